Context: an optimization exercise on an open-source flow, tuned for small area. The choices shown serve that exercise and are no tape-out recipe.
Where RTL was checked, it was by simulation tests only, not by an equivalence proof against the original.
The runs stand in the order in which they began. Some may have run side by side, so a run need not build on the results above it, and the first need not be the original design.
Not every run is shown, and edits may drop behaviour that the tests do not exercise.
For runs 3 and 4, only the layout was checked, not whether the RTL still works.
The flow treats the clock pin as an ideal source, which a real chip does not have.

[design/flow/constraint.sdc]
create_clock -name core_clock -period 15.0 [get_ports {clock}]
set_input_delay 3.0000 -clock core_clock [delete_from_list [all_inputs] [get_ports {clock}]]
set_output_delay 3.0000 -clock core_clock [all_outputs]
set_load 0.01 [all_outputs]
[design/flow/design.v]
module buttonControl #(
  parameter integer DEBOUNCE_CYCLES  = 500,
  parameter integer LONG_PRESS_CYCLES = 11
)(
  input  wire clock,
  input  wire reset,
  input  wire button_raw,
  output reg  valid_vote,
  output reg  pressed_level
);
  localparam integer DBW = $clog2(DEBOUNCE_CYCLES + 1);
  localparam integer LPW = $clog2(LONG_PRESS_CYCLES + 1);
  reg sync_0, sync_1;
  reg [DBW-1:0] debounce_cnt;
  reg debounced;
  reg [LPW-1:0] hold_cnt;
  always @(posedge clock) begin
    if (reset) begin
      sync_0        <= 1'b0;
      sync_1        <= 1'b0;
      debounce_cnt  <= {DBW{1'b0}};
      debounced     <= 1'b0;
      hold_cnt      <= {LPW{1'b0}};
      valid_vote    <= 1'b0;
      pressed_level <= 1'b0;
    end else begin
      sync_0 <= button_raw;
      sync_1 <= sync_0;
      if (sync_1 != debounced) begin
        if (debounce_cnt < DEBOUNCE_CYCLES)
          debounce_cnt <= debounce_cnt + 1'b1;
        else begin
          debounced    <= sync_1;
          debounce_cnt <= {DBW{1'b0}};
        end
      end else
        debounce_cnt <= {DBW{1'b0}};
      pressed_level <= debounced;
      valid_vote <= 1'b0;
      if (debounced) begin
        if (hold_cnt == (LONG_PRESS_CYCLES - 1)) begin
          hold_cnt   <= hold_cnt + 1'b1;
          valid_vote <= 1'b1;
        end else if (hold_cnt < (LONG_PRESS_CYCLES - 1))
          hold_cnt <= hold_cnt + 1'b1;
      end else
        hold_cnt <= {LPW{1'b0}};
    end
  end
endmodule
module voteLogger(
  input             clock,
  input             reset,
  input             mode,
  input             cand1_vote_valid,
  input             cand2_vote_valid,
  input             cand3_vote_valid,
  input             cand4_vote_valid,
  output reg [7:0]  cand1_vote_recvd,
  output reg [7:0]  cand2_vote_recvd,
  output reg [7:0]  cand3_vote_recvd,
  output reg [7:0]  cand4_vote_recvd
);
  always @(posedge clock) begin
    if (reset) begin
      cand1_vote_recvd <= 8'd0;
      cand2_vote_recvd <= 8'd0;
      cand3_vote_recvd <= 8'd0;
      cand4_vote_recvd <= 8'd0;
    end else if (mode == 1'b0) begin
      if (cand1_vote_valid)
        cand1_vote_recvd <= cand1_vote_recvd + 1'b1;
      else if (cand2_vote_valid)
        cand2_vote_recvd <= cand2_vote_recvd + 1'b1;
      else if (cand3_vote_valid)
        cand3_vote_recvd <= cand3_vote_recvd + 1'b1;
      else if (cand4_vote_valid)
        cand4_vote_recvd <= cand4_vote_recvd + 1'b1;
    end
  end
endmodule
module modeControl(
  input             clock,
  input             reset,
  input             mode,
  input             valid_vote_casted,
  input      [7:0]  candidate1_vote,
  input      [7:0]  candidate2_vote,
  input      [7:0]  candidate3_vote,
  input      [7:0]  candidate4_vote,
  input             candidate1_button_pressed_level,
  input             candidate2_button_pressed_level,
  input             candidate3_button_pressed_level,
  input             candidate4_button_pressed_level,
  output reg [7:0]  leds
);
  localparam integer FLASH_CYCLES = 100;
  localparam integer FCW = $clog2(FLASH_CYCLES + 1);
  reg [FCW-1:0] flash_ctr;
  always @(posedge clock) begin
    if (reset)
      flash_ctr <= {FCW{1'b0}};
    else if (valid_vote_casted)
      flash_ctr <= FLASH_CYCLES;
    else if (flash_ctr > 0)
      flash_ctr <= flash_ctr - 1'b1;
  end
  always @(posedge clock) begin
    if (reset)
      leds <= 8'h00;
    else if (mode == 1'b0)
      leds <= (flash_ctr > 0) ? 8'hFF : 8'h00;
    else begin
      if (candidate1_button_pressed_level)
        leds <= candidate1_vote;
      else if (candidate2_button_pressed_level)
        leds <= candidate2_vote;
      else if (candidate3_button_pressed_level)
        leds <= candidate3_vote;
      else if (candidate4_button_pressed_level)
        leds <= candidate4_vote;
      else
        leds <= 8'h00;
    end
  end
endmodule
module results(
  input  wire [7:0] cand1,
  input  wire [7:0] cand2,
  input  wire [7:0] cand3,
  input  wire [7:0] cand4,
  output reg  [2:0] winner_id,
  output reg  [7:0] winner_votes,
  output reg        tie
);
  integer eq_count;
  always @(*) begin
    winner_id    = 3'd1;
    winner_votes = cand1;
    tie          = 1'b0;
    if (cand2 > winner_votes) begin winner_votes = cand2; winner_id = 3'd2; end
    if (cand3 > winner_votes) begin winner_votes = cand3; winner_id = 3'd3; end
    if (cand4 > winner_votes) begin winner_votes = cand4; winner_id = 3'd4; end
    eq_count = 0;
    if (cand1 == winner_votes) eq_count++;
    if (cand2 == winner_votes) eq_count++;
    if (cand3 == winner_votes) eq_count++;
    if (cand4 == winner_votes) eq_count++;
    if (eq_count > 1) begin
      tie = 1'b1;
      winner_id = 3'd0;
    end
  end
endmodule
module votingMachine(
  input        clock,
  input        reset,
  input        mode,
  input        button1_raw,
  input        button2_raw,
  input        button3_raw,
  input        button4_raw,
  output [7:0] led,
  output [2:0] winner_id,
  output [7:0] winner_votes,
  output       tie,
  output [7:0] cand1_count,
  output [7:0] cand2_count,
  output [7:0] cand3_count,
  output [7:0] cand4_count
);
  wire valid_vote_1, valid_vote_2, valid_vote_3, valid_vote_4;
  wire pressed_1, pressed_2, pressed_3, pressed_4;
  wire [7:0] c1, c2, c3, c4;
  wire anyValidVote = valid_vote_1 | valid_vote_2 | valid_vote_3 | valid_vote_4;
  buttonControl bc1(clock, reset, button1_raw, valid_vote_1, pressed_1);
  buttonControl bc2(clock, reset, button2_raw, valid_vote_2, pressed_2);
  buttonControl bc3(clock, reset, button3_raw, valid_vote_3, pressed_3);
  buttonControl bc4(clock, reset, button4_raw, valid_vote_4, pressed_4);
  voteLogger VL(
    clock, reset, mode,
    valid_vote_1, valid_vote_2, valid_vote_3, valid_vote_4,
    c1, c2, c3, c4
  );
  modeControl MC(
    clock, reset, mode, anyValidVote,
    c1, c2, c3, c4,
    pressed_1, pressed_2, pressed_3, pressed_4,
    led
  );
  results RES(c1, c2, c3, c4, winner_id, winner_votes, tie);
  assign cand1_count = c1;
  assign cand2_count = c2;
  assign cand3_count = c3;
  assign cand4_count = c4;
endmodule
[design/flow/config.mk]
export PLATFORM = sky130hd
export DESIGN_NAME = votingMachine
export DESIGN_NICKNAME = votingMachine
export VERILOG_FILES = /design/flow/design.v
export SDC_FILE = /design/flow/constraint.sdc
export NUM_CORES = 4
export LEC_CHECK = 0
export CAP_MARGIN = 20
export CORE_MARGIN = 2
export CORE_UTILIZATION = 40
export SLEW_MARGIN = 20
[design/flow/run.sh]
#!/bin/bash
# synth_recipe.tcl (not shown) runs the flow's synth.tcl, then flattens the netlist and writes it again
# the make line also repeats each setting of config.mk as NAME=value (left out here)
make -C /OpenROAD-flow-scripts/flow DESIGN_CONFIG=/design/flow/config.mk WORK_HOME=/design/flow/orfs CLKGATE_MAP_FILE= SYNTH_SCRIPT=/design/flow/synth_recipe.tcl finish
==> results of run 1 <==
==> cells in the mapped netlist (3+ instances only) <==
cell	count	share of area
a211oi_1	21	0.021
a21o_1	4	0.0040
a21oi_1	64	0.043
a311oi_1	5	0.0059
a31oi_1	13	0.011
and2_1	5	0.0042
and3_1	13	0.011
and4_1	6	0.0070
buf_1	3	0.0015
clkbuf_1	46	0.023
dfxtp_1	119	0.32
ha_1	41	0.069
inv_1	51	0.026
mux2i_1	15	0.020
nand2_1	44	0.022
nand2b_1	8	0.0067
nand3_1	40	0.027
nand3b_1	6	0.0060
nand4_1	13	0.011
nor2_1	142	0.071
nor2b_1	17	0.014
nor3_1	27	0.018
o2111a_1	4	0.0060
o211ai_1	11	0.011
o21ai_0	18	0.012
o221ai_1	8	0.0094
o22ai_1	8	0.0067
o31ai_1	4	0.0040
o32ai_1	4	0.0047
or3_1	9	0.0075
xnor2_1	62	0.073
xor2_1	36	0.042
==> worst max-delay path, delay by kind of cell, from the launching register on <==
family / cells / cell delay [ps]
AO/OA/AOI/OAI: 15 / 4180
XOR/XNOR: 1 / 130
adder cells (fa/ha/maj): 4 / 1280
buffers and inverters: 4 / 950
flip-flops: 1 / 620
multiplexers: 1 / 380
AND/OR/NAND/NOR: 8 / 2300
==> how the worst max path moves through the flow <==
stage                     slack, ps  cells after the start                           startpoint      endpoint
final                          1690                     33  VL.cand1_vote_recvd[3]$_SDFFE_PP0P_  winner_id[0]
after global routing           1050                     34  VL.cand1_vote_recvd[2]$_SDFFE_PP0P_  winner_id[0]
after CTS                      1890                     34  VL.cand1_vote_recvd[2]$_SDFFE_PP0P_  winner_id[0]
after detailed placement       2380                     34  VL.cand1_vote_recvd[2]$_SDFFE_PP0P_  winner_id[0]
after global placement         2460                     34  VL.cand1_vote_recvd[2]$_SDFFE_PP0P_  winner_id[0]
after floorplan                4250                     36  VL.cand1_vote_recvd[6]$_SDFFE_PP0P_  winner_id[0]
==> cells in the final DEF, fill, tap and decap left out, drive strengths merged, types with 11 or more instances in the layout <==
cell / n
xnor2: 62
a211oi: 21
a31oi: 14
clkbuf: 19
ha: 41
inv: 56
mux2i: 15
o211ai: 12
nor3: 27
nor2: 142
dfxtp: 119
xor2: 36
clkdlybuf4s50: 57
a21oi: 66
buf: 11
nor2b: 17
o21ai: 21
nand4: 13
and3: 14
nand3: 40
nand2: 44
==> cells by family (layout without fill, tap and decap cells) <==
logic type,after synthesis,in the layout,synth area share
buffers and inverters,104,152,0.0545
AO/OA/AOI/OAI,207,207,0.199
AND/OR/NAND/NOR,344,344,0.224
flip-flops,119,119,0.319
multiplexers,15,15,0.0201
adder cells (fa/ha/maj),41,41,0.0687
XOR/XNOR,98,98,0.115
==> layout make-up <==
class | count | area, um2
multi-input combinational | 705 | 4680
inverter | 52 | 195
sequential | 119 | 2380
clock inverter | 13 | 119
fill | 1774 | 9390
tap | 229 | 287
clock buffer | 19 | 453
timing repair buffer | 68 | 651
==> sequential cells by signal (all words and copies together) (netlist names), 4 cells and up <==
register,count
bc1.debounce_cnt,9
bc2.debounce_cnt,9
bc3.debounce_cnt,9
bc4.debounce_cnt,9
MC.leds,8
VL.cand1_vote_recvd,8
VL.cand2_vote_recvd,8
VL.cand3_vote_recvd,8
VL.cand4_vote_recvd,8
MC.flash_ctr,7
bc1.hold_cnt,4
bc2.hold_cnt,4
bc3.hold_cnt,4
bc4.hold_cnt,4
==> through the flow <==
| stage | setup slack [ps] | hold WS [ps] | cells | cell area (um2) | util |
|---|---|---|---|---|---|
| 2_1_floorplan | 4250 | 413 | 928 | 7460 | - |
| 3_3_place_gp | 2460 | 425 | 1173 | 8190 | 0.451 |
| 3_5_place_dp | 2380 | 426 | 1173 | 8190 | 0.451 |
| 4_1_cts | 1890 | 444 | 1205 | 8760 | 0.483 |
| 5_1_grt | 1050 | 464 | 1205 | 8760 | 0.483 |
| 6_report | 1690 | 437 | 1205 | 8760 | 0.483 |
==> routing by layer <==
metal,global-route usage,up-vias,share of wire
li1,-,3352,-
met1,0.296,3185,0.46
met2,0.335,279,0.43
met3,0.0598,50,0.082
met4,0.0895,0,0.027
met5,0,-,0
==> key figures, run 1 <==
Status
  • Outcome: finished clean

Detailed routing
  • Via count: 6866
  • Antenna Nets Post-Route: 0
  • Final wirelength: 21500 um
  • Initial DRC Count: 716
  • DRC Markers: 0
  • Drt via density: 5.70
  • WL/cell: 17.9 um
  • DRT Pass-1 Iters: 6

CTS
  • Number of clock sinks: 119
  • Cts bufs inserted: 17
  • CTS H-Tree Depth: 4
  • Hold Buf Count CTS: 0
  • CTS tree: built
  • Post_cts resized: 0
  • Root buffer cell: clkbuf_16
  • Clock transition at path regs: 60 ps
  • Post-CTS Setup Inserts: 0
  • Worst skew pair latency: 420 ps
  • Max clock buf depth: 2

Worst setup path
  • Reg2Reg Launch Point: MC.flash_ctr[0]$_SDFFE_PP0N_
  • Reg2reg setup slack: 13010 ps
  • CP Launch Type: flip-flop
  • Slowest CP cell: a21oi_1
  • Critical Path RT: 12000 ps
  • Worst-path fanout max: 35
  • Crit. End Element: output port
  • Reg2Reg Depth: 6
  • FF-to-FF End: MC.leds[5]$_SDFF_PP0_
  • Most used cell, CP: a21oi_1
  • Worst Path Arrival: 10310 ps
  • Critical Path Max Stage Delay: 640 ps
  • CP Class: flip-flop to output port

GRT
  • First-pass GRT wire length: 34400 um
  • Antenna violations before repair: 0
  • Total gr overflow: 0
  • Pin count of the biggest net entering global routing: 57
  • Vias in the first global route: 6486
  • Gr usage total: 0.220

Synthesis
  • Syn Area/Cell: 8.04 um2
  • Synth warn: 4
  • Asr flop ratio synth: 0
  • Seq/Total Area, Yosys: 0.319
  • Gate Count Post-Synth: 928
  • Ys flop type: dfxtp_1
  • Flop and latch count out of synthesis: 119
  • Syn nets: 976
  • Netlist cell types: 75
  • Number of synthesized flops with an enable pin: 0
  • Mapped Area: 7460 um2

Floorplan
  • Std cell rows: 49
  • Initial Util: 0.411
  • DIE AREA: 19800 um2
  • Die W: 141 um
  • Area of the core: 18100 um2
  • Number of top-level pins: 59
  • Die H: 141 um

Hold path
  • Worst hold stages: 1
  • Hold Crit Start: bc1.debounce_cnt[0]$_SDFF_PP0_
  • Hold path endpoint: bc1.debounce_cnt[0]$_SDFF_PP0_
  • Hold Path Class: flip-flop to flip-flop

Timing
  • Slew @ Worst Pin: 802 ps
  • Final setup TNS: 0 ps
  • Tcrit/Tclk final: 0.887
  • Highest Clock Rate: 75.1 MHz
  • Fin Clk Skew: 17.8 ps
  • Unrepaired setup endpoints after global routing: no
  • Setup violators final: 0
  • Final min period: 13310 ps
  • Hold Vio Cnt, Final: 0
  • Max-slew violations: 0
  • Slew Limit Headroom: 0.461

Run
  • Number of max-cap violations: 0

Finish
  • Nets: 1011
  • Diode count: 0
  • Layout cell share with drive strength beyond 1: 0.0676
  • Area Overhead vs Synth: 17.4%

Place
  • Global placement routability congestion: 0.964
  • I/O Buffers: 58
  • Detailed Place HPWL: 15300 um
Power of run 1 is not shown: the default activity estimate is doubtful for this run.
==> run 2: changes to the inputs <==
==> design/flow/design.v (replaced) <==
module buttonControl (
  input  wire clock,
  input  wire reset,
  input  wire button_raw,
  output wire valid_vote,
  output wire pressed_level
);
  reg       sync_0, sync_1;
  reg [8:0] debounce_cnt;
  reg       debounced;
  reg [3:0] hold_cnt;
  wire mismatch = sync_1 ^ debounced;
  wire term     = (debounce_cnt == 9'd67);
  wire clr      = reset | ~mismatch | term;
  wire [8:0] lfsr_next = {debounce_cnt[7:0], ~(debounce_cnt[8] ^ debounce_cnt[4])};
  always @(posedge clock) begin
    sync_0       <= ~reset & button_raw;
    sync_1       <= sync_0;
    debounce_cnt <= clr ? 9'd0 : lfsr_next;
    debounced    <= ~reset & (debounced ^ (mismatch & term));
    if (reset | ~debounced)
      hold_cnt <= 4'd0;
    else if (hold_cnt[3] & hold_cnt[2])
      hold_cnt <= hold_cnt;
    else
      hold_cnt <= hold_cnt + 4'd1;
  end
  assign valid_vote    = hold_cnt[3] & hold_cnt[1] & hold_cnt[0];
  assign pressed_level = |hold_cnt;
endmodule
module voteLogger(
  input             clock,
  input             reset,
  input             mode,
  input             cand1_vote_valid,
  input             cand2_vote_valid,
  input             cand3_vote_valid,
  input             cand4_vote_valid,
  output reg [7:0]  cand1_vote_recvd,
  output reg [7:0]  cand2_vote_recvd,
  output reg [7:0]  cand3_vote_recvd,
  output reg [7:0]  cand4_vote_recvd
);
  always @(posedge clock) begin
    if (reset) begin
      cand1_vote_recvd <= 8'd0;
      cand2_vote_recvd <= 8'd0;
      cand3_vote_recvd <= 8'd0;
      cand4_vote_recvd <= 8'd0;
    end else if (mode == 1'b0) begin
      if (cand1_vote_valid)
        cand1_vote_recvd <= cand1_vote_recvd + 1'b1;
      else if (cand2_vote_valid)
        cand2_vote_recvd <= cand2_vote_recvd + 1'b1;
      else if (cand3_vote_valid)
        cand3_vote_recvd <= cand3_vote_recvd + 1'b1;
      else if (cand4_vote_valid)
        cand4_vote_recvd <= cand4_vote_recvd + 1'b1;
    end
  end
endmodule
module modeControl(
  input             clock,
  input             reset,
  input             mode,
  input             valid_vote_casted,
  input      [7:0]  candidate1_vote,
  input      [7:0]  candidate2_vote,
  input      [7:0]  candidate3_vote,
  input      [7:0]  candidate4_vote,
  input             candidate1_button_pressed_level,
  input             candidate2_button_pressed_level,
  input             candidate3_button_pressed_level,
  input             candidate4_button_pressed_level,
  output     [7:0]  leds
);
  reg [6:0] flash;
  wire flash_on = |flash;
  wire fb = flash[5] ? ~flash[6] : (flash[6] & |flash[4:0]);
  always @(posedge clock) begin
    if (reset)
      flash <= 7'd0;
    else if (valid_vote_casted)
      flash <= 7'd72;
    else
      flash <= {flash[5:0], fb};
  end
  reg sel_on, sel_1, sel_2, sel_3, sel_4;
  wire p1 = candidate1_button_pressed_level;
  wire p2 = candidate2_button_pressed_level;
  wire p3 = candidate3_button_pressed_level;
  wire p4 = candidate4_button_pressed_level;
  always @(posedge clock) begin
    sel_on <= ~reset & ~mode & flash_on;
    sel_1  <= ~reset & mode & p1;
    sel_2  <= ~reset & mode & ~p1 & p2;
    sel_3  <= ~reset & mode & ~p1 & ~p2 & p3;
    sel_4  <= ~reset & mode & ~p1 & ~p2 & ~p3 & p4;
  end
  assign leds = {8{sel_on}}
              | ({8{sel_1}} & candidate1_vote)
              | ({8{sel_2}} & candidate2_vote)
              | ({8{sel_3}} & candidate3_vote)
              | ({8{sel_4}} & candidate4_vote);
endmodule
module results(
  input  wire [7:0] cand1,
  input  wire [7:0] cand2,
  input  wire [7:0] cand3,
  input  wire [7:0] cand4,
  output reg  [2:0] winner_id,
  output reg  [7:0] winner_votes,
  output reg        tie
);
  reg [3:0] alive;
  integer b;
  always @(*) begin
    alive = 4'b1111;
    for (b = 7; b >= 0; b = b - 1) begin
      winner_votes[b] = (alive[0] & cand1[b]) | (alive[1] & cand2[b]) |
                        (alive[2] & cand3[b]) | (alive[3] & cand4[b]);
      alive = alive & ({cand4[b], cand3[b], cand2[b], cand1[b]} | {4{~winner_votes[b]}});
    end
    tie = (alive[0] & (alive[1] | alive[2] | alive[3])) |
          (alive[1] & (alive[2] | alive[3])) |
          (alive[2] & alive[3]);
    winner_id = tie ? 3'd0 :
                alive[0] ? 3'd1 : alive[1] ? 3'd2 : alive[2] ? 3'd3 : 3'd4;
  end
endmodule
module votingMachine(
  input        clock,
  input        reset,
  input        mode,
  input        button1_raw,
  input        button2_raw,
  input        button3_raw,
  input        button4_raw,
  output [7:0] led,
  output [2:0] winner_id,
  output [7:0] winner_votes,
  output       tie,
  output [7:0] cand1_count,
  output [7:0] cand2_count,
  output [7:0] cand3_count,
  output [7:0] cand4_count
);
  wire valid_vote_1, valid_vote_2, valid_vote_3, valid_vote_4;
  wire pressed_1, pressed_2, pressed_3, pressed_4;
  wire [7:0] c1, c2, c3, c4;
  wire anyValidVote = valid_vote_1 | valid_vote_2 | valid_vote_3 | valid_vote_4;
  buttonControl bc1(clock, reset, button1_raw, valid_vote_1, pressed_1);
  buttonControl bc2(clock, reset, button2_raw, valid_vote_2, pressed_2);
  buttonControl bc3(clock, reset, button3_raw, valid_vote_3, pressed_3);
  buttonControl bc4(clock, reset, button4_raw, valid_vote_4, pressed_4);
  voteLogger VL(
    clock, reset, mode,
    valid_vote_1, valid_vote_2, valid_vote_3, valid_vote_4,
    c1, c2, c3, c4
  );
  modeControl MC(
    clock, reset, mode, anyValidVote,
    c1, c2, c3, c4,
    pressed_1, pressed_2, pressed_3, pressed_4,
    led
  );
  results RES(c1, c2, c3, c4, winner_id, winner_votes, tie);
  assign cand1_count = c1;
  assign cand2_count = c2;
  assign cand3_count = c3;
  assign cand4_count = c4;
endmodule
--- a/design/flow/config.mk
+++ b/design/flow/config.mk
@@ -5,6 +5,7 @@
 export SDC_FILE = /design/flow/constraint.sdc
 export NUM_CORES = 4
 export LEC_CHECK = 0
+export ABC_AREA = 1
 export CAP_MARGIN = 20
 export CORE_MARGIN = 2
 export CORE_UTILIZATION = 40
==> run 2 against run 1 <==
- via count decreased by 36%
- synthesized cell count decreased by 28%
- worst hold slack got worse by 110 ps
- highest routed layer unchanged
- still clean on timing, DRC and antenna
- register-to-register slack got worse by 470 ps
- die area decreased by 31%
- first-iteration DRC count decreased by 67%
- sequential share of layout area increased by 8.0 points
- clock-buffer cell count decreased by 8
- core utilization increased by 0.83 points
- cell count decreased by 25%
==> key figures, run 2 <==
Synthesis
  • Seq/Total Area, Yosys: 0.426 (was 0.319)
  • Netlist cell types: 38 (was 75)
  • Synth top area cells: dfxtp_1 43%, inv_1 10%, nor2_1 5.8% (was dfxtp_1 32%, xnor2_1 7.3%, nor2_1 7.1%)
  • Synth top area share: 0.426 (was 0.319)
  • Syn nets: 689 (was 976)
  • Gate Count Post-Synth: 670 (was 928)
  • Flop and latch count out of synthesis: 108 (was 119)
  • Synth warn: 4 (unchanged)
  • Most frequent cell after synthesis: inv_1 (was nor2_1)
  • Asr flop ratio synth: 0 (unchanged)
  • Post-synth top area cell: dfxtp_1 (unchanged)
  • Synth top cells by count: 135 x inv_1, 108 x dfxtp_1, 78 x nor2_1 (was 142 x nor2_1, 119 x dfxtp_1, 64 x a21oi_1)
  • Number of synthesized flops with an enable pin: 0 (unchanged)
  • Syn Area/Cell: 7.58 um2 (was 8.04 um2)
  • Mapped Area: 5080 um2 (was 7460 um2)
  • Ys flop type: dfxtp_1 (unchanged)

Finish
  • Register area: 2160 um2 (was 2380 um2)
  • Area Overhead vs Synth: 21.0% (was 17.4%)
  • Nets: 751 (was 1011)
  • Layout cell share with drive strength beyond 1: 0.111 (was 0.0676)
  • Most frequent cells in the layout: 135 x inv_1, 108 x dfxtp_1, 78 x nor2_1, 70 x nand2_1, 58 x clkdlybuf4s50_1 (was 142 x nor2_1, 119 x dfxtp_1, 64 x a21oi_1, 62 x xnor2_1, 57 x clkdlybuf4s50_1)
  • Fin cells: 908 (was 1205)
  • Post-Layout Inst Area: 6150 um2 (was 8760 um2)
  • Filler Cell Count: 1259 (was 1774)
  • Most common cell after layout, fill and taps aside: inv_1 (was nor2_1)
  • Area of the multi-input gates: 2350 um2 (was 4680 um2)
  • Diode count: 0 (unchanged)

Detailed routing
  • Antenna Nets Post-Route: 0 (unchanged)
  • Via count: 4388 (was 6866)
  • DRC Markers: 0 (unchanged)
  • DRT Pass-1 Iters: 4 (was 6)
  • WL/cell: 12.7 um (was 17.9 um)
  • Initial DRC Count: 235 (was 716)
  • Drt via density: 4.83 (was 5.70)
  • Final wirelength: 11500 um (was 21500 um)

Worst setup path
  • FF-to-FF End: VL.cand2_vote_recvd[7]$_SDFFE_PP0P_ (was MC.leds[5]$_SDFF_PP0_)
  • Slowest CP cell: clkdlybuf4s50_1 (was a21oi_1)
  • Worst-path fanout max: 5 (was 35)
  • Most used cell, CP: nand2_2 (was a21oi_1)
  • Critical Path Max Stage Delay: 520 ps (was 640 ps)
  • Reg2Reg Depth: 12 (was 6)
  • Crit. End Element: output port (unchanged)
  • Reg2Reg Launch Point: bc2.hold_cnt[0]$_SDFFE_PP0N_ (was MC.flash_ctr[0]$_SDFFE_PP0N_)
  • CP Launch Type: flip-flop (unchanged)
  • Critical Path RT: 12000 ps (about the same)
  • Worst Path Arrival: 4420 ps (was 10310 ps)
  • CP Class: flip-flop to output port (unchanged)
  • Reg2reg setup slack: 12540 ps (was 13010 ps)

Floorplan
  • DIE AREA: 13600 um2 (was 19800 um2)
  • Initial Util: 0.406 (was 0.411)
  • Number of top-level pins: 59 (unchanged)
  • Die W: 117 um (was 141 um)
  • Std cell rows: 41 (was 49)
  • Die H: 117 um (was 141 um)
  • Area of the core: 12500 um2 (was 18100 um2)

GRT
  • Total gr overflow: 0 (unchanged)
  • Pin count of the biggest net entering global routing: 31 (was 57)
  • Gr usage total: 0.182 (was 0.220)
  • Antenna violations before repair: 0 (unchanged)
  • First-pass GRT wire length: 19600 um (was 34400 um)
  • Vias in the first global route: 4259 (was 6486)

CTS
  • CTS H-Tree Depth: 3 (was 4)
  • Max clock buf depth: 2 (unchanged)
  • Post-CTS Setup Inserts: 0 (unchanged)
  • Worst skew pair latency: 350 ps (was 420 ps)
  • CTS tree: built (unchanged)
  • Hold Buf Count CTS: 0 (unchanged)
  • Root buffer cell: clkbuf_16 (unchanged)
  • Number of clock sinks: 108 (was 119)
  • Clock transition at path regs: 70 ps (was 60 ps)
  • Post_cts resized: 0 (unchanged)
  • Cts bufs inserted: 9 (was 17)

Timing
  • Slew Limit Headroom: 0.410 (was 0.461)
  • Highest Clock Rate: 135 MHz (was 75.1 MHz)
  • Hold slack: 331 ps (was 437 ps)
  • Fin Clk Skew: 8.69 ps (was 17.8 ps)
  • Final min period: 7420 ps (was 13310 ps)
  • Unrepaired setup endpoints after global routing: no (unchanged)
  • Hold Vio Cnt, Final: 0 (unchanged)
  • Final setup TNS: 0 ps (unchanged)
  • Tcrit/Tclk final: 0.495 (was 0.887)
  • Setup violators final: 0 (unchanged)
  • Slew @ Worst Pin: 884 ps (was 802 ps)
  • Max-slew violations: 0 (unchanged)

Place
  • I/O Buffers: 58 (unchanged)
  • Detailed Place HPWL: 8720 um (was 15300 um)
  • Inst Count DP: 893 (was 1173)
  • Placement Cell Area: 5850 um2 (was 8190 um2)
  • Global placement routability congestion: 0.856 (was 0.964)

Run
  • Number of max-cap violations: 0 (unchanged)

Hold path
  • Hold Crit Start: bc2.sync_0$_DFF_P_ (was bc1.debounce_cnt[0]$_SDFF_PP0_)
  • Hold path endpoint: bc2.sync_1$_DFF_P_ (was bc1.debounce_cnt[0]$_SDFF_PP0_)
  • Worst hold stages: 0 (was 1)
  • Hold Path Class: flip-flop to flip-flop (unchanged)

Status
  • Outcome: finished clean (unchanged)
## run 2: changes by cell type after synthesis, moves of 18 or more
cell | previous run | this run
clkbuf_1 | 46 | 6
nor2_1 | 142 | 78
xnor2_1 | 62 | 0
nand2_2 | 0 | 18
nand2_1 | 44 | 70
inv_1 | 51 | 135
a21oi_1 | 64 | 43
xor2_1 | 36 | 4
ha_1 | 41 | 12
## run 2: worst max-delay path, delay by kind of cell, from the launching register on
kind                   cells  cell delay (ps)
AND/OR/NAND/NOR           27             2460
buffers and inverters      5              800
flip-flops                 1              420
AO/OA/AOI/OAI              3              380
## run 2: routing by layer
metal | vias to the layer above | global-route usage | routed length, um
li1 | 2291 | - | -
met1 | 2005 | 0.219 | 5230
met2 | 71 | 0.318 | 5490
met3 | 21 | 0.0337 | 521
met4 | 0 | 0.0784 | 272
met5 | - | 0 | 0
## run 2: logic make-up after synthesis
family	count (synthesis)	synth area share
buffers and inverters	151	0.112
xor gates and xnor gates	4	0.00689
DFF	108	0.426
AOI/OAI and AO/OA	123	0.148
adders and majority gates	12	0.0295
and+or+nand+nor	272	0.278
## run 2: area by class of cell
cell class                 count  share of cell area
sequential                   108               0.352
clock buffer                  11              0.0395
timing repair buffer          59              0.0957
multi-input combinational    411               0.383
clock inverter                 4             0.00814
tap                          172              0.0350
inverter                     143              0.0873
## run 2: worst max path at each step
stage / startpoint / end / slack (ps) / cells after the start
after floorplan: VL.cand1_vote_recvd[7]$_SDFFE_PP0P_ / winner_id[0] / 8710 / 32
after global placement: VL.cand4_vote_recvd[7]$_SDFFE_PP0P_ / winner_id[0] / 8040 / 29
after detailed placement: VL.cand4_vote_recvd[7]$_SDFFE_PP0P_ / winner_id[0] / 7980 / 29
after CTS: VL.cand4_vote_recvd[7]$_SDFFE_PP0P_ / winner_id[0] / 7590 / 29
after global routing: VL.cand2_vote_recvd[7]$_SDFFE_PP0P_ / tie / 7110 / 35
final: VL.cand2_vote_recvd[7]$_SDFFE_PP0P_ / tie / 7580 / 35
## run 2: per-stage QoR
stage | util | setup WS [ps]
after CTS | 0.491 | 7590
after detailed placement | 0.468 | 7980
after global routing | 0.491 | 7110
final | 0.491 | 7580
after global placement | 0.468 | 8040
after floorplan | - | 8710
Power of run 2 is not shown: the default activity estimate is doubtful for this run.
==> run 3: changes to the inputs <==
--- a/design/flow/design.v
+++ b/design/flow/design.v
@@ -5,28 +5,33 @@
   output wire valid_vote,
   output wire pressed_level
 );
-  reg       sync_0, sync_1;
+  reg       sync_0;
   reg [8:0] debounce_cnt;
   reg       debounced;
   reg [3:0] hold_cnt;
-  wire mismatch = sync_1 ^ debounced;
-  wire term     = (debounce_cnt == 9'd67);
+  wire mismatch = sync_0 ^ debounced;
+  localparam [8:0] INV = 9'b010101010;
+  wire [8:0] lfsr   = debounce_cnt ^ INV;
+  wire term     = (lfsr == 9'd67);
   wire clr      = reset | ~mismatch | term;
-  wire [8:0] lfsr_next = {debounce_cnt[7:0], ~(debounce_cnt[8] ^ debounce_cnt[4])};
+  wire [8:0] lfsr_next = {lfsr[7:0], ~(lfsr[8] ^ lfsr[4])};
+  reg [3:0] hold_next;
+  always @(*) begin
+    if (reset)
+      hold_next = 4'd0;
+    else if (debounced)
+      hold_next = (hold_cnt == 4'd13) ? 4'd13 : hold_cnt + 4'd1;
+    else
+      hold_next = (hold_cnt == 4'd0 || hold_cnt == 4'd15) ? 4'd0 : 4'd15;
+  end
   always @(posedge clock) begin
     sync_0       <= ~reset & button_raw;
-    sync_1       <= sync_0;
-    debounce_cnt <= clr ? 9'd0 : lfsr_next;
+    debounce_cnt <= clr ? INV : lfsr_next ^ INV;
     debounced    <= ~reset & (debounced ^ (mismatch & term));
-    if (reset | ~debounced)
-      hold_cnt <= 4'd0;
-    else if (hold_cnt[3] & hold_cnt[2])
-      hold_cnt <= hold_cnt;
-    else
-      hold_cnt <= hold_cnt + 4'd1;
+    hold_cnt     <= hold_next;
   end
-  assign valid_vote    = hold_cnt[3] & hold_cnt[1] & hold_cnt[0];
-  assign pressed_level = |hold_cnt;
+  assign valid_vote    = (hold_cnt == 4'd12);
+  assign pressed_level = (hold_cnt >= 4'd2);
 endmodule
 module voteLogger(
   input             clock,
==> design/flow/flow/run.sh (new file) <==
#!/bin/bash
# Own layout flow: the standard ORFS flow (standard.sh) with
#  - an area-oriented ABC mapping script (area.abc) in place of ORFS's,
#    applied through a wrapper around the standard flow's unchanged synthesis script;
#  - the smallest buffer for the port buffers;
#  - clock tree synthesis with small clock buffers and no dummy loads.
# Each tool's output goes to a log in this folder.
set -uo pipefail
HERE=$(pwd)
cat > my_synth.tcl <<EOT
proc abc {args} {
  set i [lsearch -exact \$args -script]
  if {\$i >= 0} { lset args [expr {\$i+1}] $HERE/flow/area.abc }
  puts "abc wrapper: [join \$args]"
  yosys abc {*}\$args
}
source $HERE/synth_recipe.tcl
EOT
source flow/settings.sh
bash standard.sh SYNTH_SCRIPT=$HERE/my_synth.tcl "${EXTRA[@]}" finish > flow_make.log 2>&1
rc=$?
cp -r orfs/logs/sky130hd/votingMachine/base orfs_logs 2>/dev/null
exit $rc
==> design/flow/flow/area.abc (new file) <==
strash; &get -n; &dch -f; &nf -R 1000; &put
==> design/flow/flow/settings.sh (new file) <==
EXTRA=(
  "BUFFER_PORTS_ARGS=-buffer_cell sky130_fd_sc_hd__buf_1"
  "CTS_ARGS=-sink_clustering_enable -repair_clock_nets -dont_use_dummy_load -buf_list sky130_fd_sc_hd__clkbuf_8"
)
==> design/flow/standard.sh (new file) <==
#!/bin/bash
# synth_recipe.tcl (not shown) runs the flow's synth.tcl, then flattens the netlist and writes it again
# the make line also repeats each setting of config.mk as NAME=value (left out here)
make -C /OpenROAD-flow-scripts/flow DESIGN_CONFIG=/design/flow/config.mk WORK_HOME=/design/flow/orfs CLKGATE_MAP_FILE= SYNTH_SCRIPT=/design/flow/synth_recipe.tcl "${@:-finish}"
--- a/design/flow/config.mk
+++ b/design/flow/config.mk
@@ -8,5 +8,5 @@
 export ABC_AREA = 1
 export CAP_MARGIN = 20
 export CORE_MARGIN = 2
-export CORE_UTILIZATION = 40
+export CORE_UTILIZATION = 60
 export SLEW_MARGIN = 20
removed: design/flow/run.sh
==> run 3 against run 2 <==
- worst hold slack improved by 45 ps
- critical path type unchanged
- maximum frequency shrank 30%
- cell count is 28% lower
- clock skew grew 29 ps
- clock-buffer cell count decreased by 2
- sequential cell count shrank 4
- synthesized cell count fell by 27%
- critical path depth down 4
- first-iteration DRC count grew 22%
- wire length decreased by 17%
- die area decreased by 43%
==> key figures, run 3 <==
Finish
  • Fin cells: 655 (was 908)
  • Filler Cell Count: 595 (was 1259)
  • Area Overhead vs Synth: 11.2% (was 21.0%)
  • Post-Layout Inst Area: 4740 um2 (was 6150 um2)
  • Nets: 572 (was 751)
  • Diode count: 0 (unchanged)
  • Most frequent cells in the layout: 104 x dfxtp_1, 57 x buf_1, 55 x nand2_1, 53 x a21oi_1, 52 x nor2_1 (was 135 x inv_1, 108 x dfxtp_1, 78 x nor2_1, 70 x nand2_1, 58 x clkdlybuf4s50_1)
  • Layout Utilization: 0.694 (was 0.491)
  • Most common cell after layout, fill and taps aside: dfxtp_1 (was inv_1)
  • Layout cell share with drive strength beyond 1: 0.0215 (was 0.111)

Timing
  • Final min period: 10550 ps (was 7420 ps)
  • Highest Clock Rate: 94.8 MHz (was 135 MHz)
  • Slew @ Worst Pin: 1050 ps (was 884 ps)
  • Final setup TNS: 0 ps (unchanged)
  • Tcrit/Tclk final: 0.704 (was 0.495)
  • Slew Limit Headroom: 0.296 (was 0.410)
  • Hold Vio Cnt, Final: 0 (unchanged)
  • Max-slew violations: 0 (unchanged)
  • Unrepaired setup endpoints after global routing: no (unchanged)
  • Setup violators final: 0 (unchanged)
  • Fin Clk Skew: 37.2 ps (was 8.69 ps)

CTS
  • Worst skew pair latency: 360 ps (was 350 ps)
  • Hold Buf Count CTS: 0 (unchanged)
  • Root buffer cell: clkbuf_8 (was clkbuf_16)
  • CTS H-Tree Depth: 3 (unchanged)
  • Post-CTS Setup Inserts: 0 (unchanged)
  • Post_cts resized: 0 (unchanged)
  • CTS tree: built (unchanged)
  • Clock transition at path regs: 100 ps (was 70 ps)
  • Number of clock sinks: 104 (was 108)
  • Cts bufs inserted: 9 (unchanged)
  • Max clock buf depth: 2 (unchanged)

Place
  • Detailed Place HPWL: 6890 um (was 8720 um)
  • I/O Buffers: 58 (unchanged)
  • Inst Count DP: 646 (was 893)
  • Global placement routability congestion: 1.00 (was 0.856)
  • Placement Cell Area: 4620 um2 (was 5850 um2)

Synthesis
  • Synth top cells by count: 104 x dfxtp_1, 55 x nand2_1, 53 x a21oi_1 (was 135 x inv_1, 108 x dfxtp_1, 78 x nor2_1)
  • Netlist cell types: 40 (was 38)
  • Synth warn: 4 (unchanged)
  • Most frequent cell after synthesis: dfxtp_1 (was inv_1)
  • Gate Count Post-Synth: 490 (was 670)
  • Flop and latch count out of synthesis: 104 (was 108)
  • Number of synthesized flops with an enable pin: 0 (unchanged)
  • Synth top area cells: dfxtp_1 49%, a21oi_1 6.2%, nand2_1 4.8% (was dfxtp_1 43%, inv_1 10%, nor2_1 5.8%)
  • Mapped Area: 4270 um2 (was 5080 um2)
  • Ys flop type: dfxtp_1 (unchanged)
  • Syn Area/Cell: 8.70 um2 (was 7.58 um2)
  • Seq/Total Area, Yosys: 0.488 (was 0.426)
  • Synth top area share: 0.488 (was 0.426)
  • Syn nets: 501 (was 689)
  • Asr flop ratio synth: 0 (unchanged)
  • Post-synth top area cell: dfxtp_1 (unchanged)

Worst setup path
  • Most used cell, CP: o21ai_0 (was nand2_2)
  • Critical Path Max Stage Delay: 740 ps (was 520 ps)
  • Worst-path fanout max: 8 (was 5)
  • CP top delay family: compound AO/OA/AOI/OAI gates (was simple AND/OR/NAND/NOR gates)
  • Crit. End Element: output port (unchanged)
  • Critical Path RT: 12000 ps (about the same)
  • Reg2reg setup slack: 12360 ps (was 12540 ps)
  • CP Class: flip-flop to output port (unchanged)
  • Bufs and invs on worst path: 4 (was 5)
  • CP Launch Type: flip-flop (unchanged)
  • Slowest CP cell: nor4_1 (was clkdlybuf4s50_1)
  • Worst Path Arrival: 7550 ps (was 4420 ps)

Detailed routing
  • Initial DRC Count: 286 (was 235)
  • WL/cell: 14.6 um (was 12.7 um)
  • DRT Pass-1 Iters: 5 (was 4)
  • Final wirelength: 9580 um (was 11500 um)
  • DRC Markers: 0 (unchanged)
  • Antenna Nets Post-Route: 0 (unchanged)
  • Via count: 3913 (was 4388)
  • Drt via density: 5.97 (was 4.83)

Floorplan
  • Area of the core: 6830 um2 (was 12500 um2)
  • Die W: 88.3 um (was 117 um)
  • DIE AREA: 7800 um2 (was 13600 um2)
  • Std cell rows: 30 (was 41)
  • Die H: 88.3 um (was 117 um)
  • Number of top-level pins: 59 (unchanged)
  • Initial Util: 0.624 (was 0.406)

GRT
  • Gr usage total: 0.247 (was 0.182)
  • Vias in the first global route: 3372 (was 4259)
  • Total gr overflow: 0 (unchanged)
  • Pin count of the biggest net entering global routing: 67 (was 31)
  • Antenna violations before repair: 0 (unchanged)
  • First-pass GRT wire length: 15300 um (was 19600 um)

Hold path
  • Hold Path Class: flip-flop to flip-flop (unchanged)

Run
  • Number of max-cap violations: 0 (unchanged)

Status
  • Outcome: finished clean (unchanged)
## run 3: through the flow
stage	hold WS, ps	setup slack (ps)
finish	377	4450
global route	376	3660
global placement	363	5600
floorplan	358	5700
detailed placement	369	5070
CTS	374	4640
## run 3: kinds of logic after synthesis
group / share of synthesized area
buf+inv: 0.0150
xor+xnor: 0.0308
mux: 0.00939
simple gates: 0.229
fa+ha+maj: 0.0117
flops: 0.488
compound gates: 0.216
## run 3: cell type report
cell class | instances | area [um2] | share of cell area
repair buffers | 60 | 234 | 0.0493
flip-flops and latches | 104 | 2080 | 0.439
inverters | 17 | 63.8 | 0.0135
multi-input cells | 369 | 2120 | 0.447
clock buffers | 9 | 124 | 0.0261
well taps | 96 | 120 | 0.0253
## run 3: layer usage
metal / global-route usage / share of wire
met3: 0.0392 / 0.068
met1: 0.322 / 0.45
met2: 0.416 / 0.47
met4: 0.0923 / 0.017
met5: 0 / 0
## run 3: worst paths after layout
check | startpoint | end | cells past startpoint
min | bc2.debounce_cnt[1]$_SDFF_PP1_ | bc2.debounce_cnt[2]$_SDFF_PP0_ | 1
min reg2reg | bc2.debounce_cnt[1]$_SDFF_PP1_ | bc2.debounce_cnt[2]$_SDFF_PP0_ | 1
max | VL.cand2_vote_recvd[7]$_SDFFE_PP0P_ | winner_id[0] | 31
max reg2reg | bc3.hold_cnt[1]$_SDFF_PP0_ | VL.cand3_vote_recvd[6]$_SDFFE_PP0P_ | 7
Power of run 3 is not shown: the default activity estimate is doubtful for this run.
==> run 4: changes to the inputs <==
--- a/design/flow/design.v
+++ b/design/flow/design.v
@@ -17,12 +17,41 @@
   wire [8:0] lfsr_next = {lfsr[7:0], ~(lfsr[8] ^ lfsr[4])};
   reg [3:0] hold_next;
   always @(*) begin
-    if (reset)
-      hold_next = 4'd0;
-    else if (debounced)
-      hold_next = (hold_cnt == 4'd13) ? 4'd13 : hold_cnt + 4'd1;
-    else
-      hold_next = (hold_cnt == 4'd0 || hold_cnt == 4'd15) ? 4'd0 : 4'd15;
+    case ({debounced, hold_cnt})
+      5'd0 : hold_next = 4'd12;
+      5'd1 : hold_next = 4'd12;
+      5'd2 : hold_next = 4'd12;
+      5'd3 : hold_next = 4'd12;
+      5'd4 : hold_next = 4'd12;
+      5'd5 : hold_next = 4'd12;
+      5'd6 : hold_next = 4'd12;
+      5'd7 : hold_next = 4'd12;
+      5'd8 : hold_next = 4'd8;
+      5'd9 : hold_next = 4'd12;
+      5'd10: hold_next = 4'd12;
+      5'd11: hold_next = 4'd12;
+      5'd12: hold_next = 4'd8;
+      5'd13: hold_next = 4'd12;
+      5'd14: hold_next = 4'd8;
+      5'd15: hold_next = 4'd12;
+      5'd16: hold_next = 4'd1;
+      5'd17: hold_next = 4'd3;
+      5'd18: hold_next = 4'd5;
+      5'd19: hold_next = 4'd6;
+      5'd20: hold_next = 4'd9;
+      5'd21: hold_next = 4'd11;
+      5'd22: hold_next = 4'd13;
+      5'd23: hold_next = 4'd15;
+      5'd24: hold_next = 4'd0;
+      5'd25: hold_next = 4'd2;
+      5'd26: hold_next = 4'd4;
+      5'd27: hold_next = 4'd7;
+      5'd28: hold_next = 4'd8;
+      5'd29: hold_next = 4'd10;
+      5'd30: hold_next = 4'd8;
+      5'd31: hold_next = 4'd15;
+    endcase
+    if (reset) hold_next = 4'd8;
   end
   always @(posedge clock) begin
     sync_0       <= ~reset & button_raw;
@@ -30,8 +59,8 @@
     debounced    <= ~reset & (debounced ^ (mismatch & term));
     hold_cnt     <= hold_next;
   end
-  assign valid_vote    = (hold_cnt == 4'd12);
-  assign pressed_level = (hold_cnt >= 4'd2);
+  assign valid_vote    = (hold_cnt == 4'd7);
+  assign pressed_level = (hold_cnt != 4'd8) & (hold_cnt != 4'd0);
 endmodule
 module voteLogger(
   input             clock,
==> run 4 against run 3 <==
- still clean
- sequential share of layout area increased by 1.3 points
- via count shrank 5.5%
- non-clock buffer count stayed put
- worst setup slack got worse by 3.3 ps
- critical path depth did not move
- cell count fell by 6.0%
- maximum frequency hardly changed
- clock-buffer cell count stayed put
==> key figures, run 4 <==
Status
  • Outcome: finished clean (unchanged)

Synthesis
  • Mapped Area: 4150 um2 (was 4270 um2)
  • Netlist cell types: 37 (was 40)
  • Syn nets: 478 (was 501)
  • Ys flop type: dfxtp_1 (unchanged)
  • Synth top area share: 0.502 (was 0.488)
  • Synth top area cells: dfxtp_1 50%, a21oi_1 4.9%, nor2_1 4.8% (was dfxtp_1 49%, a21oi_1 6.2%, nand2_1 4.8%)
  • Synth warn: 4 (unchanged)
  • Most frequent cell after synthesis: dfxtp_1 (unchanged)
  • Flop and latch count out of synthesis: 104 (unchanged)
  • Seq/Total Area, Yosys: 0.502 (was 0.488)
  • Syn Area/Cell: 8.89 um2 (was 8.70 um2)
  • Synth top cells by count: 104 x dfxtp_1, 53 x nor2_1, 41 x a21oi_1 (was 104 x dfxtp_1, 55 x nand2_1, 53 x a21oi_1)
  • Gate Count Post-Synth: 467 (was 490)
  • Asr flop ratio synth: 0 (unchanged)
  • Number of synthesized flops with an enable pin: 0 (unchanged)
  • Post-synth top area cell: dfxtp_1 (unchanged)

Worst setup path
  • Critical Path RT: 12000 ps (about the same)
  • Critical Path Max Stage Delay: 780 ps (was 740 ps)
  • Crit. End Element: output port (unchanged)
  • Most used cell, CP: o21ai_0 (unchanged)
  • CP Class: flip-flop to output port (unchanged)
  • CP Launch Type: flip-flop (unchanged)
  • Slowest CP cell: nor4_1 (unchanged)
  • Reg2reg setup slack: 12630 ps (was 12360 ps)
  • Worst Path Arrival: 7560 ps (was 7550 ps)
  • Reg2Reg Launch Point: bc3.hold_cnt[1]$_SDFF_PP0_ (unchanged)
  • FF-to-FF End: VL.cand4_vote_recvd[7]$_SDFFE_PP0P_ (was VL.cand3_vote_recvd[6]$_SDFFE_PP0P_)
  • Worst-path fanout max: 8 (unchanged)
  • Reg2Reg Depth: 8 (was 7)

Floorplan
  • Area of the core: 6760 um2 (was 6830 um2)
  • Number of top-level pins: 59 (unchanged)
  • Std cell rows: 30 (unchanged)
  • DIE AREA: 7600 um2 (was 7800 um2)
  • Die W: 87.2 um (was 88.3 um)
  • Die H: 87.2 um (was 88.3 um)
  • Initial Util: 0.614 (was 0.624)

CTS
  • Max clock buf depth: 2 (unchanged)
  • CTS H-Tree Depth: 3 (unchanged)
  • Post_cts resized: 0 (unchanged)
  • Clock transition at path regs: 90 ps (was 100 ps)
  • Worst skew pair latency: 370 ps (was 360 ps)
  • CTS tree: built (unchanged)
  • Cts bufs inserted: 9 (unchanged)
  • Post-CTS Setup Inserts: 0 (unchanged)
  • Hold Buf Count CTS: 0 (unchanged)
  • Number of clock sinks: 104 (unchanged)
  • Root buffer cell: clkbuf_8 (unchanged)

Detailed routing
  • DRT Pass-1 Iters: 5 (unchanged)
  • Via count: 3699 (was 3913)
  • DRC Markers: 0 (unchanged)
  • Drt via density: 6.00 (was 5.97)
  • WL/cell: 15.4 um (was 14.6 um)
  • Initial DRC Count: 192 (was 286)
  • Final wirelength: 9460 um (was 9580 um)
  • Antenna Nets Post-Route: 0 (unchanged)

Finish
  • Nets: 549 (was 572)
  • Most frequent cells in the layout: 104 x dfxtp_1, 57 x buf_1, 53 x nor2_1, 41 x a21oi_1, 32 x nand2_1 (was 104 x dfxtp_1, 57 x buf_1, 55 x nand2_1, 53 x a21oi_1, 52 x nor2_1)
  • Most common cell after layout, fill and taps aside: dfxtp_1 (unchanged)
  • Area Overhead vs Synth: 11.0% (was 11.2%)
  • Filler Cell Count: 591 (was 595)
  • Diode count: 0 (unchanged)
  • Layout cell share with drive strength beyond 1: 0.0224 (was 0.0215)

Hold path
  • Worst hold stages: 1 (unchanged)
  • Hold path endpoint: bc1.debounce_cnt[3]$_SDFF_PP1_ (was bc2.debounce_cnt[2]$_SDFF_PP0_)
  • Hold Crit Start: bc1.debounce_cnt[2]$_SDFF_PP0_ (was bc2.debounce_cnt[1]$_SDFF_PP1_)
  • Hold Path Class: flip-flop to flip-flop (unchanged)

Timing
  • Final setup TNS: 0 ps (unchanged)
  • Max-slew violations: 0 (unchanged)
  • Slew @ Worst Pin: 864 ps (was 1050 ps)
  • Hold Vio Cnt, Final: 0 (unchanged)
  • Fin Clk Skew: 37.3 ps (was 37.2 ps)
  • Tcrit/Tclk final: 0.704 (about the same)
  • Setup violators final: 0 (unchanged)
  • Slew Limit Headroom: 0.419 (was 0.296)
  • Unrepaired setup endpoints after global routing: no (unchanged)
  • Highest Clock Rate: 94.7 MHz (was 94.8 MHz)
  • Final min period: 10560 ps (was 10550 ps)

Place
  • Detailed Place HPWL: 6960 um (was 6890 um)
  • Global placement routability congestion: 0.921 (was 1.00)
  • I/O Buffers: 58 (unchanged)

GRT
  • First-pass GRT wire length: 15500 um (was 15300 um)
  • Total gr overflow: 0 (unchanged)
  • Pin count of the biggest net entering global routing: 72 (was 67)
  • Gr usage total: 0.261 (was 0.247)
  • Vias in the first global route: 3379 (was 3372)
  • Antenna violations before repair: 0 (unchanged)

Run
  • Number of max-cap violations: 0 (unchanged)
run 4: changes by cell type in the layout (fill, tap and decap cells not counted), sizes merged, moves of 10 or more:
cell / delta
nand2: -23
o21ai: -10
or2: -10
clkinv: +10
a21oi: -12
run 4: how the worst max path moves through the flow:
stage | from | to | depth (start not counted)
after global placement | VL.cand1_vote_recvd[7]$_SDFFE_PP0P_ | winner_id[0] | 31
after CTS | VL.cand1_vote_recvd[7]$_SDFFE_PP0P_ | winner_id[0] | 31
after floorplan | VL.cand1_vote_recvd[7]$_SDFFE_PP0P_ | winner_id[0] | 30
final | VL.cand1_vote_recvd[7]$_SDFFE_PP0P_ | winner_id[0] | 31
after global routing | VL.cand2_vote_recvd[7]$_SDFFE_PP0P_ | winner_id[0] | 31
after detailed placement | VL.cand2_vote_recvd[7]$_SDFFE_PP0P_ | winner_id[0] | 31
run 4: worst max-delay path, delay by kind of cell, from the launching register on:
family          cells  cell delay, ps
compound gates     22            4730
buf+inv             4             640
flops               1             380
simple gates        5            1440
run 4: layer usage:
metal | GRT usage | wire length, um | part of all wire
met5 | 0 | 0 | 0
met4 | 0.103 | 210 | 0.022
met3 | 0.0597 | 425 | 0.045
met2 | 0.446 | 4600 | 0.49
met1 | 0.317 | 4220 | 0.45
run 4: final cells by class:
type / count / area, um2 / area share
Sequential cell: 104 / 2080 / 0.452
Multi-Input combinational cell: 336 / 1970 / 0.427
Timing Repair Buffer: 60 / 234 / 0.0508
Clock buffer: 9 / 124 / 0.0269
Inverter: 27 / 101 / 0.0220
Tap cell: 80 / 100 / 0.0217
run 4: per-stage QoR:
| step | cell area, um2 | worst slack (ps) | std cells | util | hold WS (ps) |
|---|---|---|---|---|---|
| finish | 4610 | 4440 | 616 | 0.682 | 380 |
| global route | 4610 | 3540 | 616 | 0.682 | 386 |
| CTS | 4610 | 4600 | 616 | 0.682 | 382 |
| detailed placement | 4490 | 5010 | 607 | 0.664 | 363 |
| global placement | 4490 | 5480 | 607 | 0.664 | 361 |
| floorplan | 4150 | 5710 | 467 | - | 354 |
run 4: cell families (layout without fill, tap and decap cells):
| group | Yosys count | count (layout) | share of synthesized area |
|---|---|---|---|
| flip-flops | 104 | 104 | 0.502 |
| buffers and inverters | 27 | 96 | 0.0244 |
| AND/OR/NAND/NOR | 208 | 208 | 0.263 |
| multiplexers | 4 | 4 | 0.00964 |
| adder cells (fa/ha/maj) | 4 | 4 | 0.0121 |
| AO/OA/AOI/OAI | 111 | 111 | 0.170 |
| XOR/XNOR | 9 | 9 | 0.0190 |
Power of run 4 is not shown: the default activity estimate is doubtful for this run.
==> run 5: changes to the inputs <==
--- a/design/flow/design.v
+++ b/design/flow/design.v
@@ -75,22 +75,26 @@
   output reg [7:0]  cand3_vote_recvd,
   output reg [7:0]  cand4_vote_recvd
 );
-  always @(posedge clock) begin
-    if (reset) begin
-      cand1_vote_recvd <= 8'd0;
-      cand2_vote_recvd <= 8'd0;
-      cand3_vote_recvd <= 8'd0;
-      cand4_vote_recvd <= 8'd0;
-    end else if (mode == 1'b0) begin
-      if (cand1_vote_valid)
-        cand1_vote_recvd <= cand1_vote_recvd + 1'b1;
-      else if (cand2_vote_valid)
-        cand2_vote_recvd <= cand2_vote_recvd + 1'b1;
-      else if (cand3_vote_valid)
-        cand3_vote_recvd <= cand3_vote_recvd + 1'b1;
-      else if (cand4_vote_valid)
-        cand4_vote_recvd <= cand4_vote_recvd + 1'b1;
+  wire en1 = ~mode & cand1_vote_valid;
+  wire en2 = ~mode & ~cand1_vote_valid & cand2_vote_valid;
+  wire en3 = ~mode & ~cand1_vote_valid & ~cand2_vote_valid & cand3_vote_valid;
+  wire en4 = ~mode & ~cand1_vote_valid & ~cand2_vote_valid & ~cand3_vote_valid & cand4_vote_valid;
+  function [7:0] inc(input [7:0] c, input en);
+    reg t;
+    integer i;
+    begin
+      t = en;
+      for (i = 0; i < 8; i = i + 1) begin
+        inc[i] = c[i] ^ t;
+        t = t & c[i];
+      end
     end
+  endfunction
+  always @(posedge clock) begin
+    cand1_vote_recvd <= reset ? 8'd0 : inc(cand1_vote_recvd, en1);
+    cand2_vote_recvd <= reset ? 8'd0 : inc(cand2_vote_recvd, en2);
+    cand3_vote_recvd <= reset ? 8'd0 : inc(cand3_vote_recvd, en3);
+    cand4_vote_recvd <= reset ? 8'd0 : inc(cand4_vote_recvd, en4);
   end
 endmodule
 module modeControl(
--- a/design/flow/flow/run.sh
+++ b/design/flow/flow/run.sh
@@ -1,6 +1,6 @@
 #!/bin/bash
 # Own layout flow: the standard ORFS flow (standard.sh) with
-#  - an area-oriented ABC mapping script (area.abc) in place of ORFS's,
+#  - no separate adder mapping, and an area-oriented ABC mapping script (area.abc) in place of ORFS's,
 #    applied through a wrapper around the standard flow's unchanged synthesis script;
 #  - the smallest buffer for the port buffers;
 #  - clock tree synthesis with small clock buffers and no dummy loads.
==> design/flow/flow/settings.sh (replaced) <==
EXTRA=(
  "ADDER_MAP_FILE="
  "BUFFER_PORTS_ARGS=-buffer_cell sky130_fd_sc_hd__buf_1"
  "CTS_ARGS=-sink_clustering_enable -repair_clock_nets -dont_use_dummy_load -buf_list sky130_fd_sc_hd__clkbuf_8"
)
==> run 5 against run 4 <==
- first-iteration DRC count up 27%
- sequential cell count unchanged
- wire length down 8.9%
- non-clock buffer count down 1
- worst setup slack better by 110 ps
- synthesized cell count down 4.3%
- core utilization up 0.92 points
- register-to-register slack worse by 200 ps
- largest cell class unchanged
==> key figures, run 5 <==
Hold path
  • Hold Path Class: flip-flop to flip-flop (unchanged)

CTS
  • Max clock buf depth: 2 (unchanged)
  • Worst skew pair latency: 350 ps (was 370 ps)
  • Post-CTS Setup Inserts: 0 (unchanged)
  • Root buffer cell: clkbuf_8 (unchanged)
  • CTS tree: built (unchanged)
  • CTS H-Tree Depth: 3 (unchanged)
  • Clock transition at path regs: 100 ps (was 90 ps)
  • Cts bufs inserted: 9 (unchanged)
  • Hold Buf Count CTS: 0 (unchanged)
  • Number of clock sinks: 104 (unchanged)
  • Post_cts resized: 0 (unchanged)

Worst setup path
  • Worst-path fanout max: 8 (unchanged)
  • CP Launch Type: flip-flop (unchanged)
  • Critical Path Max Stage Delay: 710 ps (was 780 ps)
  • Slowest CP cell: nor4_1 (unchanged)
  • Critical Path RT: 12000 ps (about the same)
  • Most used cell, CP: o21ai_0 (unchanged)
  • Crit. End Element: output port (unchanged)
  • CP Class: flip-flop to output port (unchanged)
  • Worst Path Arrival: 7440 ps (was 7560 ps)

GRT
  • Antenna violations before repair: 0 (unchanged)
  • Total gr overflow: 0 (unchanged)
  • Vias in the first global route: 3202 (was 3379)
  • Gr usage total: 0.243 (was 0.261)
  • Pin count of the biggest net entering global routing: 41 (was 72)
  • First-pass GRT wire length: 14400 um (was 15500 um)

Floorplan
  • Area of the core: 6350 um2 (was 6760 um2)
  • Std cell rows: 29 (was 30)
  • Initial Util: 0.621 (was 0.614)
  • Number of top-level pins: 59 (unchanged)
  • DIE AREA: 7240 um2 (was 7600 um2)
  • Die W: 85.1 um (was 87.2 um)
  • Die H: 85.1 um (was 87.2 um)

Timing
  • Unrepaired setup endpoints after global routing: no (unchanged)
  • Slew Limit Headroom: 0.437 (was 0.419)
  • Final min period: 10440 ps (was 10560 ps)
  • Final setup TNS: 0 ps (unchanged)
  • Max-slew violations: 0 (unchanged)
  • Tcrit/Tclk final: 0.696 (was 0.704)
  • Highest Clock Rate: 95.8 MHz (was 94.7 MHz)
  • Slew @ Worst Pin: 839 ps (was 864 ps)
  • Hold Vio Cnt, Final: 0 (unchanged)
  • Setup violators final: 0 (unchanged)
  • Fin Clk Skew: 32.8 ps (was 37.3 ps)

Detailed routing
  • Antenna Nets Post-Route: 0 (unchanged)
  • Via count: 3535 (was 3699)
  • WL/cell: 14.6 um (was 15.4 um)
  • Initial DRC Count: 243 (was 192)
  • DRC Markers: 0 (unchanged)
  • Drt via density: 5.97 (was 6.00)
  • Final wirelength: 8620 um (was 9460 um)
  • DRT Pass-1 Iters: 5 (unchanged)

Place
  • Detailed Place HPWL: 6200 um (was 6960 um)
  • I/O Buffers: 58 (unchanged)
  • Inst Count DP: 583 (was 607)
  • Global placement routability congestion: 0.944 (was 0.921)

Finish
  • Filler Cell Count: 559 (was 591)
  • Layout cell share with drive strength beyond 1: 0.0214 (was 0.0224)
  • Nets: 524 (was 549)
  • Most frequent cells in the layout: 104 x dfxtp_1, 57 x buf_1, 51 x nor2_1, 46 x a21oi_1, 42 x o21ai_0 (was 104 x dfxtp_1, 57 x buf_1, 53 x nor2_1, 41 x a21oi_1, 32 x nand2_1)
  • Area Overhead vs Synth: 11.3% (was 11.0%)
  • Most common cell after layout, fill and taps aside: dfxtp_1 (unchanged)
  • Fin cells: 592 (was 616)
  • Diode count: 0 (unchanged)

Synthesis
  • Synth top cells by count: 104 x dfxtp_1, 51 x nor2_1, 46 x a21oi_1 (was 104 x dfxtp_1, 53 x nor2_1, 41 x a21oi_1)
  • Synth top area cells: dfxtp_1 53%, a21oi_1 5.8%, o21ai_0 5.3% (was dfxtp_1 50%, a21oi_1 4.9%, nor2_1 4.8%)
  • Ys flop type: dfxtp_1 (unchanged)
  • Syn Area/Cell: 8.82 um2 (was 8.89 um2)
  • Flop and latch count out of synthesis: 104 (unchanged)
  • Gate Count Post-Synth: 447 (was 467)
  • Syn nets: 454 (was 478)
  • Netlist cell types: 37 (unchanged)
  • Most frequent cell after synthesis: dfxtp_1 (unchanged)
  • Post-synth top area cell: dfxtp_1 (unchanged)
  • Synth top area share: 0.528 (was 0.502)
  • Mapped Area: 3940 um2 (was 4150 um2)
  • Number of synthesized flops with an enable pin: 0 (unchanged)
  • Asr flop ratio synth: 0 (unchanged)
  • Synth warn: 4 (unchanged)
  • Seq/Total Area, Yosys: 0.528 (was 0.502)

Run
  • Number of max-cap violations: 0 (unchanged)

Status
  • Outcome: finished clean (unchanged)
==> run 5: cell type report <==
| class | instances | area [um2] | share of cell area |
|---|---|---|---|
| sequential | 104 | 2080 | 0.474 |
| multi-input combinational | 318 | 1770 | 0.403 |
| timing repair buffer | 59 | 226 | 0.0516 |
| clock buffer | 9 | 124 | 0.0282 |
| tap | 77 | 96.3 | 0.0219 |
| inverter | 25 | 93.8 | 0.0214 |
==> run 5: cells by family after synthesis <==
kind of cell / Yosys count / share of synthesized area
xor gates and xnor gates: 3 / 0.00666
AOI/OAI and AO/OA: 126 / 0.193
and+or+nand+nor: 186 / 0.241
buffers and inverters: 25 / 0.0238
muxes: 3 / 0.00761
DFF: 104 / 0.528
==> run 5: final timing paths <==
check | slack [ps] | from | to | cells after the start
min reg2reg | 360 | bc4.debounce_cnt[2]$_SDFF_PP0_ | bc4.debounce_cnt[3]$_SDFF_PP1_ | 1
max reg2reg | 12430 | bc2.hold_cnt[2]$_SDFF_PP0_ | VL.cand2_vote_recvd[7]$_SDFF_PP0_ | 9
min | 360 | bc4.debounce_cnt[2]$_SDFF_PP0_ | bc4.debounce_cnt[3]$_SDFF_PP1_ | 1
max | 4560 | VL.cand1_vote_recvd[7]$_SDFF_PP0_ | winner_id[0] | 31
==> run 5: metal layers <==
layer | vias up | wire (um) | global-route usage
li1 | 1766 | - | -
met1 | 1634 | 3860 | 0.330
met2 | 130 | 4030 | 0.400
met3 | 5 | 667 | 0.0506
met4 | 0 | 57 | 0.0592
met5 | - | 0 | 0
==> run 5: critical path, delay by kind of cell, from the launching register on <==
| family | cells | cell delay [ps] |
|---|---|---|
| AND/OR/NAND/NOR | 5 | 1370 |
| flip-flops | 1 | 390 |
| buffers and inverters | 4 | 610 |
| AO/OA/AOI/OAI | 22 | 4720 |
==> run 5: through the flow <==
step / hold WS, ps / setup slack (ps) / instance area [um2] / utilization
CTS: 371 / 4750 / 4390 / 0.691
global route: 398 / 3800 / 4390 / 0.691
floorplan: 353 / 5730 / 3940 / -
global placement: 364 / 5550 / 4270 / 0.672
detailed placement: 364 / 5110 / 4270 / 0.672
finish: 361 / 4560 / 4390 / 0.691
Power of run 5 is not shown: the default activity estimate is doubtful for this run.
==> run 6: changes to the inputs <==
--- a/design/flow/design.v
+++ b/design/flow/design.v
@@ -112,16 +112,18 @@
   input             candidate4_button_pressed_level,
   output     [7:0]  leds
 );
-  reg [6:0] flash;
+  reg [6:0] flash_r;
+  localparam [6:0] INV = 7'b1010101;
+  wire [6:0] flash = flash_r ^ INV;
   wire flash_on = |flash;
-  wire fb = flash[5] ? ~flash[6] : (flash[6] & |flash[4:0]);
+  wire fb = (flash[6] ^ flash[5]) & |flash[5:0];
   always @(posedge clock) begin
     if (reset)
-      flash <= 7'd0;
+      flash_r <= INV;
     else if (valid_vote_casted)
-      flash <= 7'd72;
+      flash_r <= 7'd72 ^ INV;
     else
-      flash <= {flash[5:0], fb};
+      flash_r <= {flash[5:0], fb} ^ INV;
   end
   reg sel_on, sel_1, sel_2, sel_3, sel_4;
   wire p1 = candidate1_button_pressed_level;
--- a/design/flow/flow/run.sh
+++ b/design/flow/flow/run.sh
@@ -3,7 +3,9 @@
 #  - no separate adder mapping, and an area-oriented ABC mapping script (area.abc) in place of ORFS's,
 #    applied through a wrapper around the standard flow's unchanged synthesis script;
 #  - the smallest buffer for the port buffers;
-#  - clock tree synthesis with small clock buffers and no dummy loads.
+#  - clock tree synthesis with clkbuf_4 buffers and no dummy loads, after
+#    which post_cts.tcl upsizes to clkbuf_8 the leaf buffers whose
+#    flip-flop clock pins would otherwise see a slow slew.
 # Each tool's output goes to a log in this folder.
 set -uo pipefail
 HERE=$(pwd)
==> design/flow/flow/post_cts.tcl (new file) <==
# Upsize clock-tree leaf buffers whose flip-flop clock pins would see a slow
# slew: CTS builds the tree with clkbuf_4, which is enough for most leaves.
# Only buffers that drive flip-flop clock pins are looked at.
estimate_parasitics -placement
set changed 0
foreach inst [get_cells clkbuf_*] {
  if {[get_property $inst ref_name] ne "sky130_fd_sc_hd__clkbuf_4"} { continue }
  set net [get_nets -of_objects [get_pins -of_objects $inst -filter "direction==output"]]
  set mx 0
  foreach p [get_pins -of_objects $net -filter "direction==input"] {
    if {[get_property $p lib_pin_name] ne "CLK"} { continue }
    set s [get_property $p slew_max]
    if {$s > $mx} { set mx $s }
  }
  if {$mx > 0.110} {
    puts "upsizing [get_property $inst full_name]: slew $mx"
    replace_cell $inst [get_lib_cells */sky130_fd_sc_hd__clkbuf_8]
    incr changed
  }
}
if {$changed > 0} {
  detailed_placement
  estimate_parasitics -placement
}
==> design/flow/flow/settings.sh (replaced) <==
EXTRA=(
  "ADDER_MAP_FILE="
  "BUFFER_PORTS_ARGS=-buffer_cell sky130_fd_sc_hd__buf_1"
  "CTS_ARGS=-sink_clustering_enable -repair_clock_nets -dont_use_dummy_load -buf_list sky130_fd_sc_hd__clkbuf_4"
  "POST_CTS_TCL=$HERE/flow/post_cts.tcl"
)
==> run 6 against run 5 <==
- worst hold slack improved by 4.0 ps
- critical path type unchanged
- worst setup slack improved by 73 ps
- critical path depth did not move
- non-clock buffer count stayed put
- core utilization down 0.37 points
- highest routed layer unchanged
- sequential share of layout area grew 0.26 points
- clock-buffer cell count unchanged
==> key figures, run 6 <==
Detailed routing
  • DRT Pass-1 Iters: 5 (unchanged)
  • Initial DRC Count: 215 (was 243)
  • Antenna Nets Post-Route: 0 (unchanged)
  • Via count: 3475 (was 3535)
  • Final wirelength: 8120 um (was 8620 um)
  • WL/cell: 13.6 um (was 14.6 um)
  • DRC Markers: 0 (unchanged)
  • Drt via density: 5.83 (was 5.97)

Timing
  • Tcrit/Tclk final: 0.691 (was 0.696)
  • Final setup TNS: 0 ps (unchanged)
  • Fin Clk Skew: 29.4 ps (was 32.8 ps)
  • Highest Clock Rate: 96.4 MHz (was 95.8 MHz)
  • Slew Limit Headroom: 0.376 (was 0.437)
  • Setup violators final: 0 (unchanged)
  • Final min period: 10370 ps (was 10440 ps)
  • Slew @ Worst Pin: 930 ps (was 839 ps)
  • Max-slew violations: 0 (unchanged)
  • Hold Vio Cnt, Final: 0 (unchanged)
  • Unrepaired setup endpoints after global routing: no (unchanged)

Synthesis
  • Mapped Area: 3950 um2 (was 3940 um2)
  • Number of synthesized flops with an enable pin: 0 (unchanged)
  • Netlist cell types: 35 (was 37)
  • Syn Area/Cell: 8.75 um2 (was 8.82 um2)
  • Asr flop ratio synth: 0 (unchanged)
  • Syn nets: 458 (was 454)
  • Post-synth top area cell: dfxtp_1 (unchanged)
  • Synth top cells by count: 104 x dfxtp_1, 47 x nor2_1, 45 x a21oi_1, 45 x o21ai_0, 38 x nand2_1 (was 104 x dfxtp_1, 51 x nor2_1, 46 x a21oi_1)
  • Synth top area cells: dfxtp_1 53%, a21oi_1 5.7%, o21ai_0 5.7% (was dfxtp_1 53%, a21oi_1 5.8%, o21ai_0 5.3%)
  • Seq/Total Area, Yosys: 0.528 (about the same)
  • Ys flop type: dfxtp_1 (unchanged)
  • Synth top area share: 0.528 (about the same)
  • Most frequent cell after synthesis: dfxtp_1 (unchanged)
  • Flop and latch count out of synthesis: 104 (unchanged)
  • Gate Count Post-Synth: 451 (was 447)
  • Synth warn: 4 (unchanged)

Floorplan
  • Die H: 85.1 um (about the same)
  • Initial Util: 0.621 (about the same)
  • DIE AREA: 7240 um2 (about the same)
  • Std cell rows: 29 (unchanged)
  • Die W: 85.1 um (about the same)
  • Number of top-level pins: 59 (unchanged)
  • Area of the core: 6350 um2 (unchanged)

GRT
  • Vias in the first global route: 3256 (was 3202)
  • Antenna violations before repair: 0 (unchanged)
  • Pin count of the biggest net entering global routing: 38 (was 41)
  • Gr usage total: 0.238 (was 0.243)
  • First-pass GRT wire length: 14200 um (was 14400 um)
  • Total gr overflow: 0 (unchanged)

Finish
  • Nets: 528 (was 524)
  • Most frequent cells in the layout: 104 x dfxtp_1, 58 x buf_1, 47 x nor2_1, 45 x a21oi_1, 45 x o21ai_0 (was 104 x dfxtp_1, 57 x buf_1, 51 x nor2_1, 46 x a21oi_1, 42 x o21ai_0)
  • Layout cell share with drive strength beyond 1: 0.0193 (was 0.0214)
  • Diode count: 0 (unchanged)
  • Most common cell after layout, fill and taps aside: dfxtp_1 (unchanged)
  • Area Overhead vs Synth: 10.7% (was 11.3%)

Worst setup path
  • Critical Path Max Stage Delay: 770 ps (was 710 ps)
  • CP top delay family: compound AO/OA/AOI/OAI gates (unchanged)
  • Bufs and invs on worst path: 4 (unchanged)
  • Stages on worst setup path: 31 (unchanged)
  • Crit. End Element: output port (unchanged)
  • CP Launch Type: flip-flop (unchanged)
  • Most used cell, CP: o21ai_0 (unchanged)
  • Worst-path fanout max: 7 (was 8)
  • Slowest CP cell: nor4_1 (unchanged)
  • CP Class: flip-flop to output port (unchanged)
  • Worst Path Arrival: 7370 ps (was 7440 ps)
  • Reg2Reg Depth: 10 (was 9)
  • Critical Path RT: 12000 ps (about the same)

Place
  • I/O Buffers: 58 (unchanged)
  • Global placement routability congestion: 0.919 (was 0.944)
  • Detailed Place HPWL: 5940 um (was 6200 um)

CTS
  • Clock transition at path regs: 100 ps (about the same)
  • Worst skew pair latency: 420 ps (was 350 ps)
  • CTS tree: built (unchanged)
  • Number of clock sinks: 104 (unchanged)

Hold path
  • Worst hold stages: 1 (unchanged)
  • Hold Path Class: flip-flop to flip-flop (unchanged)

Run
  • Number of max-cap violations: 0 (unchanged)

Status
  • Outcome: finished clean (unchanged)
[run 6: final timing paths]
check	startpoint	end	slack (ps)
max	VL.cand4_vote_recvd[7]$_SDFF_PP0_	winner_id[0]	4630
min	bc2.debounce_cnt[0]$_SDFF_PP0_	bc2.debounce_cnt[1]$_SDFF_PP1_	370
max reg2reg	bc1.hold_cnt[1]$_SDFF_PP0_	VL.cand2_vote_recvd[7]$_SDFF_PP0_	12600
min reg2reg	bc2.debounce_cnt[0]$_SDFF_PP0_	bc2.debounce_cnt[1]$_SDFF_PP1_	370
[run 6: kinds of logic (layout without fill, tap and decap cells)]
kind of cell / Yosys count / after routing / share of synthesized area
xor gates and xnor gates: 2 / 2 / 0.00444
and+or+nand+nor: 188 / 188 / 0.241
AOI/OAI and AO/OA: 130 / 130 / 0.200
muxes: 1 / 1 / 0.00254
DFF: 104 / 104 / 0.528
buffers and inverters: 26 / 94 / 0.0247
[run 6: metal layers]
| metal | track usage | share of wire | vias to the layer above |
|---|---|---|---|
| met5 | 0 | 0 | - |
| met4 | 0.0851 | 0.013 | 0 |
| met3 | 0.0428 | 0.047 | 12 |
| met2 | 0.408 | 0.48 | 88 |
| met1 | 0.300 | 0.46 | 1598 |
| li1 | - | - | 1777 |
[run 6: through the flow]
stage | worst slack (ps) | instance area [um2] | std cells | hold slack [ps] | util
2_1_floorplan | 5720 | 3950 | 451 | 353 | -
3_3_place_gp | 5660 | 4270 | 587 | 362 | 0.672
3_5_place_dp | 5190 | 4270 | 587 | 369 | 0.672
5_1_grt | 3600 | 4370 | 596 | 382 | 0.688
6_report | 4630 | 4370 | 596 | 365 | 0.688
[run 6: layout make-up]
class	instances	area, um2
multi-input combinational	321	1770
clock buffer	9	98.8
inverter	26	97.6
fill	535	1980
sequential	104	2080
tap	77	96.3
timing repair buffer	59	225
Power of run 6 is not shown: the default activity estimate is doubtful for this run.
==> run 7: changes to the inputs <==
--- a/design/flow/design.v
+++ b/design/flow/design.v
@@ -10,9 +10,9 @@
   reg       debounced;
   reg [3:0] hold_cnt;
   wire mismatch = sync_0 ^ debounced;
-  localparam [8:0] INV = 9'b010101010;
+  localparam [8:0] INV = 9'b101010101;
   wire [8:0] lfsr   = debounce_cnt ^ INV;
-  wire term     = (lfsr == 9'd67);
+  wire term     = (lfsr == 9'd148);
   wire clr      = reset | ~mismatch | term;
   wire [8:0] lfsr_next = {lfsr[7:0], ~(lfsr[8] ^ lfsr[4])};
   reg [3:0] hold_next;
@@ -55,7 +55,7 @@
   end
   always @(posedge clock) begin
     sync_0       <= ~reset & button_raw;
-    debounce_cnt <= clr ? INV : lfsr_next ^ INV;
+    debounce_cnt <= clr ? (9'd170 ^ INV) : lfsr_next ^ INV;
     debounced    <= ~reset & (debounced ^ (mismatch & term));
     hold_cnt     <= hold_next;
   end
==> run 7 against run 6 <==
- clock skew down 11 ps
- critical path depth stayed put
- clock-buffer cell count stayed put
- first-iteration DRC count fell by 1.4%
- still clean
- worst setup slack got worse by 340 ps
- critical endpoint unchanged
==> key figures, run 7 <==
Worst setup path
  • Slowest CP cell: nor4_1 (unchanged)
  • Critical Path RT: 12000 ps (about the same)
  • Reg2Reg Launch Point: bc1.hold_cnt[1]$_SDFF_PP0_ (unchanged)
  • CP Class: flip-flop to output port (unchanged)
  • Critical Path Max Stage Delay: 790 ps (was 770 ps)
  • Most used cell, CP: o21ai_0 (unchanged)
  • Reg2Reg Depth: 10 (unchanged)
  • CP Launch Type: flip-flop (unchanged)
  • Worst Path Arrival: 7710 ps (was 7370 ps)
  • Reg2reg setup slack: 12620 ps (was 12600 ps)
  • FF-to-FF End: VL.cand2_vote_recvd[7]$_SDFF_PP0_ (unchanged)
  • Crit. End Element: output port (unchanged)
  • Worst-path fanout max: 8 (was 7)

Synthesis
  • Ys flop type: dfxtp_1 (unchanged)
  • Synth top cells by count: 104 x dfxtp_1, 59 x nand2_1, 45 x o21ai_0 (was 104 x dfxtp_1, 47 x nor2_1, 45 x a21oi_1, 45 x o21ai_0, 38 x nand2_1)
  • Gate Count Post-Synth: 444 (was 451)
  • Netlist cell types: 35 (unchanged)
  • Most frequent cell after synthesis: dfxtp_1 (unchanged)
  • Post-synthesis mux area share: 0.0102 (was 0.00254)
  • Asr flop ratio synth: 0 (unchanged)
  • Post-Synth XOR/XNOR Area: 0.0202 (was 0.00444)
  • Syn Area/Cell: 8.80 um2 (was 8.75 um2)
  • Post-synthesis adder-cell area fraction: 0 (unchanged)
  • Synth top area share: 0.533 (was 0.528)
  • Synth Area in Compound Gates: 0.191 (was 0.200)
  • Seq/Total Area, Yosys: 0.533 (was 0.528)
  • Syn nets: 451 (was 458)
  • Synth warn: 4 (unchanged)
  • Number of synthesized flops with an enable pin: 0 (unchanged)
  • Post-Synth Simple-Gate Area: 0.221 (was 0.241)
  • Flop and latch count out of synthesis: 104 (unchanged)
  • Main combinational cell family by area after synthesis: simple AND/OR/NAND/NOR gates (unchanged)
  • Mapped Area: 3910 um2 (was 3950 um2)
  • Post-synth top area cell: dfxtp_1 (unchanged)
  • Synth top area cells: dfxtp_1 53%, o21ai_0 5.8%, nand2_1 5.7% (was dfxtp_1 53%, a21oi_1 5.7%, o21ai_0 5.7%)

GRT
  • Vias in the first global route: 3193 (was 3256)
  • Gr usage total: 0.248 (was 0.238)
  • First-pass GRT wire length: 14400 um (was 14200 um)
  • Pin count of the biggest net entering global routing: 38 (unchanged)
  • Antenna violations before repair: 0 (unchanged)
  • Total gr overflow: 0 (unchanged)

Place
  • Global placement routability congestion: 0.935 (was 0.919)
  • I/O Buffers: 58 (unchanged)
  • Detailed Place HPWL: 5870 um (was 5940 um)

Run
  • Number of max-cap violations: 0 (unchanged)

Finish
  • Nets: 521 (was 528)
  • Most frequent cells in the layout: 104 x dfxtp_1, 59 x nand2_1, 58 x buf_1, 45 x o21ai_0, 42 x a21oi_1 (was 104 x dfxtp_1, 58 x buf_1, 47 x nor2_1, 45 x a21oi_1, 45 x o21ai_0)
  • Layout cell share with drive strength beyond 1: 0.0195 (was 0.0193)
  • Area Overhead vs Synth: 11.1% (was 10.7%)
  • Most common cell after layout, fill and taps aside: dfxtp_1 (unchanged)
  • Diode count: 0 (unchanged)
  • Filler Cell Count: 542 (was 535)

Detailed routing
  • Via count: 3452 (was 3475)
  • Antenna Nets Post-Route: 0 (unchanged)
  • Initial DRC Count: 212 (was 215)
  • Drt via density: 5.86 (was 5.83)
  • DRT Pass-1 Iters: 6 (was 5)
  • Final wirelength: 8430 um (was 8120 um)
  • DRC Markers: 0 (unchanged)
  • WL/cell: 14.3 um (was 13.6 um)

Timing
  • Fin Clk Skew: 18.1 ps (was 29.4 ps)
  • Highest Clock Rate: 93.4 MHz (was 96.4 MHz)
  • Unrepaired setup endpoints after global routing: no (unchanged)
  • Tcrit/Tclk final: 0.714 (was 0.691)
  • Slew Limit Headroom: 0.369 (was 0.376)
  • Final min period: 10710 ps (was 10370 ps)
  • Setup violators final: 0 (unchanged)
  • Max-slew violations: 0 (unchanged)
  • Slew @ Worst Pin: 940 ps (was 930 ps)
  • Hold Vio Cnt, Final: 0 (unchanged)
  • Final setup TNS: 0 ps (unchanged)

CTS
  • Worst skew pair latency: 430 ps (was 420 ps)
  • CTS tree: built (unchanged)
  • Clock transition at path regs: 90 ps (was 100 ps)
  • Number of clock sinks: 104 (unchanged)

Hold path
  • Hold path endpoint: bc4.debounce_cnt[7]$_SDFF_PP1_ (was bc2.debounce_cnt[1]$_SDFF_PP1_)
  • Worst hold stages: 1 (unchanged)
  • Hold Crit Start: bc4.debounce_cnt[6]$_SDFF_PP1_ (was bc2.debounce_cnt[0]$_SDFF_PP0_)
  • Hold Path Class: flip-flop to flip-flop (unchanged)

Floorplan
  • Die W: 84.7 um (was 85.1 um)
  • Number of top-level pins: 59 (unchanged)
  • DIE AREA: 7170 um2 (was 7240 um2)
  • Area of the core: 6310 um2 (was 6350 um2)
  • Std cell rows: 29 (unchanged)
  • Die H: 84.7 um (was 85.1 um)
  • Initial Util: 0.619 (was 0.621)

Status
  • Outcome: finished clean (unchanged)
==> run 7: changes by cell type after synthesis, moves of 5 or more <==
cell      before  now
nand2_1       38   59
nor4_1         9    3
xnor2_1        0    5
or4_1          5    0
nand2b_1       8    2
nor2_1        47   30
==> run 7: final cells by class <==
| class | count | area (um2) | share of cell area |
|---|---|---|---|
| repair buffers | 59 | 225 | 0.0519 |
| multi-input cells | 314 | 1730 | 0.398 |
| inverters | 26 | 97.6 | 0.0225 |
| clock buffers | 9 | 111 | 0.0257 |
| well taps | 77 | 96.3 | 0.0222 |
| flip-flops and latches | 104 | 2080 | 0.480 |
==> run 7: metal layers <==
metal  share of wire  GRT usage  vias up
met5               0          0        -
met4           0.011     0.0794        0
met3           0.065     0.0728       10
met2            0.48      0.409      119
met1            0.44      0.314     1586
li1                -          -     1737
==> run 7: how the worst max path moves through the flow <==
stage / startpoint / end
floorplan: VL.cand2_vote_recvd[7]$_SDFF_PP0_ / winner_id[0]
global placement: VL.cand2_vote_recvd[7]$_SDFF_PP0_ / winner_id[0]
detailed placement: VL.cand2_vote_recvd[7]$_SDFF_PP0_ / winner_id[0]
global route: VL.cand2_vote_recvd[7]$_SDFF_PP0_ / winner_id[0]
finish: VL.cand2_vote_recvd[7]$_SDFF_PP0_ / winner_id[0]
==> run 7: critical path: cells and delay by family (launching register included) <==
family                 cells  cell delay [ps]
DFF                        1              390
AOI/OAI and AO/OA         22             4780
and+or+nand+nor            5             1500
buffers and inverters      4              630
==> run 7: logic make-up (layout without fill, tap and decap cells) <==
| group | count (synthesis) | in the layout |
|---|---|---|
| compound gates | 124 | 124 |
| xor+xnor | 9 | 9 |
| buf+inv | 26 | 94 |
| flops | 104 | 104 |
| mux | 4 | 4 |
| simple gates | 177 | 177 |
==> run 7: through the flow <==
step / instances / worst slack (ps) / cell area, um2 / hold slack [ps] / utilization
finish: 589 / 4290 / 4340 / 363 / 0.687
global route: 589 / 3320 / 4340 / 372 / 0.687
detailed placement: 580 / 5030 / 4230 / 366 / 0.670
global placement: 580 / 5610 / 4230 / 360 / 0.670
floorplan: 444 / 5720 / 3910 / 353 / -
Power of run 7 is not shown: the default activity estimate is doubtful for this run.
==> run 8: changes to the inputs <==
--- a/design/flow/config.mk
+++ b/design/flow/config.mk
@@ -8,5 +8,5 @@
 export ABC_AREA = 1
 export CAP_MARGIN = 20
 export CORE_MARGIN = 2
-export CORE_UTILIZATION = 60
+export CORE_UTILIZATION = 72
 export SLEW_MARGIN = 20
==> run 8 against run 7 <==
- critical endpoint unchanged
- largest cell class unchanged
- critical path depth did not move
- worst hold slack improved by 10 ps
- critical path type unchanged
- non-clock buffer count did not move
- synthesized area did not move
- wire length rose by 1.1%
- core utilization rose by 15 points
- highest routed layer unchanged
- clock-buffer cell count did not move
- sequential cell count did not move
- still clean
==> key figures, run 8 <==
Status
  • Outcome: finished clean (unchanged)

Finish
  • Layout cell share with drive strength beyond 1: 0.0195 (unchanged)
  • Post-Layout Inst Area: 4330 um2 (was 4340 um2)
  • Most frequent cells in the layout: 104 x dfxtp_1, 59 x nand2_1, 58 x buf_1, 45 x o21ai_0, 42 x a21oi_1 (unchanged)
  • Most common cell after layout, fill and taps aside: dfxtp_1 (unchanged)
  • Area Overhead vs Synth: 10.7% (was 11.1%)
  • Nets: 521 (unchanged)
  • Diode count: 0 (unchanged)
  • Layout Utilization: 0.836 (was 0.687)

GRT
  • First-pass GRT wire length: 14600 um (was 14400 um)
  • Gr usage total: 0.301 (was 0.248)
  • Pin count of the biggest net entering global routing: 38 (unchanged)
  • Antenna violations before repair: 0 (unchanged)
  • Total gr overflow: 0 (unchanged)
  • Vias in the first global route: 3238 (was 3193)

Timing
  • Slew Limit Headroom: 0.330 (was 0.369)
  • Tcrit/Tclk final: 0.702 (was 0.714)
  • Hold Vio Cnt, Final: 0 (unchanged)
  • Final setup TNS: 0 ps (unchanged)
  • Max-slew violations: 0 (unchanged)
  • Final min period: 10530 ps (was 10710 ps)
  • Setup violators final: 0 (unchanged)
  • Fin Clk Skew: 28.2 ps (was 18.1 ps)
  • Slew @ Worst Pin: 996 ps (was 940 ps)
  • Unrepaired setup endpoints after global routing: no (unchanged)
  • Highest Clock Rate: 94.9 MHz (was 93.4 MHz)
  • Setup ws final: 4470 ps (was 4290 ps)

Synthesis
  • Synth top area share: 0.533 (unchanged)
  • Syn Area/Cell: 8.80 um2 (unchanged)
  • Main combinational cell family by area after synthesis: simple AND/OR/NAND/NOR gates (unchanged)
  • Post-synthesis mux area share: 0.0102 (unchanged)
  • Synth Area in Compound Gates: 0.191 (unchanged)
  • Post-Synth Simple-Gate Area: 0.221 (unchanged)
  • Synth top area cells: dfxtp_1 53%, o21ai_0 5.8%, nand2_1 5.7% (unchanged)
  • Number of synthesized flops with an enable pin: 0 (unchanged)
  • Syn nets: 451 (unchanged)
  • Seq/Total Area, Yosys: 0.533 (unchanged)
  • Most frequent cell after synthesis: dfxtp_1 (unchanged)
  • Synth warn: 4 (unchanged)
  • Asr flop ratio synth: 0 (unchanged)
  • Post-Synth XOR/XNOR Area: 0.0202 (unchanged)
  • Netlist cell types: 35 (unchanged)
  • Post-synth top area cell: dfxtp_1 (unchanged)
  • Ys flop type: dfxtp_1 (unchanged)
  • Synth top cells by count: 104 x dfxtp_1, 59 x nand2_1, 45 x o21ai_0 (unchanged)
  • Post-synthesis adder-cell area fraction: 0 (unchanged)
  • Mapped Area: 3910 um2 (unchanged)
  • Flop and latch count out of synthesis: 104 (unchanged)
  • Gate Count Post-Synth: 444 (unchanged)

Detailed routing
  • DRC Markers: 0 (unchanged)
  • Final wirelength: 8520 um (was 8430 um)
  • Initial DRC Count: 322 (was 212)
  • WL/cell: 14.6 um (was 14.3 um)
  • Via count: 3544 (was 3452)
  • Drt via density: 6.09 (was 5.86)
  • Antenna Nets Post-Route: 0 (unchanged)
  • DRT Pass-1 Iters: 5 (was 6)

Worst setup path
  • CP Class: flip-flop to output port (unchanged)
  • CP Launch Type: flip-flop (unchanged)
  • Slowest CP cell: nor4_1 (unchanged)
  • Worst Path Arrival: 7530 ps (was 7710 ps)
  • Worst-path fanout max: 8 (unchanged)
  • Reg2reg setup slack: 12520 ps (was 12620 ps)
  • Crit. End Element: output port (unchanged)
  • Critical Path RT: 12000 ps (about the same)
  • Most used cell, CP: o21ai_0 (unchanged)
  • Critical Path Max Stage Delay: 870 ps (was 790 ps)

Place
  • I/O Buffers: 58 (unchanged)
  • Detailed Place HPWL: 6030 um (was 5870 um)
  • Global placement routability congestion: 0.900 (was 0.935)
  • Placement Cell Area: 4220 um2 (was 4230 um2)
  • Post-Place Setup Slack: 5090 ps (was 5030 ps)

CTS
  • Worst skew pair latency: 440 ps (was 430 ps)
  • Number of clock sinks: 104 (unchanged)
  • CTS tree: built (unchanged)
  • Clock transition at path regs: 100 ps (was 90 ps)

Hold path
  • Hold Path Class: flip-flop to flip-flop (unchanged)

Floorplan
  • DIE AREA: 6030 um2 (was 7170 um2)
  • Std cell rows: 26 (was 29)
  • Die H: 77.7 um (was 84.7 um)
  • Die W: 77.7 um (was 84.7 um)
  • Initial Util: 0.755 (was 0.619)
  • Number of top-level pins: 59 (unchanged)
  • Area of the core: 5170 um2 (was 6310 um2)

Run
  • Number of max-cap violations: 0 (unchanged)
==> run 8: cell types whose count changed in the layout (fill, tap and decap cells not counted) <==
cell      before  now
clkbuf_4       2    3
clkbuf_8       7    6
==> run 8: final timing paths <==
kind,to,startpoint,cells after the start
worst min register to register,bc4.debounce_cnt[4]$_SDFF_PP1_,bc4.debounce_cnt[3]$_SDFF_PP1_,1
worst max register to register,VL.cand2_vote_recvd[7]$_SDFF_PP0_,bc1.hold_cnt[1]$_SDFF_PP0_,10
worst min-delay path,bc4.debounce_cnt[4]$_SDFF_PP1_,bc4.debounce_cnt[3]$_SDFF_PP1_,1
worst max-delay path,winner_id[0],VL.cand2_vote_recvd[7]$_SDFF_PP0_,31
==> run 8: per-layer routing <==
metal | up-vias | GRT usage | wire (um)
met3 | 18 | 0.0837 | 649
met5 | - | 0 | 0
li1 | 1734 | - | -
met4 | 0 | 0.0821 | 114
met2 | 177 | 0.519 | 4220
met1 | 1615 | 0.368 | 3540
==> run 8: final cells by class <==
| type | count | area (um2) |
|---|---|---|
| clock buffers | 9 | 105 |
| well taps | 70 | 87.6 |
| fillers | 336 | 847 |
| multi-input cells | 314 | 1730 |
| inverters | 26 | 97.6 |
| repair buffers | 59 | 225 |
| flip-flops and latches | 104 | 2080 |
==> run 8: kinds of logic after synthesis <==
kind of cell | after synthesis
and+or+nand+nor | 177
AOI/OAI and AO/OA | 124
DFF | 104
buffers and inverters | 26
xor gates and xnor gates | 9
muxes | 4
==> run 8: critical path: cells and delay by family, from the launching register on <==
kind | cells | cell delay [ps]
AO/OA/AOI/OAI | 22 | 4550
buffers and inverters | 4 | 630
flip-flops | 1 | 390
AND/OR/NAND/NOR | 5 | 1550
==> run 8: metrics by stage <==
stage	hold slack (ps)	cells
2_1_floorplan	353	444
3_3_place_gp	357	573
3_5_place_dp	361	573
5_1_grt	391	582
6_report	373	582
Power of run 8 is not shown: the default activity estimate is doubtful for this run.
==> run 9: changes to the inputs <==
--- a/design/flow/config.mk
+++ b/design/flow/config.mk
@@ -8,5 +8,6 @@
 export ABC_AREA = 1
 export CAP_MARGIN = 20
 export CORE_MARGIN = 2
-export CORE_UTILIZATION = 72
+export CORE_UTILIZATION = 60
+export PLACE_DENSITY = 0.85
 export SLEW_MARGIN = 20
==> run 9 against run 8 <==
- register-to-register slack better by 50 ps
- clock-buffer cell count unchanged
- wire length up 1.3%
- synthesized cell count unchanged
- final area up 0.20%
- first-iteration DRC count down 6.2%
- global-route usage down 4.6 points
==> key figures, run 9 <==
Timing
  • Max-slew violations: 0 (unchanged)
  • Slew Limit Headroom: 0.357 (was 0.330)
  • Final min period: 10810 ps (was 10530 ps)
  • Final setup TNS: 0 ps (unchanged)
  • Fin Clk Skew: 32.9 ps (was 28.2 ps)
  • Slew @ Worst Pin: 956 ps (was 996 ps)
  • Setup violators final: 0 (unchanged)
  • Unrepaired setup endpoints after global routing: no (unchanged)
  • Tcrit/Tclk final: 0.721 (was 0.702)
  • Hold Vio Cnt, Final: 0 (unchanged)
  • Highest Clock Rate: 92.5 MHz (was 94.9 MHz)

Floorplan
  • Initial Util: 0.619 (was 0.755)
  • Number of top-level pins: 59 (unchanged)
  • Die W: 84.7 um (was 77.7 um)
  • Area of the core: 6310 um2 (was 5170 um2)
  • DIE AREA: 7170 um2 (was 6030 um2)
  • Die H: 84.7 um (was 77.7 um)
  • Std cell rows: 29 (was 26)

Synthesis
  • Synth top area share: 0.533 (unchanged)
  • Synth top area cells: dfxtp_1 53%, o21ai_0 5.8%, nand2_1 5.7% (unchanged)
  • Most frequent cell after synthesis: dfxtp_1 (unchanged)
  • Seq/Total Area, Yosys: 0.533 (unchanged)
  • Synth warn: 4 (unchanged)
  • Mapped Area: 3910 um2 (unchanged)
  • Netlist cell types: 35 (unchanged)
  • Number of synthesized flops with an enable pin: 0 (unchanged)
  • Flop and latch count out of synthesis: 104 (unchanged)
  • Asr flop ratio synth: 0 (unchanged)
  • Ys flop type: dfxtp_1 (unchanged)
  • Syn Area/Cell: 8.80 um2 (unchanged)
  • Synth top cells by count: 104 x dfxtp_1, 59 x nand2_1, 45 x o21ai_0 (unchanged)
  • Gate Count Post-Synth: 444 (unchanged)
  • Post-synth top area cell: dfxtp_1 (unchanged)
  • Syn nets: 451 (unchanged)

Detailed routing
  • WL/cell: 14.6 um (about the same)
  • Via count: 3536 (was 3544)
  • Antenna Nets Post-Route: 0 (unchanged)
  • Final wirelength: 8630 um (was 8520 um)
  • Initial DRC Count: 302 (was 322)
  • Drt via density: 6.00 (was 6.09)
  • DRT Pass-1 Iters: 7 (was 5)
  • DRC Markers: 0 (unchanged)

Place
  • I/O Buffers: 58 (unchanged)
  • Detailed Place HPWL: 6110 um (was 6030 um)
  • Global placement routability congestion: 0.962 (was 0.900)

CTS
  • CTS tree: built (unchanged)
  • Clock transition at path regs: 110 ps (was 100 ps)
  • Worst skew pair latency: 440 ps (about the same)
  • Number of clock sinks: 104 (unchanged)

GRT
  • Antenna violations before repair: 0 (unchanged)
  • Pin count of the biggest net entering global routing: 38 (unchanged)
  • First-pass GRT wire length: 15000 um (was 14600 um)
  • Gr usage total: 0.255 (was 0.301)
  • Vias in the first global route: 3322 (was 3238)
  • Total gr overflow: 0 (unchanged)

Finish
  • Area of the multi-input gates: 1730 um2 (unchanged)
  • Register area: 2080 um2 (unchanged)
  • Diode count: 0 (unchanged)
  • Filler Cell Count: 527 (was 336)
  • Most frequent cells in the layout: 104 x dfxtp_1, 59 x nand2_1, 58 x buf_1, 45 x o21ai_0, 42 x a21oi_1 (unchanged)
  • Layout cell share with drive strength beyond 1: 0.0195 (unchanged)
  • Area Overhead vs Synth: 10.9% (was 10.7%)
  • Nets: 521 (unchanged)
  • Most common cell after layout, fill and taps aside: dfxtp_1 (unchanged)

Run
  • Number of max-cap violations: 0 (unchanged)

Hold path
  • Worst hold stages: 1 (unchanged)
  • Hold Path Class: flip-flop to flip-flop (unchanged)

Worst setup path
  • CP Class: flip-flop to output port (unchanged)
  • Most used cell, CP: o21ai_0 (unchanged)
  • CP Launch Type: flip-flop (unchanged)
  • Slowest CP cell: nor4_1 (unchanged)
  • Crit. End Element: output port (unchanged)
  • Worst-path fanout max: 7 (was 8)
  • Critical Path RT: 12000 ps (about the same)
  • Reg2Reg Depth: 9 (was 10)
  • Worst Path Arrival: 7810 ps (was 7530 ps)
  • Critical Path Max Stage Delay: 840 ps (was 870 ps)

Status
  • Outcome: finished clean (unchanged)
==> run 9: cell counts after synthesis <==
No cell type changed its count.
==> run 9: metrics by stage <==
step / area [um2] / utilization / hold slack [ps] / worst slack, ps / instances
after floorplan: 3910 / - / 353 / 5720 / 444
after global placement: 4230 / 0.670 / 358 / 5680 / 580
after detailed placement: 4230 / 0.670 / 366 / 4910 / 580
after global routing: 4330 / 0.686 / 371 / 3440 / 589
final: 4330 / 0.686 / 356 / 4190 / 589
==> run 9: kinds of logic after synthesis <==
group / count (synthesis) / synth area share
AND/OR/NAND/NOR: 177 / 0.221
AO/OA/AOI/OAI: 124 / 0.191
flip-flops: 104 / 0.533
buffers and inverters: 26 / 0.0250
XOR/XNOR: 9 / 0.0202
multiplexers: 4 / 0.0102
==> run 9: metal layers <==
| metal | up-vias | global-route usage | wire (um) | share of wire |
|---|---|---|---|---|
| met4 | 0 | 0.0996 | 143 | 0.017 |
| met2 | 124 | 0.438 | 4340 | 0.50 |
| met5 | - | 0 | 0 | 0 |
| met3 | 19 | 0.0551 | 524 | 0.061 |
| li1 | 1736 | - | - | - |
| met1 | 1657 | 0.312 | 3630 | 0.42 |
==> run 9: worst paths after layout <==
| check | slack, ps | end | startpoint |
|---|---|---|---|
| worst max-delay path | 4190 | winner_id[0] | VL.cand4_vote_recvd[7]$_SDFF_PP0_ |
| worst min-delay path | 360 | bc1.debounce_cnt[8]$_SDFF_PP1_ | bc1.debounce_cnt[7]$_SDFF_PP1_ |
| worst max register to register | 12570 | VL.cand4_vote_recvd[7]$_SDFF_PP0_ | bc3.hold_cnt[3]$_SDFF_PP1_ |
| worst min register to register | 360 | bc1.debounce_cnt[8]$_SDFF_PP1_ | bc1.debounce_cnt[7]$_SDFF_PP1_ |
==> run 9: worst max-delay path, delay by kind of cell, from the launching register on <==
kind	cells	cell delay [ps]
AOI/OAI and AO/OA	22	4820
and+or+nand+nor	5	1540
buffers and inverters	4	630
DFF	1	370
==> run 9: cell type report <==
cell class,count,area share
clock buffers,9,0.0242
inverters,26,0.0225
multi-input cells,314,0.399
flip-flops and latches,104,0.480
well taps,77,0.0222
repair buffers,59,0.0520
Power of run 9 is not shown: the default activity estimate is doubtful for this run.

## re-timing with driven ports
The results above use ideal ports. As a check the final layouts listed here were re-extracted and re-timed, cells and wires unchanged.
Step 1, drivers: a clkbuf_16 drives clock and a buf_2 each remaining input, both assumed.
Step 2, shift: input delay + t, output delay - t, t = (earliest + latest rising clock arrival at the registers) / 2. This alone moves slack from input paths to output paths.
Three values: ideal ports, drivers, drivers and shift; two values: the first two.
| run | t, ns | setup WS [ns] | cell pins on the clock port's net |
|---|---|---|---|
| run 1 | 0.457 | 1.689 / 1.646 / 2.103 | 1 |
| run 2 | 0.384 | 7.580 / 7.546 / 7.929 | 1 |
| run 3 | 0.374 | 4.447 / 4.416 / 4.790 | 1 |
| run 4 | 0.385 | 4.443 / 4.412 / 4.797 | 1 |
| run 5 | 0.369 | 4.557 / 4.524 / 4.894 | 1 |
| run 6 | 0.431 | 4.629 / 4.601 / 5.032 | 1 |
| run 7 | 0.451 | 4.290 / 4.260 / 4.711 | 1 |
| run 8 | 0.452 | 4.466 / 4.437 / 4.889 | 1 |
| run 9 | 0.454 | 4.188 / 4.159 / 4.612 | 1 |
After both steps every run listed still meets setup and hold.
